Source: an optimization exercise on an open RTL-to-GDS flow (aim: small area). Production flows keep margins and buffers that such runs may drop. At most, simulation tests tie the RTL to the original design; equivalence was not proved. Order is by start time. A run may have started before the one above it ended, and the first run may already hold edits. Some runs may be left out. An edit can pass the tests and still lose a function that they never use. Only the layout flow was run in run 1; the RTL was not checked for function there. The clock port is modelled as an ideal driver; clocking choices that lean on that would not hold on a real chip. Power is estimated from default activity; no workload was simulated.

==> design/flow/config.mk <==
export PLATFORM = sky130hd
export DESIGN_NAME = RISCtop
export DESIGN_NICKNAME = RISCtop
export VERILOG_FILES = /design/flow/design.v
export SDC_FILE = /design/flow/constraint.sdc
export NUM_CORES = 4
export LEC_CHECK = 0
export CAP_MARGIN = 20
export CORE_MARGIN = 2
export CORE_UTILIZATION = 40
export PLACE_DENSITY = 0.6
export SLEW_MARGIN = 20
==> design/flow/constraint.sdc <==
create_clock -name core_clock -period 10.0 [get_ports {clk}]
set_input_delay 2.0000 -clock core_clock [delete_from_list [all_inputs] [get_ports {clk}]]
set_output_delay 2.0000 -clock core_clock [all_outputs]
set_load 0.01 [all_outputs]
==> design/flow/design.v <==
`timescale 1ns / 1ps
module ALU(
   input [3:0] Opcode,
   input [15:0] A,
   input [15:0] B,
   output reg [15:0] Output,
	output reg Z
	);
	reg [15:0]result;
	always @(*)
	begin
		case(Opcode)
		4'b0000:
			result = A + B;
		4'b0001:
			result = A - B;
		4'b0010:
			result = A & B;
		4'b0011:
			result = A | B;
		4'b0100:
			result = A ^ B;
		4'b0101:
			result = ~A;
		4'b0110:
			result = A << 1;
		4'b0111:
			result = A >> 1;
		default:
			result = 16'b0000000000000000;
	endcase
	Output = result;
	if (A == 0)begin
		Z = 1;
	end
	else begin
		Z = 0;
	end
	end
endmodule
`timescale 1ns / 1ps
module RISCmodified2to1mux(
    input [15:0] A,
    input [15:0] B,
    input Sel,
    output reg [15:0] Z
    );
	always @(A or B or Sel)
		if(Sel == 1'b0)
			Z = A;
		else
			Z = B;
endmodule
`timescale 1ns / 1ps
module RISCmodified4to1mux(
    input [15:0] A,
    input [15:0] B,
    input [15:0] C,
    input [15:0] D,
    input [1:0]  Sel,
    output reg [15:0] Z
    );
	always @(A or B or C or D or Sel)
		case (Sel)
			2'b00:	Z = A;
			2'b01:	Z = B;
			2'b10:	Z = C;
			2'b11:	Z = D;
		endcase	
endmodule
`timescale 1ns / 1ps
module RISCregfile(
	 input reset,
    input [3:0] R1, R2,
    input [3:0] W1,
    input [15:0] D1,
    input Wenable,
	 input clk,
    output reg [15:0] OUT1,
    output reg [15:0] OUT2
    );
	 reg [15:0] register[15:0];
	 always @ (posedge clk or posedge reset) begin
	 if(reset == 1) begin
	 register[0] <= 0;
	 register[1] <= 0;
	 register[2] <= 0;
	 register[3] <= 0;
	 register[4] <= 0;
	 register[5] <= 0;
	 register[6] <= 0;
	 register[7] <= 0;
	 register[8] <= 0;
	 register[9] <= 0;
	 register[10] <= 0;
	 register[11] <= 0;
	 register[12] <= 0;
	 register[13] <= 0;
	 register[14] <= 0;
	 register[15] <= 0;
	 OUT1 <= 16'b0000000000000000;
	 OUT2 <= 16'b0000000000000000;
	 end
	 else begin
	 if(Wenable == 1) begin
	 register[W1] <= D1;
	 OUT1 <= register[R1];
	 OUT2 <= register[R2];
	 end
	 end
	 end
endmodule
`timescale 1ns / 1ps
module RISCcontroller(
    input [15:0] data,
	 input [15:0] RegA,
	 input clk,
	 input reset,
	 input Z,
    output reg [3:0] Rd,
    output reg [3:0] Rs,
    output reg [3:0] Rt,
	 output reg [3:0] OP,
	 output reg writeregister,
	 output reg writeram,
	 output reg readram,
	 output reg [5:0] addresstorom,
	 output reg enablerom,
	 output reg [1:0] MUX2sel,
	 output reg [7:0] offset
    );
	 reg [5:0] programcounter;
	 reg [15:0] storage;
	 reg [3:0] operand;
	 reg [3:0] destination;
	 reg [3:0] source;
	 reg [3:0] target;
	 reg state;
	 always @ (posedge clk or posedge reset) begin
		if (reset==1) begin
			programcounter <= 6'b000000;
			Rd <= 4'b0000;
			Rs <= 4'b0000;
			Rt <= 4'b0000;
			operand <= 4'b0000;
			OP <= 4'b0000;
			state <= 0;
			storage <= 16'b0000000000000000;
			destination <= 4'b0000;
			source <= 4'b0000;
			target <= 4'b0000;
			writeregister <= 0;
			writeram <= 0;
			readram <= 0;
			addresstorom <= 6'b000000;
			enablerom <= 0;
			MUX2sel <= 2'b00;
			offset <= 8'b00000000;
			end
		else begin
		if(state == 0) begin
			enablerom <= 1;		
			addresstorom <= programcounter;
			storage <= data;		
			operand <= storage[15:12];
			destination <= storage[11:8];
			source <= storage[7:4];
			target <= storage[3:0];
			state <= 1;
		end
		else begin
		if(state == 1) begin
		enablerom <= 0;
			programcounter <= programcounter + 1;
			case (operand)
				0: begin
						Rd <= destination;
						Rs <= source;
						Rt <= target;
						OP <= operand;
						MUX2sel <= 0;
						writeregister <= 1;
						writeram <= 0;
						readram <= 0;
						addresstorom <= 0;
						enablerom <= 0;
						offset <= 0;
					end
				1: begin
						Rd <= destination;
						Rs <= source;
						Rt <= target;
						OP <= operand;
						MUX2sel <= 0;
						writeregister <= 1;
						writeram <= 0;
						readram <= 0;
						addresstorom <= 0;
						enablerom <= 0;
						offset <= 0;
					end
				2: begin
						Rd <= destination;
						Rs <= source;
						Rt <= target;
						OP <= operand;
						MUX2sel <= 0;
						writeregister <= 1;
						writeram <= 0;
						readram <= 0;
						addresstorom <= 0;
						enablerom <= 0;
						offset <= 0;
					end
				3: begin
						Rd <= destination;
						Rs <= source;
						Rt <= target;
						OP <= operand;
						MUX2sel <= 0;
						writeregister <= 1;
						writeram <= 0;
						readram <= 0;
						addresstorom <= 0;
						enablerom <= 0;
						offset <= 0;
					end
				4: begin
						Rd <= destination;
						Rs <= source;
						Rt <= target;
						OP <= operand;
						MUX2sel <= 0;
						writeregister <= 1;
						writeram <= 0;
						readram <= 0;
						addresstorom <= 0;
						enablerom <= 0;
						offset <= 0;
					end
				5: begin
						Rd <= destination;
						Rs <= source;
						Rt <= 0;
						OP <= operand;
						MUX2sel <= 0;
						writeregister <= 1;
						writeram <= 0;
						readram <= 0;
						addresstorom <= 0;
						enablerom <= 0;
						offset <= 0;
					end
				6: begin
						Rd <= destination;
						Rs <= source;
						Rt <= 0;
						OP <= operand;
						MUX2sel <= 0;
						writeregister <= 1;
						writeram <= 0;
						readram <= 0;
						addresstorom <= 0;
						enablerom <= 0;
						offset <= 0;
					end
				7: begin
						Rd <= destination;
						Rs <= source;
						Rt <= 0;
						OP <= operand;
						MUX2sel <= 0;
						writeregister <= 1;
						writeram <= 0;
						readram <= 0;
						addresstorom <= 0;
						enablerom <= 0;
						offset <= 0;
					end
				8: begin
						Rd <= destination;
						Rs <= 0;
						Rt <= 0;
						OP <= operand;
						MUX2sel <= 2;
						writeregister <= 1;
						writeram <= 0;
						readram <= 0;
						addresstorom <= 0;
						enablerom <= 0;
						offset <= {8'b00000000,storage[7:0]};
					end
				9: begin
						Rd <= destination;
						Rs <= source;
						Rt <= 0;
						OP <= operand;
						MUX2sel <= 1;
						writeregister <= 1;
						writeram <= 0;
						readram <= 1;
						addresstorom <= 0;
						enablerom <= 0;
						offset <= 0;
					end
				10: begin
						Rd <= 0;
						Rs <= source;
						Rt <= target;
						OP <= operand;
						MUX2sel <= 1;
						writeregister <= 0;
						writeram <= 1;
						readram <= 0;
						addresstorom <= 0;
						enablerom <= 0;
						offset <= 0;		
					end
				11: begin
						Rd <= 0;
						Rs <= destination;
						Rt <= 0;
						OP <= operand;
						MUX2sel <= 1;
						writeregister <= 0;
						writeram <= 0;
						readram <= 0;
						addresstorom <= 0;
						enablerom <= 0;
						offset <= 0;
						if(Z) programcounter <= programcounter + storage[5:0];
					end
				12: begin
						Rd <= destination;
						Rs <= source;
						Rt <= 0;
						OP <= operand;
						MUX2sel <= 1;
						writeregister <= 1;
						writeram <= 0;
						readram <= 1;
						addresstorom <= 0;
						enablerom <= 0;
						offset <= 0;
						if(~Z) programcounter <= programcounter + storage[5:0];
					end
				13: begin
						Rd <= destination;
						Rs <= 0;
						Rt <= 0;
						OP <= operand;
						MUX2sel <= 3;
						writeregister <= 1;
						writeram <= 0;
						readram <= 0;
						addresstorom <= 0;
						enablerom <= 0;
						offset <= {12'b000000000000,programcounter + 1};
						programcounter <= offset + storage[5:0];
					end
				14: begin
						Rd <= 0;
						Rs <= 0;
						Rt <= 0;
						OP <= operand;
						MUX2sel <= 0;
						writeregister <= 0;
						writeram <= 0;
						readram <= 0;
						addresstorom <= 0;
						enablerom <= 0;
						offset <= 0;
						programcounter <= programcounter + storage[5:0];
					 end
				15: begin
						if(storage[11:8] == 0)
						begin
						Rd <= 0;
						Rs <= source;
						Rt <= 0;
						OP <= 0;
						writeregister <= 0;
						writeram <= 0;
						readram <= 0;
						addresstorom <= 0;
						enablerom <= 0;
						offset <= 0;
						programcounter <= RegA[5:0];
						end
					 end		
			endcase
			state <= 0;
		end
		end
	end
end
endmodule
`timescale 1ns / 1ps
module RISCtop(
    input [15:0] data_from_rom,
    input reset,
    input clk,
    input[15:0] data_from_ram,
    output [5:0] address_to_rom,
    output enable_to_rom,
    output[15:0] data_to_ram,
    output write_enable_to_ram,
    output read_enable_to_ram,
    output [5:0] address_to_ram,
    output enable_ram_read
    );
	wire RW, WEnabletoRam, CheckZero;
	wire [1:0] MD;
	wire [3:0] opcode, Rd, Rs, Rt;
	wire [7:0] offsetsig;
	wire [15:0] A, B, C, RamOut, D, F, DfromMux;
	 RISCcontroller controller(
    .data			(data_from_rom),
	 .RegA			(A),
	 .clk				(clk),
	 .reset			(reset),
    .Rd				(Rd),
    .Rs				(Rs),
    .Rt				(Rt),
	 .OP				(opcode),
	 .writeregister		(RW),
	 .writeram				(WEnabletoRam),
	 .readram				(read_enable_to_ram),
	 .addresstorom			(address_to_rom),
	 .enablerom				(enable_to_rom),
	 .MUX2sel				(MD),
	 .offset					(offsetsig),
	 .Z						(CheckZero)
    );
	 RISCregfile regfile(
	 .reset			(reset),
    .R1		(Rs),
    .R2		(Rt),
	 .W1		(Rd),
	 .D1	(D),
	 .Wenable	(RW),
	 .clk		(clk),
	 .OUT1	(A),
	 .OUT2	(B)
	 );
	 RISCmodified2to1mux mux1(
    .A			(data_from_ram),
    .B			(B),
    .Sel			(WEnabletoRam),
    .Z			(data_to_ram)
    );
	 RISCmodified4to1mux mux3(
    .A			(F),
    .B			(data_from_ram),
	 .C			(offsetsig),
	 .D			(offsetsig),
    .Sel			(MD),
    .Z			(D)
    );
	 assign write_enable_to_ram = WEnabletoRam;
	 assign address_to_ram = A[5:0];
	 assign enable_ram_read = 1'b0;
	 ALU topalu(
    .Opcode			(opcode),
    .A				(A),
    .B				(B),
    .Output			(F),
	 .Z				(CheckZero)
	 );
endmodule
==> design/flow/run.sh <==
#!/bin/bash
# synth_recipe.tcl (not shown) runs the flow's synth.tcl, then flattens the netlist and writes it again
# the make line also repeats each setting of config.mk as NAME=value (left out here)
make -C /OpenROAD-flow-scripts/flow DESIGN_CONFIG=/design/flow/config.mk WORK_HOME=/design/flow/orfs CLKGATE_MAP_FILE= SYNTH_SCRIPT=/design/flow/synth_recipe.tcl finish
==> flow_summary.json, run 1 <==
{
  "r2r-end": "regfile.register[15][15]$_DFFE_PP0P_",
  "rr_startpoint": "controller.OP[2]$_DFFE_PP0P_",
  "dp_cells": 2823,
  "fillers": 4813,
  "synthToLayoutAreaGrowth_pct": 15.0,
  "cp_cell_sequence": "clkdlybuf4s50_1 > inv_1 > o21ai_0 > clkdlybuf4s50_1",
  "synth.distinct_cells": 74,
  "root_buffer": "clkbuf_16",
  "crit_type": "primary input to primary output",
  "clkSlewWorstSetupHoldPaths_ns": 0.05,
  "numPortBuffers": 64,
  "antenna_found_initial": 3,
  "synth_top_flop_cell": "dfrtp_1",
  "cts_tree": "done",
  "cts_htree_levels": 2,
  "grt_pass1_vias": 18416,
  "power_frac_comb": 0.312,
  "wirelength_um": 81600,
  "dieWidth_um": 230,
  "synth_area_per_cell_um2": 9.41,
  "min_period_ns": 5.24,
  "rsz0062_at_grt": "no",
  "period_share": 0.524,
  "route.met2.wl_um": 34500,
  "io_pins": 66,
  "max_freq_mhz": 191,
  "grt-ovfl-total": 0,
  "yosysWarnings": 8,
  "grt_max_degree": 167,
  "drt_iter0_markers": 2909,
  "maxCapViolCount": 0,
  "powerDensity_nw_per_um2": 258,
  "wl_per_cell_um": 28.1,
  "core_um2": 50400,
  "grt_pass1_wl_um": 121000,
  "p_switching_w": 0.00232,
  "holdCritStartpoint": "controller.addresstorom[1]$_DFFE_PP0P_",
  "ir_worst_vdd_v": 0.000109,
  "worst-path-max-fanout": 2,
  "initial_utilization": 0.407,
  "holdPathStages": 2,
  "power_frac_seq": 0.414,
  "routed_via_density": 6.59,
  "rows": 82,
  "die_h_um": 230,
  "fin_worst_skew_ns": 0.0181,
  "worst_setup_path_end_kind": "primary output",
  "start_kind": "primary input",
  "drt-met1-wl_um": 32800,
  "hpwl_um": 54100,
  "r2r_slack_ns": 5.52,
  "pre_cts_slack_ns": 4.75,
  "cts_resized": 0,
  "final_common_cell": "dfrtp_1",
  "synth_enable_flop_cells": 0,
  "relSlewSlack": 0.188,
  "setup_violations": 0,
  "drc": 0,
  "worst_hold_path.endpoint": "controller.addresstorom[1]$_DFFE_PP0P_",
  "crit_slowest_cell": "clkdlybuf4s50_1",
  "syn_inst": 2179,
  "postRouteAntennaNets": 0,
  "intPower_w": 0.00377,
  "place_congestion": 0.952,
  "ys_ff_latch": 362,
  "slowest_delay_ns": 0.57,
  "fin_setup_tns_ns": 0,
  "holdWs_ns": 0.480,
  "numCtsBuffers": 41,
  "cp_common_cell": "clkdlybuf4s50_1",
  "drive_gt1_frac": 0.144,
  "cp_data_arrival_time_ns": 3.24,
  "netlist_area_um2": 20500,
  "switching_share": 0.380,
  "p_leak_nw": 9.62,
  "worst_pin_slew_ns": 1.22,
  "hold_path.class": "register to register",
  "clk_path_buf_depth": 3,
  "fp.dieArea_um2": 53100,
  "hold_viol_final": 0,
  "met3_length_um": 9700,
  "stdcell_count": 2902,
  "async_flop_share": 1.00,
  "cp.required_ns": 8.00,
  "dr.pass1.iters": 9,
  "highest_layer": "met5",
  "via_count": 19125,
  "numClockSinks": 362,
  "gr-usage-all-layers": 0.304,
  "worstRegToRegCells": 13,
  "slew_viol_final": 0,
  "status": "complete, no violations",
  "clkPwrFrac": 0.274,
  "postCtsSetupRepairBufs": 0,
  "final_cell_mix": "dfrtp_1 (360), nor2_1 (223), a21oi_1 (170)",
  "hold_buffers": 0,
  "setup_slack_ns": 4.76,
  "final_nets": 2292,
  "clock_latency_ns": 0.58,
  "seq_area_frac_synth": 0.442
}
cell families (layout without fill, tap and decap cells):
| group | Yosys count | in the layout | synth area share |
|---|---|---|---|
| AND/OR/NAND/NOR | 598 | 598 | 0.133 |
| flip-flops | 362 | 362 | 0.442 |
| AO/OA/AOI/OAI | 743 | 743 | 0.245 |
| multiplexers | 149 | 149 | 0.0797 |
| buffers and inverters | 226 | 276 | 0.0451 |
| adder cells (fa/ha/maj) | 62 | 62 | 0.0389 |
| other | 1 | 2 | 0.000183 |
| XOR/XNOR | 38 | 38 | 0.0162 |
flip-flops by register name, indices dropped and copies added, names as in the netlist:
| signal | flops |
|---|---|
| controller.target | 4 |
| controller.enablerom | 1 |
| controller.source | 4 |
| controller.OP | 4 |
| regfile.OUT1 | 16 |
| controller.Rd | 4 |
| controller.MUX2sel | 2 |
| controller.Rs | 4 |
| controller.addresstorom | 6 |
| controller.offset | 8 |
| controller.storage | 16 |
| controller.readram | 1 |
| controller.destination | 4 |
| controller.writeram | 1 |
| regfile.register | 256 |
| controller.operand | 4 |
| controller.programcounter | 6 |
| regfile.OUT2 | 16 |
| controller.Rt | 4 |
| controller.writeregister | 1 |
metal layers:
metal,vias to the layer above,GRT usage
met5,-,0
met4,2,0.158
met3,288,0.0884
met2,1300,0.435
met1,9398,0.415
li1,8137,-
cell type report:
| type | instances | area (um^2) | share of cell area |
|---|---|---|---|
| diodes | 1 | 2.50 | 0.000106 |
| well taps | 672 | 841 | 0.0356 |
| flip-flops and latches | 362 | 9060 | 0.384 |
| clock buffers | 55 | 1190 | 0.0505 |
| clock inverters | 21 | 298 | 0.0126 |
| repair buffers | 137 | 1200 | 0.0509 |
| multi-input cells | 1591 | 10800 | 0.456 |
| inverters | 63 | 240 | 0.0102 |
worst max-delay path by stage:
stage | start | to | slack [ns]
floorplan | reset | controller.MUX2sel[0]$_DFFE_PP0P_ | 3.15
global placement | data_from_ram[4] | data_to_ram[4] | 4.77
detailed placement | data_from_ram[5] | data_to_ram[5] | 4.75
CTS | data_from_ram[5] | data_to_ram[5] | 4.74
global route | data_from_ram[6] | data_to_ram[6] | 4.71
finish | data_from_ram[5] | data_to_ram[5] | 4.76
Yosys cell counts, types with 6 or more instances:
| library cell | n | area share |
|---|---|---|
| buf_2 | 26 | 0.0063 |
| nor3_1 | 34 | 0.0083 |
| o221ai_1 | 24 | 0.010 |
| a211o_1 | 7 | 0.0030 |
| a32oi_1 | 12 | 0.0051 |
| inv_1 | 63 | 0.012 |
| o21ai_1 | 6 | 0.0015 |
| a211oi_1 | 10 | 0.0037 |
| a22o_1 | 47 | 0.020 |
| a21oi_1 | 171 | 0.042 |
| xnor2_1 | 26 | 0.011 |
| or3_1 | 7 | 0.0021 |
| nand4_1 | 19 | 0.0058 |
| nand2b_1 | 21 | 0.0064 |
| a222oi_1 | 21 | 0.010 |
| nand3_1 | 43 | 0.010 |
| o2111ai_1 | 8 | 0.0034 |
| mux2i_1 | 35 | 0.017 |
| ha_1 | 59 | 0.036 |
| nor3b_1 | 7 | 0.0026 |
| nand2_1 | 157 | 0.029 |
| nor3_2 | 8 | 0.0039 |
| a221oi_1 | 40 | 0.017 |
| a21o_1 | 10 | 0.0037 |
| a21oi_2 | 10 | 0.0043 |
| a22oi_1 | 113 | 0.041 |
| o21a_1 | 6 | 0.0022 |
| o22ai_1 | 10 | 0.0031 |
| a31oi_1 | 60 | 0.018 |
| o21ai_0 | 133 | 0.032 |
| nor2_1 | 240 | 0.044 |
| a2111oi_0 | 6 | 0.0026 |
| nor4_1 | 9 | 0.0027 |
| mux2_2 | 114 | 0.063 |
| nor2b_1 | 26 | 0.0079 |
| buf_1 | 15 | 0.0027 |
| dfrtp_1 | 362 | 0.44 |
| clkbuf_1 | 112 | 0.020 |
| o211ai_1 | 7 | 0.0026 |
| buf_4 | 8 | 0.0029 |
| and3_1 | 6 | 0.0018 |
| xor2_1 | 12 | 0.0051 |
power by group through the flow:
stage / combinational [W] / clock [W] / sequential, W
3_5_place_dp: 0.00184 / 0 / 0.00252
6_report: 0.00190 / 0.00167 / 0.00252
3_3_place_gp: 0.00180 / 0 / 0.00250
4_1_cts: 0.00186 / 0.00168 / 0.00250
5_1_grt: 0.00208 / 0.00174 / 0.00257
2_1_floorplan: 0.00134 / 0 / 0.00231
per-stage QoR:
| stage | total power, W | utilization | cell area (um^2) |
|---|---|---|---|
| floorplan | 0.00365 | - | 20500 |
| global placement | 0.00430 | 0.438 | 22000 |
| detailed placement | 0.00436 | 0.438 | 22100 |
| CTS | 0.00603 | 0.467 | 23500 |
| global route | 0.00639 | 0.468 | 23600 |
| finish | 0.00609 | 0.468 | 23600 |
critical path: cells and delay by family:
kind,cells,cell delay (ns)
buffers and inverters,3,1.08
AOI/OAI and AO/OA,1,0.16
==> run 2: changes to the inputs <==
==> design/flow/design.v (replaced) <==
module RISCtop(
    input  [15:0] data_from_rom,
    input         reset,
    input         clk,
    input  [15:0] data_from_ram,
    output [5:0]  address_to_rom,
    output        enable_to_rom,
    output [15:0] data_to_ram,
    output        write_enable_to_ram,
    output        read_enable_to_ram,
    output [5:0]  address_to_ram,
    output        enable_ram_read
    );
    reg        state;       
    reg  [5:0] pc;
    reg        h;           
    reg [15:0] storage;     
    reg [15:0] fields;      
    reg  [3:0] c_op, c_d, c_s, c_t;  
    reg  [7:0] offset;
    reg [15:0] A, B;        
    wire       Z = (A == 16'd0);
    wire [3:0] fop = fields[15:12];
    wire hold  = (fop == 4'd15) && (storage[11:8] != 4'd0);
    wire RW   = (c_op[3] == 1'b0) || (c_op == 4'd8) || (c_op == 4'd9) || (c_op == 4'd12) || (c_op == 4'd13);
    wire wram = (c_op == 4'd10);
    wire rram = (c_op == 4'd9) || (c_op == 4'd12);
    wire [6:0] pc_inc = {1'b0, pc} + 7'd1;
    wire       jl     = (fop == 4'd13);
    wire [5:0] tgt    = (jl ? offset[5:0] : pc) + storage[5:0];
    wire take = (fop == 4'd11 && Z) || (fop == 4'd12 && !Z) || fop == 4'd13 || fop == 4'd14;
    always @(posedge clk or posedge reset) begin
        if (reset) begin
            state <= 1'b0;
            pc <= 6'd0;
            h <= 1'b0;
            offset <= 8'd0;
        end else if (!state) begin
            state <= 1'b1;
            if (h) pc <= pc_inc[5:0];
            h <= 1'b0;
        end else begin
            state <= 1'b0;
            if (hold) h <= 1'b1;
            else begin
                pc <= take ? tgt : (fop == 4'd15) ? A[5:0] : pc_inc[5:0];
                offset <= (fop == 4'd8) ? storage[7:0] : jl ? {1'b0, pc_inc} : 8'd0;
            end
        end
    end
    always @(posedge clk) storage <= data_from_rom;
    always @(posedge clk) begin
        if (reset) fields <= 16'd0;
        else if (state) fields <= storage;
    end
    always @(posedge clk) begin
        if (reset) begin
            c_op <= 4'd0; c_d <= 4'd0; c_s <= 4'd0; c_t <= 4'd0;
        end else if (state && !hold) begin
            c_op <= fop;
            c_d  <= fields[11:8];
            c_s  <= (fop == 4'd8 || fop == 4'd13) ? 4'd0 : fields[7:4];
            c_t  <= (fop[3:2] == 2'b00 || fop == 4'd4) ? fields[3:0] : 4'd0;
        end
    end
    wire        sub  = (c_op[2:0] == 3'd1);
    wire [15:0] sum  = A + (B ^ {16{sub}}) + {15'd0, sub};
    reg  [15:0] F;
    always @(*) begin
        case (c_op[2:0])
            3'd0, 3'd1: F = sum;
            3'd2: F = A & B;
            3'd3: F = A | B;
            3'd4: F = A ^ B;
            3'd5: F = ~A;
            3'd6: F = {A[14:0], 1'b0};
            default: F = {1'b0, A[15:1]};
        endcase
    end
    wire [15:0] D = (c_op[3] == 1'b0) ? F :
                    (c_op == 4'd9 || c_op == 4'd12) ? data_from_ram : {8'd0, offset};
    reg [15:0] r [0:15];
    wire [15:0] wd = reset ? 16'd0 : D;
    genvar gi;
    generate for (gi = 0; gi < 16; gi = gi + 1) begin : g_reg
        always @(posedge clk)
            if (reset || (RW && c_d == gi)) r[gi] <= wd;
    end endgenerate
    always @(posedge clk) begin
        if (reset) begin
            A <= 16'd0; B <= 16'd0;
        end else if (RW) begin
            A <= r[c_s];
            B <= r[c_t];
        end
    end
    assign enable_to_rom       = state;
    assign address_to_rom      = (state | h) ? pc : 6'd0;
    assign write_enable_to_ram = wram;
    assign read_enable_to_ram  = rram;
    assign data_to_ram         = wram ? B : data_from_ram;
    assign address_to_ram      = A[5:0];
    assign enable_ram_read     = 1'b0;
endmodule
--- a/design/flow/config.mk
+++ b/design/flow/config.mk
@@ -6,4 +6,5 @@
 export NUM_CORES = 4
 export LEC_CHECK = 0
+export ABC_AREA = 1
 export CAP_MARGIN = 20
 export CORE_MARGIN = 2
==> run 2 against run 1 <==
Wire length decreased by 27%. Worst setup slack got worse by 0.13 ns. Register-to-register slack improved by 0.33 ns. Synthesized cell count decreased by 8.4%. Count of clock-buffer cells in the layout increased by 4. Clock skew increased by 0.017 ns. Critical path type unchanged. Critical endpoint is now data_to_ram[8]. Highest routed layer is now met4.
==> flow_summary.json, run 2 <==
{
  "status": "complete, no violations",
  "clk_path_buf_depth": 3,
  "relSlewSlack": 0.0620,
  "maxCapViolCount": 0,
  "syn_inst": 1996,
  "dr.pass1.iters": 5,
  "worst_setup_path_end_kind": "primary output",
  "synthToLayoutAreaGrowth_pct": 14.8,
  "worst-path-max-fanout": 2,
  "numClockSinks": 352,
  "core_um2": 44400,
  "synth_enable_flop_cells": 256,
  "synth.area.top_cells": "edfxtp_1 (43%), dfxtp_1 (8.9%), inv_1 (7.4%)",
  "rr_startpoint": "c_op[1]$_SDFFE_PP0P_",
  "rsz0062_at_grt": "no",
  "cp.required_ns": 8.00,
  "seq_area_frac_synth": 0.536,
  "holdCritStartpoint": "storage[12]$_DFF_P_",
  "stdcell_count": 2689,
  "drc": 0,
  "wl_per_cell_um": 22.3,
  "fin_setup_tns_ns": 0,
  "netlist_area_um2": 18100,
  "slew_viol_final": 0,
  "yosysWarnings": 2,
  "fp.dieArea_um2": 46900,
  "postRouteAntennaNets": 0,
  "worst_pin_slew_ns": 1.39,
  "grt-ovfl-total": 0,
  "grt_pass1_wl_um": 88500,
  "final_nets": 2155,
  "antennaDiodeCount": 0,
  "worst_hold_path.endpoint": "fields[12]$_SDFFE_PP0P_",
  "gr-usage-all-layers": 0.252,
  "grt_pass1_vias": 14627,
  "routed_via_density": 5.67,
  "synth_top_area_share": 0.426,
  "worstRegToRegCells": 14,
  "max_freq_mhz": 186,
  "final_util": 0.467,
  "start_kind": "primary input",
  "hpwl_um": 40600,
  "antenna_found_initial": 0,
  "cts_htree_levels": 2,
  "place_congestion": 0.901,
  "initial_utilization": 0.407,
  "r2r_slack_ns": 5.85,
  "die_h_um": 217,
  "cts_resized": 0,
  "yosys.cell_count.top_type": "inv_1",
  "pre_cts_slack_ns": 4.64,
  "synth_common_cells": "inv_1 (356), nand2_1 (348), edfxtp_1 (256)",
  "setup_slack_ns": 4.63,
  "via_count": 15244,
  "synth_top_area_cell": "edfxtp_1",
  "hold_viol_final": 0,
  "drt_iter0_markers": 1679,
  "hold_path.class": "register to register",
  "rows": 77,
  "r2r-end": "r[11][14]$_DFFE_PP_",
  "final_common_cell": "inv_1",
  "holdPathStages": 2,
  "numCtsBuffers": 41,
  "hold_buffers": 0,
  "postCtsSetupRepairBufs": 0,
  "cts_tree": "done",
  "powerDensity_nw_per_um2": 185,
  "async_flop_share": 0.0455,
  "ys_ff_latch": 352,
  "synth_top_flop_cell": "edfxtp_1",
  "fin_worst_skew_ns": 0.0352,
  "synth_area_per_cell_um2": 9.05,
  "grt_max_degree": 62,
  "io_pins": 66,
  "synth.distinct_cells": 44,
  "ir_worst_vdd_v": 0.000129,
  "drive_gt1_frac": 0.0634,
  "crit_type": "primary input to primary output",
  "period_share": 0.537,
  "largest_reg_flops": 256,
  "dp_cells": 2614,
  "dieWidth_um": 217,
  "clock_latency_ns": 0.57,
  "wirelength_um": 59900,
  "final_cell_mix": "inv_1 (355), nand2_1 (348), edfxtp_1 (256)",
  "numPortBuffers": 64,
  "min_period_ns": 5.37,
  "p_leak_nw": 8.80,
  "top_register": "r",
  "cp_data_arrival_time_ns": 3.37,
  "setup_violations": 0,
  "root_buffer": "clkbuf_16",
  "clkSlewWorstSetupHoldPaths_ns": 0.05
}
==> run 2: cell count changes in the layout (fill, tap and decap cells not counted), sizes merged, moves of 80 or more <==
| cell | change |
|---|---|
| mux2 | -114 |
| nand2 | +193 |
| dfxtp | +80 |
| o22ai | +158 |
| nor2 | -153 |
| a22oi | -109 |
| dfrtp | -346 |
| inv | +299 |
| edfxtp | +256 |
==> run 2: critical path: stages <==
cell and delay (ns):
clkdlybuf4s50_1 0.50, nand2_1 0.06, o21ai_0 0.14, clkdlybuf4s50_1 0.66
==> run 2: area by class of cell <==
cell class | instances | area [um^2]
tap | 592 | 741
sequential | 352 | 9690
timing repair buffer | 109 | 978
multi-input combinational | 1202 | 6720
inverter | 359 | 1350
clock buffer | 59 | 1130
fill | 4174 | 23700
clock inverter | 16 | 121
==> run 2: how the worst max path moves through the flow <==
stage,startpoint,endpoint,cells past startpoint
CTS,c_op[1]$_SDFFE_PP0P_,read_enable_to_ram,6
global placement,data_from_ram[8],data_to_ram[8],4
finish,data_from_ram[8],data_to_ram[8],4
global route,c_op[1]$_SDFFE_PP0P_,read_enable_to_ram,6
floorplan,data_from_ram[10],data_to_ram[10],2
detailed placement,data_from_ram[8],data_to_ram[8],4
==> run 2: stage by stage <==
stage | cell area, um^2 | hold WS [ns] | total power (W)
after floorplan | 18100 | 0.431 | 0.00219
after global placement | 19400 | 0.443 | 0.00241
after CTS | 20700 | 0.463 | 0.00384
final | 20700 | 0.460 | 0.00383
after global routing | 20700 | 0.487 | 0.00398
after detailed placement | 19400 | 0.447 | 0.00243
==> run 2: layer usage <==
metal	vias up	wire, um	part of all wire	GRT usage
met1	7315	24700	0.41	0.332
met5	-	0	0	0
met3	144	6250	0.10	0.0637
met4	0	2310	0.038	0.107
li1	7051	-	-	-
met2	734	26700	0.45	0.393
==> run 2: power breakdown <==
part	internal (W)	leakage [nW]	total, W	switching (W)
clock network	0.000817	0.611	0.00142	0.000604
registers	0.00175	3.51	0.00184	0.0000812
logic	0.000194	4.68	0.000572	0.000378
==> run 2: logic make-up after synthesis <==
kind of cell | after synthesis | synth area share
adders and majority gates | 56 | 0.0396
other | 1 | 0.000208
buffers and inverters | 442 | 0.0959
and+or+nand+nor | 617 | 0.152
AOI/OAI and AO/OA | 506 | 0.165
xor gates and xnor gates | 22 | 0.0107
DFF | 352 | 0.536
==> run 3: changes to the inputs <==
--- a/design/flow/design.v
+++ b/design/flow/design.v
@@ -1,2 +1,117 @@
+module g_aoi222(input a1, a2, b1, b2, c1, c2, output y);
+    assign y = ~((a1 & a2) | (b1 & b2) | (c1 & c2));
+endmodule
+module g_aoi31(input a1, a2, a3, b1, output y);
+    assign y = ~((a1 & a2 & a3) | b1);
+endmodule
+module g_and4(input a, b, c, d, output y);
+    assign y = a & b & c & d;
+endmodule
+module g_nand2(input a, b, output y);
+    assign y = ~(a & b);
+endmodule
+module g_aoi21(input a1, a2, b1, output y);
+    assign y = ~((a1 & a2) | b1);
+endmodule
+module g_xor2(input a, b, output y);
+    assign y = a ^ b;
+endmodule
+module g_ao21(input a1, a2, b1, output y);
+    assign y = (a1 & a2) | b1;
+endmodule
+module g_ha(input a, b, output s, c);
+    assign s = a ^ b;
+    assign c = a & b;
+endmodule
+module rd_bit(input [15:0] sel, input [15:0] d, input clr, output y);
+    wire p0, p1, p2, p3, p4, p5, q;
+    g_aoi222 u0(.a1(sel[0]),  .a2(d[0]),  .b1(sel[1]),  .b2(d[1]),  .c1(sel[2]),  .c2(d[2]),  .y(p0));
+    g_aoi222 u1(.a1(sel[3]),  .a2(d[3]),  .b1(sel[4]),  .b2(d[4]),  .c1(sel[5]),  .c2(d[5]),  .y(p1));
+    g_aoi222 u2(.a1(sel[6]),  .a2(d[6]),  .b1(sel[7]),  .b2(d[7]),  .c1(sel[8]),  .c2(d[8]),  .y(p2));
+    g_aoi222 u3(.a1(sel[9]),  .a2(d[9]),  .b1(sel[10]), .b2(d[10]), .c1(sel[11]), .c2(d[11]), .y(p3));
+    g_aoi222 u4(.a1(sel[12]), .a2(d[12]), .b1(sel[13]), .b2(d[13]), .c1(sel[14]), .c2(d[14]), .y(p4));
+    g_nand2  u5(.a(sel[15]), .b(d[15]), .y(p5));
+    g_and4   u6(.a(p2), .b(p3), .c(p4), .d(p5), .y(q));
+    g_aoi31  u7(.a1(p0), .a2(p1), .a3(q), .b1(clr), .y(y));
+endmodule
+module alu_bit(input a, input b, input en_b, input ninv, input ci, input al, input ar,
+               input ram, input off,
+               input s_sum, input s_x, input s_g, input s_l, input s_r, input s_ram, input s_off,
+               input clr, output y, output co);
+    wire nb, bb, x, g, sum, p0, p1, p2;
+    g_nand2  i0(.a(b), .b(en_b), .y(nb));
+    g_xor2   i1(.a(nb), .b(ninv), .y(bb));
+    g_ha     h(.a(a), .b(bb), .s(x), .c(g));
+    g_xor2   s(.a(x), .b(ci), .y(sum));
+    g_ao21   c(.a1(x), .a2(ci), .b1(g), .y(co));
+    g_aoi222 m0(.a1(s_sum), .a2(sum), .b1(s_x), .b2(x), .c1(s_g), .c2(g), .y(p0));
+    g_aoi222 m1(.a1(s_l), .a2(al), .b1(s_r), .b2(ar), .c1(s_ram), .c2(ram), .y(p1));
+    g_nand2  m2(.a(s_off), .b(off), .y(p2));
+    g_aoi31  m3(.a1(p0), .a2(p1), .a3(p2), .b1(clr), .y(y));
+endmodule
+module alu_bit_hi(input a, input b, input en_b, input ninv, input ci, input al, input ar,
+               input ram,
+               input s_sum, input s_x, input s_g, input s_l, input s_r, input s_ram,
+               input clr, output y, output co);
+    wire nb, bb, x, g, sum, p0, p1;
+    g_nand2  i0(.a(b), .b(en_b), .y(nb));
+    g_xor2   i1(.a(nb), .b(ninv), .y(bb));
+    g_ha     h(.a(a), .b(bb), .s(x), .c(g));
+    g_xor2   s(.a(x), .b(ci), .y(sum));
+    g_ao21   c(.a1(x), .a2(ci), .b1(g), .y(co));
+    g_aoi222 m0(.a1(s_sum), .a2(sum), .b1(s_x), .b2(x), .c1(s_g), .c2(g), .y(p0));
+    g_aoi222 m1(.a1(s_l), .a2(al), .b1(s_r), .b2(ar), .c1(s_ram), .c2(ram), .y(p1));
+    g_aoi21  m2(.a1(p0), .a2(p1), .b1(clr), .y(y));
+endmodule
+module RISCregfile(input [15:0] sel, input [255:0] flat, input clr, output [15:0] y);
+    genvar b, w;
+    generate for (b = 0; b < 16; b = b + 1) begin : g_b
+        wire [15:0] col;
+        for (w = 0; w < 16; w = w + 1) begin : g_w
+            assign col[w] = flat[w*16 + b];
+        end
+        rd_bit u(.sel(sel), .d(col), .clr(clr), .y(y[b]));
+    end endgenerate
+endmodule
+module g_inv(input a, output y);
+    assign y = ~a;
+endmodule
+module g_nand3(input a, b, c, output y);
+    assign y = ~(a & b & c);
+endmodule
+module g_oai21(input a1, a2, b1, output y);
+    assign y = ~((a1 | a2) & b1);
+endmodule
+module dec16(input [3:0] a, output [15:0] y);
+    wire [3:0] na;
+    wire [3:0] lo_n, hi_n;
+    genvar i;
+    generate for (i = 0; i < 4; i = i + 1) begin : g_i
+        g_inv  n(.a(a[i]), .y(na[i]));
+        g_nand2 l(.a(i[0] ? a[0] : na[0]), .b(i[1] ? a[1] : na[1]), .y(lo_n[i]));
+        g_nand2 h(.a(i[0] ? a[2] : na[2]), .b(i[1] ? a[3] : na[3]), .y(hi_n[i]));
+    end
+    for (i = 0; i < 16; i = i + 1) begin : g_o
+        g_nor2 o(.a(lo_n[i % 4]), .b(hi_n[i / 4]), .y(y[i]));
+    end endgenerate
+endmodule
+module wdec16(input [3:0] a, input we, input clr, output [15:0] en);
+    wire [3:0] na;
+    wire [3:0] lo_n, hi_n;
+    wire nclr;
+    g_inv c(.a(clr), .y(nclr));
+    genvar i;
+    generate for (i = 0; i < 4; i = i + 1) begin : g_i
+        g_inv  n(.a(a[i]), .y(na[i]));
+        g_nand2 l(.a(i[0] ? a[0] : na[0]), .b(i[1] ? a[1] : na[1]), .y(lo_n[i]));
+        g_nand3 h(.a(i[0] ? a[2] : na[2]), .b(i[1] ? a[3] : na[3]), .c(we), .y(hi_n[i]));
+    end
+    for (i = 0; i < 16; i = i + 1) begin : g_o
+        g_oai21 o(.a1(lo_n[i % 4]), .a2(hi_n[i / 4]), .b1(nclr), .y(en[i]));
+    end endgenerate
+endmodule
+module g_nor2(input a, b, output y);
+    assign y = ~(a | b);
+endmodule
 module RISCtop(
     input  [15:0] data_from_rom,
@@ -64,33 +179,52 @@
         end
     end
-    wire        sub  = (c_op[2:0] == 3'd1);
-    wire [15:0] sum  = A + (B ^ {16{sub}}) + {15'd0, sub};
-    reg  [15:0] F;
-    always @(*) begin
-        case (c_op[2:0])
-            3'd0, 3'd1: F = sum;
-            3'd2: F = A & B;
-            3'd3: F = A | B;
-            3'd4: F = A ^ B;
-            3'd5: F = ~A;
-            3'd6: F = {A[14:0], 1'b0};
-            default: F = {1'b0, A[15:1]};
-        endcase
-    end
-    wire [15:0] D = (c_op[3] == 1'b0) ? F :
-                    (c_op == 4'd9 || c_op == 4'd12) ? data_from_ram : {8'd0, offset};
+    wire sub  = (c_op == 4'd1);
+    wire en_b = (c_op != 4'd5);
+    wire inv  = (c_op == 4'd1) || (c_op == 4'd5);
+    wire s_sum = (c_op[3:1] == 3'd0);
+    wire s_g   = (c_op == 4'd2) || (c_op == 4'd3);
+    wire s_x   = (c_op == 4'd3) || (c_op == 4'd4) || (c_op == 4'd5);
+    wire s_l   = (c_op == 4'd6);
+    wire s_r   = (c_op == 4'd7);
+    wire s_ram = (c_op == 4'd9) || (c_op == 4'd12);
+    wire s_off = (c_op == 4'd8) || (c_op == 4'd13);
+    wire [15:0] wd;         
+    wire [16:0] cy;
+    assign cy[0] = sub;
+    genvar gi;
+    generate for (gi = 0; gi < 16; gi = gi + 1) begin : g_alu
+        if (gi < 8) begin : lo
+            alu_bit u(.a(A[gi]), .b(B[gi]), .en_b(en_b), .ninv(~inv), .ci(cy[gi]),
+                      .al(gi == 0 ? 1'b0 : A[gi == 0 ? 0 : gi-1]), .ar(A[gi+1]),
+                      .ram(data_from_ram[gi]), .off(offset[gi]),
+                      .s_sum(s_sum), .s_x(s_x), .s_g(s_g), .s_l(s_l), .s_r(s_r), .s_ram(s_ram), .s_off(s_off),
+                      .clr(reset), .y(wd[gi]), .co(cy[gi+1]));
+        end else begin : hi
+            alu_bit_hi u(.a(A[gi]), .b(B[gi]), .en_b(en_b), .ninv(~inv), .ci(cy[gi]),
+                      .al(A[gi-1]), .ar(gi == 15 ? 1'b0 : A[gi == 15 ? 15 : gi+1]),
+                      .ram(data_from_ram[gi]),
+                      .s_sum(s_sum), .s_x(s_x), .s_g(s_g), .s_l(s_l), .s_r(s_r), .s_ram(s_ram),
+                      .clr(reset), .y(wd[gi]), .co(cy[gi+1]));
+        end
+    end endgenerate
     reg [15:0] r [0:15];
-    wire [15:0] wd = reset ? 16'd0 : D;
-    genvar gi;
+    wire [255:0] flat;
+    wire [15:0] wen;
+    wdec16 dw(.a(c_d), .we(RW), .clr(reset), .en(wen));
     generate for (gi = 0; gi < 16; gi = gi + 1) begin : g_reg
         always @(posedge clk)
-            if (reset || (RW && c_d == gi)) r[gi] <= wd;
-    end endgenerate
+            if (wen[gi]) r[gi] <= wd;
+        assign flat[gi*16 +: 16] = r[gi];
+    end endgenerate
+    wire [15:0] sel_s, sel_t;
+    dec16 ds(.a(c_s), .y(sel_s));
+    dec16 dt(.a(c_t), .y(sel_t));
+    wire [15:0] ra, rb;     
+    RISCregfile port_a(.sel(sel_s), .flat(flat), .clr(reset), .y(ra));
+    RISCregfile port_b(.sel(sel_t), .flat(flat), .clr(reset), .y(rb));
     always @(posedge clk) begin
-        if (reset) begin
-            A <= 16'd0; B <= 16'd0;
-        end else if (RW) begin
-            A <= r[c_s];
-            B <= r[c_t];
+        if (reset || RW) begin
+            A <= ra;
+            B <= rb;
         end
     end
==> design/flow/flow/run.sh (new file) <==
#!/bin/bash
set -euo pipefail
export BUFFER_PORTS_ARGS="-buffer_cell sky130_fd_sc_hd__buf_1"
export CTS_ARGS="-sink_clustering_enable -repair_clock_nets -dont_use_dummy_load -buf_list {sky130_fd_sc_hd__clkbuf_4} -sink_clustering_size 10 -sink_clustering_max_diameter 40"
export RECOVER_POWER=100
bash standard.sh > standard_flow.log 2>&1
==> design/flow/standard.sh (new file) <==
#!/bin/bash
# synth_recipe.tcl (not shown) runs the flow's synth.tcl, then flattens the netlist and writes it again
# the make line also repeats each setting of config.mk as NAME=value (left out here)
make -C /OpenROAD-flow-scripts/flow DESIGN_CONFIG=/design/flow/config.mk WORK_HOME=/design/flow/orfs CLKGATE_MAP_FILE= SYNTH_SCRIPT=/design/flow/synth_recipe.tcl "${@:-finish}"
--- a/design/flow/config.mk
+++ b/design/flow/config.mk
@@ -6,8 +6,9 @@
 export NUM_CORES = 4
 export LEC_CHECK = 0
-export ABC_AREA = 1
+export ABC_AREA = 0
 export CAP_MARGIN = 20
 export CORE_MARGIN = 2
-export CORE_UTILIZATION = 40
-export PLACE_DENSITY = 0.6
+export CORE_UTILIZATION = 60
+export PLACE_DENSITY = 0.75
 export SLEW_MARGIN = 20
+export SYNTH_HIERARCHICAL = 1
removed: design/flow/run.sh
==> run 3 against run 2 <==
The layout now fails its checks (capacitance limit, slew limit). Hold slack worse by 0.055 ns. Sequential power is 2% higher. Sequential cell count stayed put. Maximum frequency is 13% lower. Largest power group unchanged.
==> flow_summary.json, run 3 <==
{
  "largest_reg_flops": 256,
  "initial_utilization": 0.615,
  "place_congestion": 0.915,
  "max_freq_mhz": 162,
  "violations": "capacitance limit, slew limit",
  "postCtsSetupRepairBufs": 0,
  "drt_iter0_markers": 2859,
  "powerDensity_nw_per_um2": 172,
  "period_share": 0.616,
  "crit_type": "register to register",
  "slew_viol_final": 161,
  "grt_pass1_wl_um": 65200,
  "cp_data_arrival_time_ns": 6.41,
  "holdPathStages": 2,
  "numClockSinks": 352,
  "hold_viol_final": 0,
  "synth_area_per_cell_um2": 13.7,
  "postRouteAntennaNets": 0,
  "synthToLayoutAreaGrowth_pct": 7.25,
  "fillers": 1882,
  "clk_path_buf_depth": 3,
  "die_h_um": 165,
  "top_register": "r",
  "grt_max_degree": 45,
  "routed_via_density": 7.48,
  "fin_setup_tns_ns": 0,
  "numCtsBuffers": 46,
  "r2r-end": "r[3][15]$_DFFE_PP_",
  "io_pins": 66,
  "worst-path-max-fanout": 17,
  "holdWs_ns": 0.405,
  "final_cell_mix": "edfxtp_1 (288), a222oi_1 (192), nand2_1 (133)",
  "rr_startpoint": "c_op[1]$_SDFFE_PP0P_",
  "status": "complete, but fails checks",
  "worst_setup_path_end_kind": "register",
  "worst_hold_path.endpoint": "c_d[0]$_SDFFE_PP0P_",
  "numPortBuffers": 64,
  "fin_worst_skew_ns": 0.120,
  "p_leak_nw": 5.84,
  "syn_inst": 1136,
  "worst_pin_slew_ns": 2.14,
  "dieWidth_um": 165,
  "clkSlewWorstSetupHoldPaths_ns": 0.08,
  "root_buffer": "clkbuf_4",
  "yosysWarnings": 8,
  "grt_pass1_vias": 11375,
  "netlist_area_um2": 15600,
  "clock_latency_ns": 0.72,
  "fp.dieArea_um2": 27300,
  "cts_htree_levels": 2,
  "r2r_slack_ns": 3.84,
  "drc": 0,
  "min_period_ns": 6.16,
  "setup_violations": 0,
  "hpwl_um": 27500,
  "hold_buffers": 0,
  "maxCapViolCount": 5,
  "relSlewSlack": -0.427,
  "rsz0062_at_grt": "no",
  "cp.required_ns": 10.25,
  "via_count": 11980,
  "hold_path.class": "register to register",
  "holdCritStartpoint": "fields[8]$_SDFFE_PP0P_",
  "wirelength_um": 43900,
  "drive_gt1_frac": 0.0881,
  "gr-usage-all-layers": 0.322,
  "start_kind": "register",
  "rows": 58,
  "antenna_found_initial": 2,
  "cts_resized": 0,
  "dr.pass1.iters": 14,
  "wl_per_cell_um": 27.4,
  "cts_tree": "done",
  "ir_worst_vdd_v": 0.000124,
  "final_nets": 1330,
  "worstRegToRegCells": 22,
  "grt-ovfl-total": 0,
  "core_um2": 25300,
  "final_common_cell": "edfxtp_1"
}
run 3: how the worst max path moves through the flow:
stage	depth (start not counted)	slack (ns)	to	startpoint
2_1_floorplan	22	4.84	r[0][15]$_DFFE_PP_	c_op[0]$_SDFFE_PP0P_
3_3_place_gp	22	4.49	r[6][15]$_DFFE_PP_	c_op[1]$_SDFFE_PP0P_
3_5_place_dp	22	4.36	r[6][15]$_DFFE_PP_	c_op[1]$_SDFFE_PP0P_
4_1_cts	22	4.30	r[5][15]$_DFFE_PP_	c_op[1]$_SDFFE_PP0P_
5_1_grt	22	3.50	r[5][15]$_DFFE_PP_	c_op[1]$_SDFFE_PP0P_
6_report	22	3.84	r[3][15]$_DFFE_PP_	c_op[1]$_SDFFE_PP0P_
run 3: area by class of cell:
class | count | area (um^2) | area share
inverters | 18 | 67.6 | 0.00404
well taps | 330 | 413 | 0.0247
repair buffers | 118 | 534 | 0.0320
diodes | 1 | 2.50 | 0.000150
multi-input cells | 737 | 5330 | 0.319
clock buffers | 46 | 345 | 0.0207
flip-flops and latches | 352 | 10000 | 0.599
run 3: critical path: stages, from the launching register on:
cell and delay [ns]:
dfxtp_1 0.40, nor2_1 0.16, nand2_1 0.55, xor2_1 0.36, ha_1 0.36, a21o_1 0.21
a21o_1 0.19, a21o_1 0.19, a21o_1 0.19, a21o_1 0.18, a21o_1 0.18, a21o_1 0.18
a21o_1 0.18, a21o_1 0.18, a21o_1 0.19, a21o_1 0.18, a21o_1 0.18, a21o_1 0.18
a21o_1 0.18, a21o_1 0.16, xor2_1 0.15, a222oi_1 0.11, a21oi_1 0.91
run 3: metrics by stage:
step | setup slack (ns) | instances | total power [W] | cell area, um^2 | util
floorplan | 4.84 | 1138 | 0.00211 | 15600 | -
global placement | 4.49 | 1555 | 0.00223 | 16500 | 0.652
detailed placement | 4.36 | 1555 | 0.00225 | 16500 | 0.652
CTS | 4.30 | 1601 | 0.00287 | 16900 | 0.665
global route | 3.50 | 1602 | 0.00298 | 16700 | 0.660
finish | 3.84 | 1602 | 0.00287 | 16700 | 0.660
run 3: per-layer routing:
layer	GRT usage	routed length, um	up-vias
met4	0.125	1630	0
met1	0.449	16100	5764
met3	0.0764	6600	143
met2	0.495	19600	965
li1	-	-	5108
met5	0	0	-
run 3: power breakdown:
group | internal [W] | switching [W]
clock network | 0.000211 | 0.000434
logic | 0.000133 | 0.000216
registers | 0.00177 | 0.000104
total | 0.00212 | 0.000754
==> run 4: changes to the inputs <==
--- a/design/flow/design.v
+++ b/design/flow/design.v
@@ -113,4 +113,48 @@
 module g_nor2(input a, b, output y);
     assign y = ~(a | b);
+endmodule
+module g_ao22(input a1, a2, b1, b2, output y);
+    assign y = (a1 & a2) | (b1 & b2);
+endmodule
+module g_fa(input a, b, c, output s, co);
+    assign s = a ^ b ^ c;
+    assign co = (a & b) | (c & (a | b));
+endmodule
+module pc_next(input [5:0] pc, input [7:0] offset, input [7:0] imm, input [5:0] a5,
+               input jl, input njl, input k_pc, input k_inc, input k_tgt, input k_a,
+               input k_off, input k_imm, input k_lnk, input clr,
+               output [5:0] pc_n, output [7:0] off_n);
+    wire [6:0] inc;
+    wire [6:1] ic;
+    g_inv i0(.a(pc[0]), .y(inc[0]));
+    assign ic[1] = pc[0];
+    genvar i;
+    generate for (i = 1; i < 6; i = i + 1) begin : g_inc
+        g_ha h(.a(pc[i]), .b(ic[i]), .s(inc[i]), .c(ic[i+1]));
+    end endgenerate
+    assign inc[6] = ic[6];
+    wire [5:0] x, tgt;
+    wire [5:1] tc;
+    generate for (i = 0; i < 6; i = i + 1) begin : g_x
+        g_ao22 m(.a1(jl), .a2(offset[i]), .b1(njl), .b2(pc[i]), .y(x[i]));
+    end endgenerate
+    g_ha t0(.a(x[0]), .b(imm[0]), .s(tgt[0]), .c(tc[1]));
+    generate for (i = 1; i < 5; i = i + 1) begin : g_t
+        g_fa f(.a(x[i]), .b(imm[i]), .c(tc[i]), .s(tgt[i]), .co(tc[i+1]));
+    end endgenerate
+    wire t5;
+    g_xor2 t5a(.a(x[5]), .b(imm[5]), .y(t5));
+    g_xor2 t5b(.a(t5), .b(tc[5]), .y(tgt[5]));
+    generate for (i = 0; i < 6; i = i + 1) begin : g_pc
+        wire p0, p1;
+        g_aoi222 m0(.a1(k_pc), .a2(pc[i]), .b1(k_inc), .b2(inc[i]), .c1(k_tgt), .c2(tgt[i]), .y(p0));
+        g_nand2  m1(.a(k_a), .b(a5[i]), .y(p1));
+        g_aoi21  m2(.a1(p0), .a2(p1), .b1(clr), .y(pc_n[i]));
+    end endgenerate
+    generate for (i = 0; i < 8; i = i + 1) begin : g_off
+        wire q;
+        g_aoi222 m0(.a1(k_off), .a2(offset[i]), .b1(k_imm), .b2(imm[i]), .c1(k_lnk), .c2(i < 7 ? inc[i < 7 ? i : 0] : 1'b0), .y(q));
+        g_nor2   m1(.a(q), .b(clr), .y(off_n[i]));
+    end endgenerate
 endmodule
 module RISCtop(
@@ -141,26 +185,25 @@
     wire wram = (c_op == 4'd10);
     wire rram = (c_op == 4'd9) || (c_op == 4'd12);
-    wire [6:0] pc_inc = {1'b0, pc} + 7'd1;
-    wire       jl     = (fop == 4'd13);
-    wire [5:0] tgt    = (jl ? offset[5:0] : pc) + storage[5:0];
-    wire take = (fop == 4'd11 && Z) || (fop == 4'd12 && !Z) || fop == 4'd13 || fop == 4'd14;
-    always @(posedge clk or posedge reset) begin
-        if (reset) begin
-            state <= 1'b0;
-            pc <= 6'd0;
-            h <= 1'b0;
-            offset <= 8'd0;
-        end else if (!state) begin
-            state <= 1'b1;
-            if (h) pc <= pc_inc[5:0];
-            h <= 1'b0;
-        end else begin
-            state <= 1'b0;
-            if (hold) h <= 1'b1;
-            else begin
-                pc <= take ? tgt : (fop == 4'd15) ? A[5:0] : pc_inc[5:0];
-                offset <= (fop == 4'd8) ? storage[7:0] : jl ? {1'b0, pc_inc} : 8'd0;
-            end
-        end
+    wire jl    = (fop == 4'd13);
+    wire take  = (fop == 4'd11 && Z) || (fop == 4'd12 && !Z) || fop == 4'd13 || fop == 4'd14;
+    wire ex    = state && !hold;       
+    wire k_pc  = (!state && !h) || (state && hold);
+    wire k_inc = (!state && h) || (ex && !take && fop != 4'd15);
+    wire k_tgt = ex && take;
+    wire k_a   = ex && fop == 4'd15;
+    wire k_off = !ex;
+    wire k_imm = ex && fop == 4'd8;
+    wire k_lnk = ex && jl;
+    wire [5:0] pc_n;
+    wire [7:0] off_n;
+    pc_next pn(.pc(pc), .offset(offset), .imm(storage[7:0]), .a5(A[5:0]),
+               .jl(jl), .njl(!jl), .k_pc(k_pc), .k_inc(k_inc), .k_tgt(k_tgt), .k_a(k_a),
+               .k_off(k_off), .k_imm(k_imm), .k_lnk(k_lnk), .clr(reset),
+               .pc_n(pc_n), .off_n(off_n));
+    always @(posedge clk) begin
+        pc     <= pc_n;
+        offset <= off_n;
+        h      <= !reset && state && hold;
+        state  <= !reset && !state;
     end
     always @(posedge clk) storage <= data_from_rom;
==> design/flow/flow/run.sh (replaced) <==
#!/bin/bash
set -euo pipefail
export BUFFER_PORTS_ARGS="-buffer_cell sky130_fd_sc_hd__buf_1"
export CTS_ARGS="-sink_clustering_enable -repair_clock_nets -dont_use_dummy_load -buf_list {sky130_fd_sc_hd__clkbuf_4} -sink_clustering_size 10 -sink_clustering_max_diameter 40"
export POST_CTS_TCL="$(pwd)/flow/post_cts.tcl"
bash standard.sh > standard_flow.log 2>&1
==> design/flow/flow/post_cts.tcl (new file) <==
# After clock tree synthesis: downsize cells off the critical paths, then
# repair any slew or capacitance violation that this leaves.
estimate_parasitics -placement
repair_timing -recover_power 100 -verbose
repair_design -slew_margin 20 -cap_margin 20 -verbose
detailed_placement
check_placement -verbose
==> run 4 against run 3 <==
The run now finishes clean. First-iteration DRC count down 5.8%. Register-to-register slack better by 0.58 ns. Global-route usage down 0.64 points. Critical path type unchanged.
==> flow_summary.json, run 4 <==
{
  "ir_worst_vdd_v": 0.0000885,
  "period_share": 0.559,
  "numPortBuffers": 64,
  "stdcell_count": 1527,
  "routed_via_density": 7.54,
  "fin_setup_tns_ns": 0,
  "start_kind": "register",
  "relSlewSlack": 0.183,
  "power_frac_comb": 0.106,
  "clock_latency_ns": 0.71,
  "max_freq_mhz": 179,
  "hold_viol_final": 0,
  "largest_reg_flops": 256,
  "final_area_um2": 16400,
  "min_period_ns": 5.59,
  "power_frac_seq": 0.667,
  "drt_iter0_markers": 2693,
  "setup_slack_ns": 4.41,
  "hpwl_um": 26400,
  "holdWs_ns": 0.463,
  "syn_inst": 1058,
  "rsz0062_at_grt": "no",
  "drive_gt1_frac": 0.117,
  "synthToLayoutAreaGrowth_pct": 8.03,
  "hold_path.class": "register to register",
  "cp.required_ns": 10.31,
  "fp.dieArea_um2": 26600,
  "slowest_delay_ns": 0.54,
  "grt_max_degree": 61,
  "final_nets": 1258,
  "gr-usage-all-layers": 0.316,
  "grt-ovfl-total": 0,
  "final_common_cell": "edfxtp_1",
  "intPower_w": 0.00208,
  "initial_utilization": 0.607,
  "clkPwrFrac": 0.226,
  "rows": 58,
  "grt_pass1_vias": 10990,
  "worst_setup_path_end_kind": "register",
  "final_cell_mix": "edfxtp_1 (288), a222oi_1 (206), nand2_1 (111)",
  "dr.pass1.iters": 14,
  "dieWidth_um": 163,
  "powerDensity_nw_per_um2": 170,
  "maxCapViolCount": 0,
  "io_pins": 66,
  "place_congestion": 0.896,
  "wirelength_um": 42700,
  "fin_worst_skew_ns": 0.116,
  "clkSlewWorstSetupHoldPaths_ns": 0.10,
  "slew_viol_final": 0,
  "r2r_slack_ns": 4.41,
  "yosysWarnings": 8,
  "cp_common_cell": "a21o_1",
  "top_register": "r",
  "switching_share": 0.253,
  "placed_area_um2": 16100,
  "p_switching_w": 0.000706,
  "status": "complete, no violations",
  "wl_per_cell_um": 28.0,
  "worst-path-max-fanout": 16,
  "antenna_found_initial": 1,
  "pre_cts_slack_ns": 4.43,
  "p_leak_nw": 5.55,
  "grt_pass1_wl_um": 63100,
  "dp_cells": 1478,
  "synth_area_per_cell_um2": 14.4,
  "netlist_area_um2": 15200,
  "worst_pin_slew_ns": 1.22,
  "cp_data_arrival_time_ns": 5.89,
  "cts_tree": "done",
  "cp_cell_sequence": "nand3_1 > nand2_1 > xor2_1 > ha_1 > a21o_1 > a21o_1 > a21o_1 > a21o_1 > a21o_1 > a21o_1 > a21o_1 > a21o_1 > a21o_1 > a21o_1 > a21o_1 > a21o_1 > a21o_1 > a21o_1 > a21o_1 > xor2_1 > a222oi_1 > a21oi_2",
  "setup_violations": 0,
  "postRouteAntennaNets": 0,
  "numClockSinks": 352,
  "via_count": 11519,
  "crit_type": "register to register",
  "drc": 0,
  "die_h_um": 163,
  "core_um2": 25000,
  "crit_slowest_cell": "dfxtp_1"
}
==> run 4: through the flow <==
step           utilization  power (W)
2_1_floorplan            -    0.00205
3_3_place_gp         0.644    0.00216
3_5_place_dp         0.644    0.00218
5_1_grt              0.656    0.00289
6_report             0.656    0.00279
==> run 4: path summary, 6_finish.rpt <==
| kind | startpoint | endpoint | cells after the start |
|---|---|---|---|
| min reg2reg | fields[11]$_SDFFE_PP0P_ | c_d[3]$_SDFFE_PP0N_ | 2 |
| max | c_op[2]$_SDFFE_PP0N_ | r[2][15]$_DFFE_PP_ | 22 |
| min | fields[11]$_SDFFE_PP0P_ | c_d[3]$_SDFFE_PP0N_ | 2 |
| max reg2reg | c_op[2]$_SDFFE_PP0N_ | r[2][15]$_DFFE_PP_ | 22 |
==> run 4: critical path, delay by kind of cell, from the launching register on <==
kind	cells	cell delay, ns
AOI/OAI and AO/OA	17	3.32
and+or+nand+nor	2	0.77
DFF	1	0.54
xor gates and xnor gates	2	0.32
adders and majority gates	1	0.30
==> run 4: layout make-up <==
type	count	area (um^2)
diodes	1	2.50
clock buffers	45	338
fillers	1866	8620
inverters	16	61.3
multi-input cells	669	5120
flip-flops and latches	352	9930
well taps	330	413
repair buffers	114	557
==> run 4: power groups by stage <==
stage	clock network [W]	logic, W	registers (W)
finish	0.000631	0.000296	0.00186
floorplan	0	0.000197	0.00186
global placement	0	0.000285	0.00188
detailed placement	0	0.000292	0.00189
global route	0.000699	0.000317	0.00187
==> run 4: metal layers <==
metal	routed length (um)	track usage
met4	1590	0.131
met3	6070	0.0729
met1	15600	0.429
met2	19400	0.495
met5	0	0
==> run 5: changes to the inputs <==
--- a/design/flow/design.v
+++ b/design/flow/design.v
@@ -24,6 +24,6 @@
     assign c = a & b;
 endmodule
-module rd_bit(input [15:0] sel, input [15:0] d, input clr, output y);
-    wire p0, p1, p2, p3, p4, p5, q;
+module rd_bit(input [15:0] sel, input [15:0] d, input hold, input q, input clr, output y);
+    wire p0, p1, p2, p3, p4, p5, r;
     g_aoi222 u0(.a1(sel[0]),  .a2(d[0]),  .b1(sel[1]),  .b2(d[1]),  .c1(sel[2]),  .c2(d[2]),  .y(p0));
     g_aoi222 u1(.a1(sel[3]),  .a2(d[3]),  .b1(sel[4]),  .b2(d[4]),  .c1(sel[5]),  .c2(d[5]),  .y(p1));
@@ -31,7 +31,7 @@
     g_aoi222 u3(.a1(sel[9]),  .a2(d[9]),  .b1(sel[10]), .b2(d[10]), .c1(sel[11]), .c2(d[11]), .y(p3));
     g_aoi222 u4(.a1(sel[12]), .a2(d[12]), .b1(sel[13]), .b2(d[13]), .c1(sel[14]), .c2(d[14]), .y(p4));
-    g_nand2  u5(.a(sel[15]), .b(d[15]), .y(p5));
-    g_and4   u6(.a(p2), .b(p3), .c(p4), .d(p5), .y(q));
-    g_aoi31  u7(.a1(p0), .a2(p1), .a3(q), .b1(clr), .y(y));
+    g_aoi222 u5(.a1(sel[15]), .a2(d[15]), .b1(hold),    .b2(q),     .c1(hold),    .c2(q),     .y(p5));
+    g_and4   u6(.a(p2), .b(p3), .c(p4), .d(p5), .y(r));
+    g_aoi31  u7(.a1(p0), .a2(p1), .a3(r), .b1(clr), .y(y));
 endmodule
 module alu_bit(input a, input b, input en_b, input ninv, input ci, input al, input ar,
@@ -64,5 +64,5 @@
     g_aoi21  m2(.a1(p0), .a2(p1), .b1(clr), .y(y));
 endmodule
-module RISCregfile(input [15:0] sel, input [255:0] flat, input clr, output [15:0] y);
+module RISCregfile(input [15:0] sel, input [255:0] flat, input hold, input [15:0] q, input clr, output [15:0] y);
     genvar b, w;
     generate for (b = 0; b < 16; b = b + 1) begin : g_b
@@ -71,5 +71,5 @@
             assign col[w] = flat[w*16 + b];
         end
-        rd_bit u(.sel(sel), .d(col), .clr(clr), .y(y[b]));
+        rd_bit u(.sel(sel), .d(col), .hold(hold), .q(q[b]), .clr(clr), .y(y[b]));
     end endgenerate
 endmodule
@@ -83,5 +83,5 @@
     assign y = ~((a1 | a2) & b1);
 endmodule
-module dec16(input [3:0] a, output [15:0] y);
+module dec16(input [3:0] a, input en, output [15:0] y);
     wire [3:0] na;
     wire [3:0] lo_n, hi_n;
@@ -90,5 +90,5 @@
         g_inv  n(.a(a[i]), .y(na[i]));
         g_nand2 l(.a(i[0] ? a[0] : na[0]), .b(i[1] ? a[1] : na[1]), .y(lo_n[i]));
-        g_nand2 h(.a(i[0] ? a[2] : na[2]), .b(i[1] ? a[3] : na[3]), .y(hi_n[i]));
+        g_nand3 h(.a(i[0] ? a[2] : na[2]), .b(i[1] ? a[3] : na[3]), .c(en), .y(hi_n[i]));
     end
     for (i = 0; i < 16; i = i + 1) begin : g_o
@@ -261,14 +261,12 @@
     end endgenerate
     wire [15:0] sel_s, sel_t;
-    dec16 ds(.a(c_s), .y(sel_s));
-    dec16 dt(.a(c_t), .y(sel_t));
-    wire [15:0] ra, rb;     
-    RISCregfile port_a(.sel(sel_s), .flat(flat), .clr(reset), .y(ra));
-    RISCregfile port_b(.sel(sel_t), .flat(flat), .clr(reset), .y(rb));
-    always @(posedge clk) begin
-        if (reset || RW) begin
-            A <= ra;
-            B <= rb;
-        end
+    dec16 ds(.a(c_s), .en(RW), .y(sel_s));
+    dec16 dt(.a(c_t), .en(RW), .y(sel_t));
+    wire [15:0] ra, rb;
+    RISCregfile port_a(.sel(sel_s), .flat(flat), .hold(!RW), .q(A), .clr(reset), .y(ra));
+    RISCregfile port_b(.sel(sel_t), .flat(flat), .hold(!RW), .q(B), .clr(reset), .y(rb));
+    always @(posedge clk) begin
+        A <= ra;
+        B <= rb;
     end
     assign enable_to_rom       = state;
--- a/design/flow/config.mk
+++ b/design/flow/config.mk
@@ -7,8 +7,8 @@
 export LEC_CHECK = 0
 export ABC_AREA = 0
-export CAP_MARGIN = 20
+export CAP_MARGIN = 10
 export CORE_MARGIN = 2
-export CORE_UTILIZATION = 60
-export PLACE_DENSITY = 0.75
-export SLEW_MARGIN = 20
+export CORE_UTILIZATION = 50
+export PLACE_DENSITY = 0.65
+export SLEW_MARGIN = 10
 export SYNTH_HIERARCHICAL = 1
==> run 5 against run 4 <==
Still clean. Design area is 0.21% lower. Sequential power barely moved. Hold slack worse by 0.0020 ns. Cell count increased by 3.8%. Register-to-register slack got worse by 0.22 ns. Non-clock buffer count decreased by 4. Sequential share of layout area fell by 1.8 points. Critical endpoint is now r[3][14]$_DFFE_PP_. Largest power group unchanged.
==> flow_summary.json, run 5 <==
{
  "grt_pass1_vias": 11221,
  "clock_latency_ns": 0.73,
  "postRouteAntennaNets": 0,
  "cp.required_ns": 10.34,
  "rows": 63,
  "initial_utilization": 0.509,
  "clkSlewWorstSetupHoldPaths_ns": 0.10,
  "crit_slowest_cell": "a21oi_1",
  "worst_pin_slew_ns": 1.20,
  "fin_worst_skew_ns": 0.0779,
  "p_leak_nw": 5.44,
  "fin_setup_tns_ns": 0,
  "wirelength_um": 48200,
  "rr_startpoint": "c_op[3]$_SDFFE_PP0N_",
  "grt_max_degree": 61,
  "drc": 0,
  "final_common_cell": "edfxtp_1",
  "top_usage_layer": "met2",
  "largest_reg_flops": 256,
  "drive_gt1_frac": 0.118,
  "min_period_ns": 5.81,
  "synthToLayoutAreaGrowth_pct": 8.61,
  "fp.dieArea_um2": 31600,
  "slew_viol_final": 0,
  "synth_area_per_cell_um2": 14.3,
  "drt_iter0_markers": 2649,
  "top_register": "r",
  "status": "complete, no violations",
  "met1_usage": 0.406,
  "place_congestion": 0.895,
  "worst-path-max-fanout": 17,
  "numPortBuffers": 64,
  "gr-usage-all-layers": 0.301,
  "die_h_um": 178,
  "dr.pass1.iters": 10,
  "holdCritStartpoint": "fields[11]$_SDFFE_PP0P_",
  "final_nets": 1256,
  "antenna_found_initial": 2,
  "slowest_delay_ns": 0.89,
  "grt_use_met2": 0.463,
  "use_met3": 0.0812,
  "netlist_area_um2": 15100,
  "pre_cts_slack_ns": 4.30,
  "crit_type": "register to register",
  "via_count": 11700,
  "worst_setup_path_end_kind": "register",
  "cp_cell_sequence": "nor2_1 > nand2_1 > xor2_1 > ha_1 > a21o_1 > a21o_1 > a21o_1 > a21o_1 > a21o_1 > a21o_1 > a21o_1 > a21o_1 > a21o_1 > a21o_1 > a21o_1 > a21o_1 > a21o_1 > a21o_1 > xor2_1 > a222oi_1 > a21oi_1",
  "max_freq_mhz": 172,
  "syn_inst": 1058,
  "setup_violations": 0,
  "cp_data_arrival_time_ns": 6.15,
  "hpwl_um": 30600,
  "io_pins": 66,
  "hold_path.class": "register to register",
  "wl_per_cell_um": 30.4,
  "period_share": 0.581,
  "routed_via_density": 7.38,
  "hold_viol_final": 0,
  "crit_path_start": "c_op[3]$_SDFFE_PP0N_",
  "dieWidth_um": 178,
  "cts_tree": "done",
  "cp_common_cell": "a21o_1",
  "relSlewSlack": 0.197,
  "final_cell_mix": "edfxtp_1 (256), a222oi_1 (238), dfxtp_1 (96)",
  "numClockSinks": 352,
  "core_um2": 29600,
  "maxCapViolCount": 0,
  "powerDensity_nw_per_um2": 171,
  "grt-ovfl-total": 0,
  "start_kind": "register",
  "ir_worst_vdd_v": 0.0000746,
  "grt_pass1_wl_um": 69500,
  "yosysWarnings": 8,
  "rsz0062_at_grt": "no",
  "setup_slack_ns": 4.19
}
run 5: final cells by class:
cell class              instances  area [um^2]
multi-input cells             668         5330
repair buffers                110          536
inverters                      17         66.3
diodes                          1         2.50
flip-flops and latches        352         9610
clock buffers                  47          353
fillers                      2478        13300
well taps                     390          488
run 5: critical path: cells and delay by family (launching register included):
kind | cells | cell delay (ns)
fa+ha+maj | 1 | 0.35
simple gates | 2 | 0.68
flops | 1 | 0.38
compound gates | 16 | 3.57
xor+xnor | 2 | 0.49
run 5: path summary, 6_finish.rpt:
kind,endpoint,slack (ns),depth (start not counted)
hold reg to reg,c_d[3]$_SDFFE_PP0N_,0.46,2
setup reg to reg,r[3][14]$_DFFE_PP_,4.19,21
hold / removal,c_d[3]$_SDFFE_PP0N_,0.46,2
setup / recovery,r[3][14]$_DFFE_PP_,4.19,21
run 5: stage by stage:
stage                     power [W]  hold WS [ns]  std cells  utilization  area (um^2)
after floorplan             0.00203         0.431       1060            -        15100
after global placement      0.00215         0.446       1533        0.542        16100
after detailed placement    0.00216         0.449       1533        0.542        16100
after global routing        0.00290         0.492       1585        0.553        16400
final                       0.00280         0.461       1585        0.553        16400
run 5: layer usage:
| metal | vias to the layer above | share of wire |
|---|---|---|
| met4 | 0 | 0.030 |
| met1 | 5731 | 0.38 |
| li1 | 4977 | - |
| met5 | - | 0 |
| met3 | 122 | 0.14 |
| met2 | 870 | 0.45 |
run 5: power by group:
part           leakage [nW]  internal [W]  total, W  switching (W)
registers              3.45       0.00174   0.00184      0.0000979
logic                  1.77      0.000102  0.000295       0.000193
clock network         0.216      0.000215  0.000669       0.000454
total                  5.44       0.00206   0.00280       0.000744
==> run 6: changes to the inputs <==
--- a/design/flow/design.v
+++ b/design/flow/design.v
@@ -205,16 +205,21 @@
         offset <= off_n;
         h      <= !reset && state && hold;
-        state  <= !reset && !state;
-    end
+    end
+    always @(posedge clk or posedge reset)
+        if (reset) state <= 1'b0;
+        else state <= !state;
     always @(posedge clk) storage <= data_from_rom;
     always @(posedge clk) begin
-        if (reset) fields <= 16'd0;
-        else if (state) fields <= storage;
-    end
-    always @(posedge clk) begin
-        if (reset) begin
-            c_op <= 4'd0; c_d <= 4'd0; c_s <= 4'd0; c_t <= 4'd0;
-        end else if (state && !hold) begin
-            c_op <= fop;
+        if (reset) fields[15:12] <= 4'd0;
+        else if (state) fields[15:12] <= storage[15:12];
+    end
+    always @(posedge clk)
+        if (state) fields[11:0] <= storage[11:0];
+    always @(posedge clk or posedge reset) begin
+        if (reset) c_op <= 4'd0;
+        else if (state && !hold) c_op <= fop;
+    end
+    always @(posedge clk) begin
+        if (state && !hold) begin
             c_d  <= fields[11:8];
             c_s  <= (fop == 4'd8 || fop == 4'd13) ? 4'd0 : fields[7:4];
==> run 6 against run 5 <==
Still clean. Global-route usage down 0.85 points. Maximum frequency decreased by 7.6%. Sequential power down 2%. Largest cell class unchanged.
==> flow_summary.json, run 6 <==
{
  "powerDensity_nw_per_um2": 163,
  "slowest_delay_ns": 0.95,
  "die_h_um": 178,
  "gr-usage-all-layers": 0.292,
  "io_pins": 66,
  "numClockSinks": 352,
  "max_freq_mhz": 159,
  "largest_reg_flops": 256,
  "setup_violations": 0,
  "fp.dieArea_um2": 31500,
  "clkSlewWorstSetupHoldPaths_ns": 0.10,
  "wirelength_um": 46700,
  "period_share": 0.628,
  "drive_gt1_frac": 0.124,
  "final_cell_mix": "edfxtp_1 (280), a222oi_1 (238), dfxtp_1 (67)",
  "worst-path-max-fanout": 16,
  "initial_utilization": 0.508,
  "drc": 0,
  "worst_pin_slew_ns": 1.22,
  "syn_inst": 990,
  "multi_input_area_um2": 5080,
  "rsz0062_at_grt": "no",
  "antenna_found_initial": 2,
  "cp_common_cell": "a21o_1",
  "drt_iter0_markers": 2083,
  "grt_pass1_vias": 10781,
  "wl_per_cell_um": 30.6,
  "netlist_area_um2": 15100,
  "holdWs_ns": 0.375,
  "via_count": 11301,
  "maxCapViolCount": 0,
  "cts_tree": "done",
  "r2r-end": "r[15][15]$_DFFE_PP_",
  "dr.pass1.iters": 10,
  "synth_area_per_cell_um2": 15.2,
  "top_register": "r",
  "status": "complete, no violations",
  "slew_viol_final": 0,
  "synthToLayoutAreaGrowth_pct": 8.68,
  "power_w": 0.00266,
  "worst_hold_path.endpoint": "fields[10]$_DFFE_PP_",
  "place_congestion": 0.892,
  "worst_setup_path_end_kind": "register",
  "crit_type": "register to register",
  "hpwl_um": 29700,
  "grt_pass1_wl_um": 67100,
  "holdPathStages": 0,
  "grt-ovfl-total": 0,
  "fin_worst_skew_ns": 0.0958,
  "start_kind": "register",
  "seq_area_um2": 9870,
  "final_area_um2": 16400,
  "ir_worst_vdd_v": 0.0000721,
  "worstRegToRegCells": 23,
  "fillers": 2465,
  "rows": 63,
  "routed_via_density": 7.42,
  "yosysWarnings": 8,
  "cp_data_arrival_time_ns": 6.58,
  "grt_max_degree": 65,
  "numPortBuffers": 64,
  "placed_area_um2": 16100,
  "hold_viol_final": 0,
  "r2r_slack_ns": 3.72,
  "postRouteAntennaNets": 0,
  "p_leak_nw": 5.56,
  "cp_cell_sequence": "nor2b_1 > nand3b_1 > nand2_1 > xor2_1 > ha_1 > a21o_1 > a21o_1 > a21o_1 > a21o_1 > a21o_1 > a21o_1 > a21o_1 > a21o_1 > a21o_1 > a21o_1 > a21o_1 > a21o_1 > a21o_1 > a21o_1 > a21o_1 > xor2_1 > a222oi_1 > a21oi_1",
  "crit_slowest_cell": "a21oi_1",
  "holdCritStartpoint": "storage[10]$_DFF_P_",
  "final_util": 0.552,
  "hold_path.class": "register to register",
  "final_nets": 1194,
  "core_um2": 29600,
  "final_common_cell": "edfxtp_1",
  "clock_latency_ns": 0.71,
  "rr_startpoint": "c_op[2]$_DFFE_PP0N_",
  "fin_setup_tns_ns": 0,
  "dieWidth_um": 178,
  "cp.required_ns": 10.29,
  "relSlewSlack": 0.183,
  "min_period_ns": 6.28
}
==> run 6: metal layers <==
layer / GRT usage / vias up / routed length, um
li1: - / 4786 / -
met1: 0.397 / 5535 / 17400
met3: 0.101 / 96 / 7610
met2: 0.438 / 882 / 20500
met4: 0.103 / 2 / 1110
met5: 0 / - / 11
==> run 6: how the worst max path moves through the flow <==
stage	start	to	slack [ns]
floorplan	c_op[3]$_DFFE_PP0N_	r[0][15]$_DFFE_PP_	4.78
global placement	c_op[2]$_DFFE_PP0N_	r[6][15]$_DFFE_PP_	4.33
detailed placement	c_op[2]$_DFFE_PP0N_	r[10][15]$_DFFE_PP_	4.17
global route	c_op[2]$_DFFE_PP0N_	r[15][15]$_DFFE_PP_	3.32
finish	c_op[2]$_DFFE_PP0N_	r[15][15]$_DFFE_PP_	3.72
==> run 6: metrics by stage <==
step           cells  worst slack [ns]
2_1_floorplan    992              4.78
3_3_place_gp    1474              4.33
3_5_place_dp    1474              4.17
5_1_grt         1523              3.32
6_report        1523              3.72
==> run 6: worst max-delay path, delay by kind of cell, from the launching register on <==
family | cells | cell delay (ns)
DFF | 1 | 0.53
adders and majority gates | 1 | 0.28
AOI/OAI and AO/OA | 17 | 3.84
xor gates and xnor gates | 2 | 0.32
and+or+nand+nor | 3 | 0.99
==> run 6: final cells by class <==
cell class | count | area share
clock buffer | 46 | 0.0211
timing repair buffer | 108 | 0.0310
inverter | 19 | 0.00436
tap | 390 | 0.0298
antenna | 1 | 0.000153
multi-input combinational | 607 | 0.310
sequential | 352 | 0.603
==> run 6: where the power goes <==
group / internal [W] / switching (W) / leakage (nW) / total [W]
Combinational: 0.0000726 / 0.000147 / 1.83 / 0.000219
Clock: 0.000211 / 0.000435 / 0.212 / 0.000646
Sequential: 0.00172 / 0.0000728 / 3.52 / 0.00180
Total: 0.00201 / 0.000654 / 5.56 / 0.00266
==> run 7: changes to the inputs <==
--- a/design/flow/design.v
+++ b/design/flow/design.v
@@ -279,5 +279,7 @@
     assign write_enable_to_ram = wram;
     assign read_enable_to_ram  = rram;
-    assign data_to_ram         = wram ? B : data_from_ram;
+    generate for (gi = 0; gi < 16; gi = gi + 1) begin : g_dout
+        g_ao22 m(.a1(wram), .a2(B[gi]), .b1(!wram), .b2(data_from_ram[gi]), .y(data_to_ram[gi]));
+    end endgenerate
     assign address_to_ram      = A[5:0];
     assign enable_ram_read     = 1'b0;
==> run 7 against run 6 <==
Clock power about the same. Sequential cell count unchanged. Power barely moved. Maximum frequency is 8.3% higher. Design area about the same. Non-clock buffer count rose by 6. Register-to-register slack better by 0.48 ns.
==> flow_summary.json, run 7 <==
{
  "p_switching_w": 0.000654,
  "top_register": "r",
  "grt_max_degree": 65,
  "max_freq_mhz": 172,
  "cp_data_arrival_time_ns": 6.14,
  "relSlewSlack": 0.164,
  "grt_pass1_wl_um": 66200,
  "grt_pass1_vias": 10569,
  "switching_share": 0.246,
  "rr_startpoint": "c_op[2]$_DFFE_PP0N_",
  "core_um2": 29600,
  "rsz0062_at_grt": "no",
  "cts_tree": "done",
  "ir_worst_vdd_v": 0.0000651,
  "power_frac_comb": 0.083,
  "cp.required_ns": 10.34,
  "slew_viol_final": 0,
  "wl_per_cell_um": 29.6,
  "period_share": 0.580,
  "maxCapViolCount": 0,
  "postRouteAntennaNets": 0,
  "setup_violations": 0,
  "dieWidth_um": 177,
  "power_w": 0.00266,
  "final_nets": 1201,
  "worst_setup_path_end_kind": "register",
  "largest_reg_flops": 256,
  "power_frac_seq": 0.674,
  "netlist_area_um2": 15000,
  "via_count": 11306,
  "synth_area_per_cell_um2": 15.1,
  "final_common_cell": "edfxtp_1",
  "r2r_slack_ns": 4.20,
  "fin_worst_skew_ns": 0.105,
  "worst_hold_path.endpoint": "fields[8]$_DFFE_PP_",
  "worst_pin_slew_ns": 1.25,
  "synthToLayoutAreaGrowth_pct": 9.22,
  "initial_utilization": 0.507,
  "rows": 63,
  "fillers": 2449,
  "intPower_w": 0.00201,
  "crit_type": "register to register",
  "start_kind": "register",
  "gr-usage-all-layers": 0.285,
  "worstRegToRegCells": 23,
  "yosysWarnings": 8,
  "wirelength_um": 45200,
  "io_pins": 66,
  "clkPwrFrac": 0.243,
  "clock_latency_ns": 0.71,
  "die_h_um": 177,
  "numPortBuffers": 64,
  "place_congestion": 0.881,
  "fin_setup_tns_ns": 0,
  "drt_iter0_markers": 2057,
  "hpwl_um": 29300,
  "numClockSinks": 352,
  "p_leak_nw": 5.62,
  "powerDensity_nw_per_um2": 163,
  "dr.pass1.iters": 8,
  "fp.dieArea_um2": 31400,
  "holdWs_ns": 0.391,
  "holdPathStages": 0,
  "clkSlewWorstSetupHoldPaths_ns": 0.10,
  "final_util": 0.554,
  "drive_gt1_frac": 0.110,
  "min_period_ns": 5.80,
  "routed_via_density": 7.39,
  "holdCritStartpoint": "storage[8]$_DFF_P_",
  "r2r-end": "r[15][15]$_DFFE_PP_",
  "hold_viol_final": 0,
  "syn_inst": 990,
  "status": "complete, no violations",
  "grt-ovfl-total": 0,
  "hold_path.class": "register to register",
  "drc": 0,
  "antenna_found_initial": 2,
  "final_cell_mix": "edfxtp_1 (280), a222oi_1 (238), dfxtp_1 (67)",
  "worst-path-max-fanout": 16
}
[run 7: how the worst max path moves through the flow]
stage,start,end,slack [ns],cells after the start
floorplan,c_op[0]$_DFFE_PP0N_,r[0][15]$_DFFE_PP_,4.72,22
global placement,c_op[1]$_DFFE_PP0N_,r[6][15]$_DFFE_PP_,4.35,21
detailed placement,c_op[1]$_DFFE_PP0N_,r[6][15]$_DFFE_PP_,4.26,21
global route,c_op[2]$_DFFE_PP0N_,r[15][15]$_DFFE_PP_,3.83,23
finish,c_op[2]$_DFFE_PP0N_,r[15][15]$_DFFE_PP_,4.20,23
[run 7: power by group through the flow]
stage | logic, W | clock network (W) | registers (W)
after floorplan | 0.000139 | 0 | 0.00180
after global placement | 0.000212 | 0 | 0.00182
final | 0.000220 | 0.000647 | 0.00179
after global routing | 0.000236 | 0.000718 | 0.00181
after detailed placement | 0.000217 | 0 | 0.00182
[run 7: final cells by class]
| cell class | count | area [um^2] | share of cell area |
|---|---|---|---|
| sequential | 352 | 9870 | 0.604 |
| tap | 390 | 488 | 0.0298 |
| antenna | 1 | 2.50 | 0.000153 |
| timing repair buffer | 114 | 561 | 0.0343 |
| inverter | 20 | 75.1 | 0.00459 |
| clock buffer | 46 | 345 | 0.0211 |
| multi-input combinational | 607 | 5020 | 0.307 |
[run 7: metal layers]
metal	GRT usage	part of all wire	vias to the layer above
met2	0.437	0.45	856
met3	0.0634	0.14	89
met5	0	0.00029	-
met1	0.405	0.38	5544
met4	0.0906	0.022	2
li1	-	-	4815
[run 7: per-stage QoR]
stage               instance area (um^2)  worst slack, ns  cells
global route                       16400             3.83   1530
global placement                   16000             4.35   1479
floorplan                          15000             4.72    992
detailed placement                 16000             4.26   1479
finish                             16400             4.20   1530
[run 7: worst max-delay path, stage by stage, from the launching register on]
cell and delay, ns:
dfrtp_1 0.51, nor2b_1 0.24, nand3b_1 0.46, nand2_1 0.21, xor2_1 0.16, ha_1 0.28
a21o_1 0.21, a21o_1 0.19, a21o_1 0.18, a21o_1 0.19, a21o_1 0.18, a21o_1 0.18
a21o_1 0.18, a21o_1 0.19, a21o_1 0.18, a21o_1 0.18, a21o_1 0.18, a21o_1 0.18
a21o_1 0.18, a21o_1 0.18, a21o_1 0.17, xor2_1 0.15, a222oi_1 0.13, a21oi_2 0.60
==> run 8: changes to the inputs <==
==> design/flow/flow/post_cts.tcl (replaced) <==
# After clock tree synthesis: downsize cells off the critical paths, then
# repair any slew or capacitance violation that this leaves.
estimate_parasitics -placement
repair_timing -recover_power 100 -verbose
repair_design -slew_margin 5 -cap_margin 5 -verbose
detailed_placement
check_placement -verbose
--- a/design/flow/config.mk
+++ b/design/flow/config.mk
@@ -7,8 +7,8 @@
 export LEC_CHECK = 0
 export ABC_AREA = 0
-export CAP_MARGIN = 10
+export CAP_MARGIN = 0
 export CORE_MARGIN = 2
 export CORE_UTILIZATION = 50
 export PLACE_DENSITY = 0.65
-export SLEW_MARGIN = 10
+export SLEW_MARGIN = 0
 export SYNTH_HIERARCHICAL = 1
==> run 8 against run 7 <==
Worst setup slack worse by 0.44 ns. Hold slack worse by 0.0020 ns. Combinational power is 2% lower. Clock skew is 0.0018 ns higher. Maximum frequency is 7.1% lower. Power is 0.20% lower. Critical path type unchanged. Critical endpoint unchanged.
==> flow_summary.json, run 8 <==
{
  "grt_max_degree": 65,
  "placed_area_um2": 16000,
  "final_cell_mix": "edfxtp_1 (280), a222oi_1 (238), dfxtp_1 (67)",
  "worst_pin_slew_ns": 1.41,
  "cp_data_arrival_time_ns": 6.51,
  "holdPathStages": 0,
  "grt_pass1_wl_um": 66200,
  "worst_setup_path_end_kind": "register",
  "final_nets": 1200,
  "rows": 63,
  "cts_tree": "done",
  "drt_iter0_markers": 2142,
  "numClockSinks": 352,
  "r2r-end": "r[15][15]$_DFFE_PP_",
  "final_area_um2": 16300,
  "grt_pass1_vias": 10568,
  "worst-path-max-fanout": 16,
  "postRouteAntennaNets": 0,
  "synth_area_per_cell_um2": 15.1,
  "via_count": 11351,
  "fin_worst_skew_ns": 0.106,
  "relSlewSlack": 0.0573,
  "gr-usage-all-layers": 0.285,
  "hold_path.class": "register to register",
  "crit_type": "register to register",
  "fillers": 2466,
  "period_share": 0.625,
  "rsz0062_at_grt": "no",
  "status": "complete, no violations",
  "grt-ovfl-total": 0,
  "final_util": 0.551,
  "p_leak_nw": 5.58,
  "yosysWarnings": 8,
  "clock_latency_ns": 0.71,
  "holdWs_ns": 0.389,
  "place_congestion": 0.881,
  "holdCritStartpoint": "storage[8]$_DFF_P_",
  "r2r_slack_ns": 3.75,
  "synthToLayoutAreaGrowth_pct": 8.74,
  "powerDensity_nw_per_um2": 163,
  "routed_via_density": 7.42,
  "wl_per_cell_um": 29.6,
  "hold_viol_final": 0,
  "drive_gt1_frac": 0.0914,
  "drc": 0,
  "cp.required_ns": 10.27,
  "clkSlewWorstSetupHoldPaths_ns": 0.09,
  "min_period_ns": 6.25,
  "max_freq_mhz": 160,
  "slew_viol_final": 0,
  "die_h_um": 177,
  "numPortBuffers": 64,
  "dieWidth_um": 177,
  "core_um2": 29600,
  "maxCapViolCount": 0,
  "syn_inst": 990,
  "worst_hold_path.endpoint": "fields[8]$_DFFE_PP_",
  "dr.pass1.iters": 12,
  "netlist_area_um2": 15000,
  "wirelength_um": 45200,
  "antenna_found_initial": 2,
  "worstRegToRegCells": 23,
  "setup_violations": 0,
  "initial_utilization": 0.507,
  "start_kind": "register",
  "rr_startpoint": "c_op[2]$_DFFE_PP0N_",
  "final_common_cell": "edfxtp_1",
  "ir_worst_vdd_v": 0.0000654,
  "top_register": "r",
  "largest_reg_flops": 256,
  "fp.dieArea_um2": 31400,
  "io_pins": 66,
  "fin_setup_tns_ns": 0,
  "hpwl_um": 29300
}
-- run 8: area by class of cell --
type	instances	area [um^2]	share of cell area
antenna	1	2.50	0.000154
tap	390	488	0.0300
inverter	20	75.1	0.00461
clock buffer	46	345	0.0212
sequential	352	9870	0.606
multi-input combinational	607	4980	0.306
timing repair buffer	113	520	0.0320
-- run 8: worst max-delay path by stage --
stage | to | slack [ns] | from
2_1_floorplan | r[0][15]$_DFFE_PP_ | 4.72 | c_op[0]$_DFFE_PP0N_
3_3_place_gp | r[6][15]$_DFFE_PP_ | 4.35 | c_op[1]$_DFFE_PP0N_
3_5_place_dp | r[6][15]$_DFFE_PP_ | 4.26 | c_op[1]$_DFFE_PP0N_
5_1_grt | r[15][15]$_DFFE_PP_ | 3.32 | c_op[2]$_DFFE_PP0N_
6_report | r[15][15]$_DFFE_PP_ | 3.75 | c_op[2]$_DFFE_PP0N_
-- run 8: stage by stage --
step                      power [W]  cells  worst slack (ns)
after global placement      0.00203   1479              4.35
final                       0.00266   1529              3.75
after detailed placement    0.00204   1479              4.26
after floorplan             0.00194    992              4.72
after global routing        0.00276   1529              3.32
-- run 8: routing by layer --
layer  share of wire  wire, um  global-route usage
met1            0.39     17500               0.409
met5         0.00029        13                   0
met2            0.45     20500               0.433
met4           0.023      1050              0.0926
met3            0.14      6190              0.0610
-- run 8: critical path, cell delays in order (launching register included) --
cell      delay, ns
dfrtp_1        0.50
nor2b_1        0.24
nand3b_1       0.46
nand2_1        0.21
xor2_1         0.16
ha_1           0.28
a21o_1         0.22
a21o_1         0.19
a21o_1         0.18
a21o_1         0.19
a21o_1         0.18
a21o_1         0.18
a21o_1         0.18
a21o_1         0.19
a21o_1         0.18
a21o_1         0.18
a21o_1         0.18
a21o_1         0.18
a21o_1         0.18
a21o_1         0.18
a21o_1         0.17
xor2_1         0.15
a222oi_1       0.11
a21oi_1        1.00
-- run 8: report_power, final --
group	total (W)	switching, W	internal, W
registers	0.00180	0.0000724	0.00172
logic	0.000215	0.000143	0.0000715
clock network	0.000645	0.000434	0.000211
total	0.00266	0.000650	0.00201

-- port drivers added, routing unchanged --
How much do the figures lean on ideal ports? The routed layouts below were timed once more, with nothing changed but the port constraints. Step 1 assumes that a clkbuf_16 drives the clock port and a buf_2 every other input. Step 2 times the ports against the registers' clock, not the clock port: input delays grow and output delays shrink by t, the midpoint of the rising clock arrivals with the driver on. Slacks: no drivers / after step 1 / after step 2; pairs: no drivers / after step 1.
| run | t, ns | slack for setup (ns) | worst setup path at the end | worst slew at a driven data input, ns | pins driven straight from the clock port |
|---|---|---|---|---|---|
| run 1 | 0.624 | 4.760 / 4.737 / 4.737 | input to output | 0.04 | 1 |
| run 2 | 0.607 | 4.628 / 4.582 / 4.600 | input to output | 0.04 | 1 |
| run 3 | 0.703 | 3.836 / 3.836 / 3.406 | input to register | 0.03 | 1 |
| run 4 | 0.699 | 4.413 / 4.413 / 4.413 | register to register | 0.04 | 1 |
| run 5 | 0.736 | 4.194 / 4.194 / 4.194 | register to register | 0.04 | 1 |
| run 6 | 0.713 | 3.715 / 3.715 / 3.715 | register to register | 0.03 | 1 |
| run 7 | 0.711 | 4.196 / 4.196 / 4.196 | register to register | 0.04 | 1 |
| run 8 | 0.709 | 3.754 / 3.754 / 3.754 | register to register | 0.04 | 1 |
The setup slack of run 3, which loses most, moves by 0.000 ns with the drivers and by -0.430 ns with both steps.
